Background: an optimization exercise with open tools, aiming at small area, a short achievable clock period and few clock cycles per item. Do not read the settings as production practice.
Function was checked by simulation only, so behaviour that the tests miss may differ from the original.
The runs stand in the order in which they began. Some may have run side by side, so a run need not build on the results above it, and the first need not be the original design.
Some runs may be left out. An edit can pass the tests and still lose a function that they never use.
No activity file was given, so power comes from the tool's default toggle rates.

## design/flow/config.mk

```make
export PLATFORM = sky130hd
export DESIGN_NAME = decrypt_rc4
export DESIGN_NICKNAME = decrypt_rc4
export VERILOG_FILES = /design/flow/design.v
export SDC_FILE = /design/flow/constraint.sdc
export NUM_CORES = 4
export LEC_CHECK = 0
export CAP_MARGIN = 20
export CORE_MARGIN = 2
export CORE_UTILIZATION = 55
export PLACE_DENSITY = 0.65
export SETUP_SLACK_MARGIN = 5
export SLEW_MARGIN = 20
export SYNTH_MEMORY_MAX_BITS = 4096
export TNS_END_PERCENT = 100
```

## design/flow/constraint.sdc

```tcl
create_clock -name core_clock -period 8.0 [get_ports {clk}]
set_input_delay 1.6000 -clock core_clock [delete_from_list [all_inputs] [get_ports {clk}]]
set_output_delay 1.6000 -clock core_clock [all_outputs]
set_load 0.01 [all_outputs]
```

## design/flow/design.v

```verilog
`default_nettype none
module decrypt_rc4 #(
    parameter K_BYTES_LEN =  3,
    parameter M_BYTES_LEN = 16
) (
    input wire logic                                        clk,         
    input wire logic                                        reset,       
    input wire logic                                        enable,      
    input wire logic    [(K_BYTES_LEN * 8) - 1:0]           key,         
    input wire logic    [(M_BYTES_LEN * 8) - 1:0]           bytes_in,    
    output logic        [(M_BYTES_LEN * 8) - 1:0]           bytes_out,   
    output logic                                            done         
);
    logic st_idle, st_ksa, st_b0, st_a, st_b, st_done;
    logic [7:0]  si;         
    logic [7:0]  sp;         
    logic [7:0]  a;          
    logic [7:0]  kk;         
    logic [1:0]  kq;         
    logic [7:0]  pa, qa;     
    logic        we2;        
    logic [7:0]  n;          
    logic [15:0] w;          
    logic [7:0]   R [0:256-1];
    logic [255:0] dec;       
    logic [7:0]   x;         
    logic [7:0]   wr;        
    logic         init, we;
    assign init = st_idle | st_done;
    assign we   = (st_ksa & we2) | st_b0 | st_a;
    logic [7:0]  h, g;
    logic [3:0]  e0 [0:7];   
    logic [15:0] dlo;
    logic [31:0] dhi;
    assign h = pa ^ qa;
    assign g = pa & qa;
    always_comb begin
        for (int b = 0; b < 8; b++)
            for (int c = 0; c < 4; c++) begin
                if (b == 0)
                    e0[b][c] = (h[0] == c[1]);
                else
                    e0[b][c] = ((h[b] ^ c[1]) == (g[b-1] | (h[b-1] & ~c[0])));
            end
        for (int k = 0; k < 16; k++)
            dlo[k] = e0[0][{k[0], 1'b0}] & e0[1][{k[1], k[0]}] &
                     e0[2][{k[2], k[1]}] & e0[3][{k[3], k[2]}];
        for (int k = 0; k < 32; k++)    
            dhi[k] = e0[4][{k[1], k[0]}] & e0[5][{k[2], k[1]}] &
                     e0[6][{k[3], k[2]}] & e0[7][{k[4], k[3]}];
        for (int k = 0; k < 256; k++)
            dec[k] = dlo[k % 16] & dhi[k / 8];
    end
    always_comb begin
        x = 8'd0;
        for (int k = 0; k < 256; k++)
            x = x | ({8{dec[k]}} & R[(k + 1) % 256]);
    end
    always_comb begin
        wr = 8'd0;
        for (int k = 0; k < 16; k++)
            wr = wr | ({8{w[k]}} & R[(240 + k + 2) % 256]);
    end
    genvar p;
    generate
        for (p = 0; p < 256; p++) begin : g_ent
            logic [7:0] q;
            always_comb begin
                q = R[(p + 1) % 256];
                if (we && dec[p])
                    q = sp;
                if (p >= 240) begin
                    if (we && w[(p - 240) % 16])
                        q = x;
                end
                if (init)
                    q = p[7:0];
            end
            always_ff @(posedge clk)
                R[p] <= q;
        end
    endgenerate
    logic [7:0] knext;
    always_comb begin
        case (kq)
            2'd0:    knext = key[7:0];
            2'd1:    knext = key[15:8];
            default: knext = key[23:16];
        endcase
    end
    logic       fwd_new, fwd_old;
    logic [7:0] si_next;
    assign fwd_new = st_ksa & ((si ^ a) == 8'hff);    
    assign fwd_old = we & dec[0];                      
    assign si_next = fwd_new ? si : (fwd_old ? sp : R[1]);
    always_ff @(posedge clk) begin
        if (init) begin
            si  <= 8'd0;
            a   <= key[7:0] - 8'd2;
            kk  <= key[15:8];
            kq  <= 2'd2;
            pa  <= 8'd0;
            qa  <= 8'd0;
            we2 <= 1'b0;
            n   <= 8'd0;
            w   <= 16'h4000;
        end else if (st_ksa) begin
            si  <= si_next;
            sp  <= si;
            pa  <= a + si;
            a   <= a + si + kk - 8'd1;
            kk  <= knext;
            kq  <= (kq == 2'd2) ? 2'd0 : kq + 2'd1;
            we2 <= 1'b1;
            n   <= n + 8'd1;
        end else if (st_b0) begin
            si  <= si_next;
            sp  <= si_next;
            pa  <= fwd_old ? sp - 8'd2 : R[1] - 8'd2;
            w   <= 16'h8000;
            n   <= 8'd1;
        end else if (st_a) begin
            pa  <= x;
            qa  <= sp + ~{n[6:0], 1'b0};
            a   <= pa - 8'd2;
            w   <= w >> 1;
        end else if (st_b) begin
            si  <= wr;
            sp  <= wr;
            pa  <= a + wr;
            qa  <= 8'd0;
            n   <= n + 8'd1;
        end
    end
    logic [3:0] ob;
    assign ob = 4'd0 - n[3:0];
    generate
        for (p = 0; p < 16; p++) begin : g_out
            always_ff @(posedge clk)
                if (st_b && ob == p)
                    bytes_out[p*8 +: 8] <= bytes_in[p*8 +: 8] ^ x;
        end
    endgenerate
    always_ff @(posedge clk) begin
        done <= 1'b0;
        if (reset) begin
            st_idle <= 1'b1;
            st_ksa  <= 1'b0;
            st_b0   <= 1'b0;
            st_a    <= 1'b0;
            st_b    <= 1'b0;
            st_done <= 1'b0;
        end else begin
            if (st_idle && enable) begin
                st_idle <= 1'b0;
                st_ksa  <= 1'b1;
            end
            if (st_ksa && n == 8'd255) begin
                st_ksa <= 1'b0;
                st_b0  <= 1'b1;
            end
            if (st_b0) begin
                st_b0 <= 1'b0;
                st_a  <= 1'b1;
            end
            if (st_a) begin
                st_a <= 1'b0;
                st_b <= 1'b1;
            end
            if (st_b) begin
                st_b <= 1'b0;
                if (n == 8'd16) begin
                    st_done <= 1'b1;
                    done    <= 1'b1;
                end else begin
                    st_a <= 1'b1;
                end
            end
            if (st_done && !enable) begin
                st_done <= 1'b0;
                st_idle <= 1'b1;
            end
        end
    end
endmodule
```

## design/flow/run.sh

```bash
#!/bin/bash
# synth_recipe.tcl (not shown) runs the flow's synth.tcl, then flattens the netlist and writes it again
# the make line also repeats each setting of config.mk as NAME=value (left out here)
make -C /OpenROAD-flow-scripts/flow DESIGN_CONFIG=/design/flow/config.mk WORK_HOME=/design/flow/orfs CLKGATE_MAP_FILE= SYNTH_SCRIPT=/design/flow/synth_recipe.tcl finish
```

==> results of run 1 <==
## power groups by stage
stage	Combinational, mW	Sequential [mW]	Clock, mW
4_1_cts	5.04	12.4	11.1
3_3_place_gp	3.31	12.7	0
3_5_place_dp	3.38	12.7	0
2_1_floorplan	1.94	12.1	0
## per-stage QoR
stage | util | total power [mW]
global placement | 0.595 | 16.0
CTS | 0.716 | 28.6
floorplan | - | 14.1
detailed placement | 0.596 | 16.0
## worst min path at each step
stage	start	to	slack, ns	cells after the start
2_1_floorplan	R[234][4]	R[233][4]	0.43	2
4_1_cts	R[31][7]	R[30][7]	0.45	2
3_3_place_gp	R[98][1]	R[97][1]	0.45	2
3_5_place_dp	R[46][7]	R[45][7]	0.45	2
## cells by family after synthesis
| logic type | share of synthesized area |
|---|---|
| multiplexers | 0.0196 |
| buffers and inverters | 0.0401 |
| flip-flops | 0.460 |
| XOR/XNOR | 0.0187 |
| AO/OA/AOI/OAI | 0.171 |
| AND/OR/NAND/NOR | 0.283 |
| adder cells (fa/ha/maj) | 0.00769 |
## metal layers
metal,GRT overflow,track usage
met5,400,0.909
met4,3413,1.06
met3,3463,0.990
met2,14191,1.34
met1,7492,1.09
## timing repair
action | 4_1_cts
buffers inserted | 642
gates cloned | 80
hold buffers | 0
pin swaps | 334
resized for setup | 1980
endpoints found under the setup margin | 2325
==> impl_metrics.py, run 1 <==
metrics = {
    "status": {
        "lastStage": "global routing (5_1_grt)",
        "run_status": "aborted with a tool error",
        "flow.first_error": "[ERROR GRT-0116] Global routing finished with congestion. Check the congestion regions in the DRC Viewer.",
    },
    "placed_design": {
        "dp_worst_setup_slack_ns": 1.80,
        "place.detailed.instances": 15068,
        "portBuffers": 283,
        "place.gp.congestion": 2.32,
        "post_detail_place_hpwl_um": 663000,
        "placedInstanceArea_mm2": 0.109,
    },
    "floorplanning": {
        "std_cell_rows": 157,
        "floorplan.initialDensity": 0.554,
        "die_w_um": 434,
        "die_height_um": 434,
        "io_pins": 284,
    },
    "logic_synthesis": {
        "synth_commonest_cells": "nand2_1 (3760), dfxtp_1 (2106), nand3_1 (1103)",
        "netlist.top_cell.by_area": "dfxtp_1",
        "synth.cell_area_mm2": 0.102,
        "synth_top_flop_cell": "dfxtp_1",
        "postSynthAreaPerCell_um2": 7.93,
        "synth_cell_type_count": 91,
        "yosys.cell_count.top_type": "nand2_1",
        "post_synth_inst_count": 12802,
        "ys_seq_area_frac": 0.460,
        "share_of_the_synthesized_area_in_the_top_cell_type": 0.415,
        "synth-edff-count": 152,
        "yosys_warning_total": 3,
        "synth_top_cells_by_area": "dfxtp_1 (42%), nand2_1 (14%), nand3_1 (5.4%)",
        "net_count_of_the_mapped_netlist": 13017,
        "asyncSetResetFlopFracSynth": 0,
        "synth_seq_cells": 2258,
    },
    "global_route": {
        "grt_pass1_wl_um": 1430000,
        "number_of_global_route_vias_before_repair": 140653,
        "grt_usage": 1.13,
        "grt_overflow": 28959,
        "largest_net_degree_at_the_start_of_global_routing": 230,
    },
    "clocking": {
        "cts.sinks": 2258,
        "cts-htree-levels": 4,
        "cts_buffer_depth": 3,
        "cts_made_buffers": 224,
        "clock_tree.root_cell": "clkbuf_16",
    },
}
Testbench counts, summed over its fixed seeds: cycles 18,616, items 64.
==> run 2, diff against run 1 <==
==> design/flow/design.v (replaced) <==
`default_nettype none
module decrypt_rc4 #(
    parameter K_BYTES_LEN =  3,
    parameter M_BYTES_LEN = 16
) (
    input wire logic                                        clk,         
    input wire logic                                        reset,       
    input wire logic                                        enable,      
    input wire logic    [(K_BYTES_LEN * 8) - 1:0]           key,         
    input wire logic    [(M_BYTES_LEN * 8) - 1:0]           bytes_in,    
    output logic        [(M_BYTES_LEN * 8) - 1:0]           bytes_out,   
    output logic                                            done         
);
    logic st_idle, st_ksa, st_f, st_a, st_r, st_done;
    logic [7:0]  si;         
    logic [7:0]  sp;         
    logic [7:0]  a;          
    logic [7:0]  kk;         
    logic [1:0]  kq;         
    logic        we2;        
    logic [7:0]  n;          
    logic [15:0] w;          
    logic [15:0] dlo, dlo2, wlo;
    logic [31:0] dhi, whi;
    logic [7:0]  dm;         
    logic [7:0]  xr;         
    logic [7:0]  qv;         
    logic        eq_i, eq_j; 
    logic [7:0]   R [0:255];
    logic [7:0]   x;         
    logic [7:0]   wr;        
    logic         init, we;
    assign init = st_idle | st_done;
    assign we   = (st_ksa & we2) | st_f | st_a;
    function automatic logic [47:0] sumdec(input logic [7:0] u, input logic [7:0] v);
        logic [7:0]  h, g;
        logic [3:0]  e [0:7];    
        logic [15:0] lo;
        logic [31:0] hi;
        h = u ^ v;
        g = u & v;
        for (int b = 0; b < 8; b++)
            for (int c = 0; c < 4; c++) begin
                if (b == 0)
                    e[b][c] = (h[0] == c[1]);
                else
                    e[b][c] = ((h[b] ^ c[1]) == (g[b-1] | (h[b-1] & ~c[0])));
            end
        for (int k = 0; k < 16; k++)
            lo[k] = e[0][{k[0], 1'b0}] & e[1][{k[1], k[0]}] &
                    e[2][{k[2], k[1]}] & e[3][{k[3], k[2]}];
        for (int k = 0; k < 32; k++)
            hi[k] = e[4][{k[1], k[0]}] & e[5][{k[2], k[1]}] &
                    e[6][{k[3], k[2]}] & e[7][{k[4], k[3]}];
        sumdec = {hi, lo};
    endfunction
    logic [7:0] xg [0:31];
    always_comb begin
        for (int gi = 0; gi < 32; gi++) begin
            xg[gi] = 8'd0;
            for (int l = 0; l < 8; l++)
                xg[gi] = xg[gi] | ({8{(gi < 16) ? dlo[(gi * 8 + l) % 16] : dlo2[(gi * 8 + l) % 16]}} &
                                   R[(gi * 8 + l + 1) % 256]);
        end
        x = 8'd0;
        for (int gi = 0; gi < 32; gi++)
            x = x | ({8{dhi[gi]}} & xg[gi]);
    end
    always_comb begin
        wr = 8'd0;
        for (int k = 0; k < 16; k++)
            wr = wr | ({8{w[k]}} & R[(240 + k + 2) % 256]);
    end
    function automatic logic [7:0] mask(input integer p);
        logic [7:0] pm;
        pm = p - 1;
        mask = ~pm;
    endfunction
    logic [7:0] Q [0:255];       
    genvar p;
    generate
        for (p = 0; p < 256; p++) begin : g_ent
            localparam logic [7:0] M  = mask(p);
            localparam logic [7:0] MN = mask((p + 1) % 256);
            logic       t1, t2;
            logic [7:0] a, m, q;
            assign t1 = ~(wlo[p % 16] & whi[p / 8]);
            assign t2 = (wlo[p % 16] & whi[p / 8]) | init;
            assign a  = Q[(p + 1) % 256];
            for (genvar b = 0; b < 8; b++) begin : g_bit
                if (M[b] != MN[b]) begin : g_inv
                    rc4_oi u_c (.t1(t1), .t2(t2), .b(~(sp[b] ^ M[b])), .a(a[b]), .y(m[b]));
                end else begin : g_non
                    rc4_o u_c (.t1(t1), .t2(t2), .b(sp[b] ^ M[b]), .a(a[b]), .y(m[b]));
                end
            end
            if (p >= 240) begin : g_win
                assign q = (we && w[(p - 240) % 16]) ? (x ^ M) : m;
            end else begin : g_nowin
                assign q = m;
            end
            always_ff @(posedge clk)
                Q[p] <= q;
            assign R[p] = Q[p] ^ M;
        end
    endgenerate
    logic [7:0] knext;
    always_comb begin
        case (kq)
            2'd0:    knext = key[7:0];
            2'd1:    knext = key[15:8];
            default: knext = key[23:16];
        endcase
    end
    logic       fwd_new, fwd_old;
    logic [7:0] si_next;
    assign fwd_new = st_ksa & ((si ^ a) == 8'hff);    
    assign fwd_old = wlo[0] & whi[0];            
    assign si_next = fwd_new ? si : (fwd_old ? sp : R[1]);
    logic [7:0] tv;          
    assign tv = xr + qv;
    logic [7:0] du, dv;
    always_comb begin
        if (st_ksa) begin
            du = a;
            dv = si;
        end else if (st_f) begin
            du = si_next;
            dv = 8'hfe;
        end else if (st_a || (st_r && n == 8'd16)) begin
            du = xr;
            dv = qv;
        end else begin
            du = a;
            dv = wr;
        end
    end
    logic we_next;
    assign we_next = ~reset & (st_ksa | st_f | (st_r & n < 8'd16));
    always_ff @(posedge clk) begin
        logic [47:0] dd;
        dd = sumdec(du, dv);
        dlo  <= dd[15:0];
        dlo2 <= dd[15:0];
        dhi  <= dd[47:16];
        wlo  <= dd[15:0] & {16{we_next}};
        whi  <= dd[47:16];
    end
    always_ff @(posedge clk) begin
        if (init) begin
            si  <= 8'd0;
            a   <= key[7:0] - 8'd2;
            kk  <= key[15:8];
            kq  <= 2'd2;
            we2 <= 1'b0;
            n   <= 8'd0;
            w   <= 16'h4000;
        end else if (st_ksa) begin
            si  <= si_next;
            sp  <= si;
            a   <= a + si + kk - 8'd1;
            kk  <= knext;
            kq  <= (kq == 2'd2) ? 2'd0 : kq + 2'd1;
            we2 <= 1'b1;
            n   <= n + 8'd1;
        end else if (st_f) begin
            si  <= si_next;
            sp  <= si_next;
            dm  <= si_next - 8'd2;
            w   <= 16'h8000;
            n   <= 8'd1;
        end else if (st_a) begin
            xr  <= x;
            eq_i <= (tv == ~n);
            eq_j <= (tv == dm - 8'd1);
            qv  <= sp + ~{n[6:0] + 7'd1, 1'b0} + {7'd0, n == 8'd16};
            a   <= dm - 8'd2;
            w   <= w >> 1;
        end else if (st_r) begin
            si  <= wr;
            sp  <= wr;
            if (n == 8'd16) begin
                eq_i <= 1'b0;
                eq_j <= 1'b0;
            end
            dm  <= a + wr;
            n   <= n + 8'd1;
        end
    end
    logic [7:0] ks;
    logic [3:0] ob;
    assign ks = eq_i ? sp : (eq_j ? xr : x);
    assign ob = 4'd1 - n[3:0];
    generate
        for (p = 0; p < 16; p++) begin : g_out
            always_ff @(posedge clk)
                if (st_r && n != 8'd1 && ob == p)
                    bytes_out[p*8 +: 8] <= bytes_in[p*8 +: 8] ^ ks;
        end
    endgenerate
    always_ff @(posedge clk) begin
        done <= 1'b0;
        if (reset) begin
            st_idle <= 1'b1;
            st_ksa  <= 1'b0;
            st_f    <= 1'b0;
            st_a    <= 1'b0;
            st_r    <= 1'b0;
            st_done <= 1'b0;
        end else begin
            if (st_idle && enable) begin
                st_idle <= 1'b0;
                st_ksa  <= 1'b1;
            end
            if (st_ksa && n == 8'd255) begin
                st_ksa <= 1'b0;
                st_f   <= 1'b1;
            end
            if (st_f) begin
                st_f <= 1'b0;
                st_a <= 1'b1;
            end
            if (st_a) begin
                st_a <= 1'b0;
                st_r <= 1'b1;
            end
            if (st_r) begin
                if (n == 8'd17) begin
                    st_r    <= 1'b0;
                    st_done <= 1'b1;
                    done    <= 1'b1;
                end else if (n != 8'd16) begin
                    st_r <= 1'b0;
                    st_a <= 1'b1;
                end
            end
            if (st_done && !enable) begin
                st_done <= 1'b0;
                st_idle <= 1'b1;
            end
        end
    end
endmodule
module rc4_oi (input wire logic t1, t2, b, a, output logic y);
    assign y = ~((t1 | b) & (t2 | a));
endmodule
module rc4_o (input wire logic t1, t2, b, a, output logic y);
    assign y = (t1 | b) & (t2 | a);
endmodule
--- a/design/flow/config.mk
+++ b/design/flow/config.mk
@@ -7,9 +7,11 @@
 export LEC_CHECK = 0
 export CAP_MARGIN = 20
 export CORE_MARGIN = 2
-export CORE_UTILIZATION = 55
-export PLACE_DENSITY = 0.65
-export SETUP_SLACK_MARGIN = 5
+export CORE_UTILIZATION = 40
+export PLACE_DENSITY = 0.55
+export SETUP_SLACK_MARGIN = 4
 export SLEW_MARGIN = 20
+export SYNTH_HIERARCHICAL = 1
 export SYNTH_MEMORY_MAX_BITS = 4096
-export TNS_END_PERCENT = 100
+export SYNTH_MINIMUM_KEEP_SIZE = 0
+export TNS_END_PERCENT = 10
==> impl_metrics.py, run 2 <==
metrics = {
    "status": {
        "run_status": "no timing/DRC/antenna violations",
    },
    "floorplanning": {
        "io_pins": 284,
        "floorplan.initialDensity": 0.402,
        "std_cell_rows": 177,
        "die_height_um": 488,
        "floorplan.core_area_mm2": 0.233,
        "die_w_um": 488,
        "die-area_mm2": 0.238,
    },
    "route": {
        "dr.max_layer_used": "met5",
        "drcViolationCount": 0,
        "drt.antenna.violating_nets": 0,
        "routed-wl-met2_um": 198000,
        "drt_wl_total_um": 480000,
        "routedWlPerCell_um": 37.1,
        "drt_iter0_markers": 14070,
        "post_drt_via_cell_ratio": 7.01,
        "first_pass_iters": 9,
        "via_count": 90607,
        "route.met3.wl_um": 60500,
        "wirelength_met1_um": 188000,
    },
    "clocking": {
        "cts-htree-levels": 5,
        "cts_buffer_depth": 4,
        "clk_latency_ns": 0.96,
        "cts_made_buffers": 275,
        "cts.sinks": 2332,
        "clock_tree.root_cell": "clkbuf_16",
        "clk_pin_slew_worst_paths_ns": 0.06,
        "cts_tree": "built",
    },
    "worst_setup_path": {
        "critical_path.reg2reg.startpoint": "dlo[8]",
        "timing.critical_path.cells": "clkinv_4, buf_12, o21ai_0, o41ai_4, o2111ai_2, or4_1, buf_4, nor2_8, inv_2",
        "timing.critical_path.slowest_cell_delay_ns": 0.86,
        "worst-path-buf-inv": 4,
        "ff2ff_setup_slack_ns": 3.66,
        "worst_path_dominant_cell_family": "compound AO/OA/AOI/OAI gates",
        "critical_path_class": "register to register",
        "cp.required_ns": 8.63,
        "rr_worst_depth": 9,
        "worst_path_max_delay_cell": "o41ai_4",
        "worst_r2r_endpoint": "xr[2]",
        "cp-end-kind": "register",
        "worst_setup_path_start_kind": "register",
        "timing.critical_path.fanout_max": 29,
        "worstPathArrival_ns": 4.97,
    },
    "timing": {
        "report.final.hold_viol_count": 0,
        "final_setup_violation_count": 0,
        "worst_hold_slack_ns": 0.427,
        "setup_tns_ns": 0,
        "timing.fmax_ghz": 0.230,
        "rsz0062_at_grt": "yes",
        "max_slew_margin": 0.150,
        "worst_clock_skew_ns": 0.0673,
        "layout_worst_path_cycle_share": 0.543,
        "maxSlewViolCount": 0,
        "max_slew.worst_pin.slew_ns": 1.27,
        "final_period_minus_worst_setup_slack_ns": 4.34,
    },
    "pwr": {
        "switching_power_mw": 11.0,
        "power_frac_seq": 0.387,
        "fraction_of_power_consumed_by_the_clock_network": 0.388,
        "internal-power_mw": 21.7,
        "power_frac_comb": 0.224,
        "switching_share": 0.336,
        "p_leak_nw": 37.4,
        "fin_total_pwr_mw": 32.7,
        "power.ir.vdd_worst_uv": 240,
        "pwr_density_cell_mw_per_mm2": 296,
    },
    "min_path": {
        "worstHoldStart": "Q[234][0]",
        "worst_hold_path.endpoint": "Q[233][0]",
        "hold_class": "register to register",
        "hold-path-cell-count": 1,
    },
    "layout": {
        "stdcell_area_mm2": 0.110,
        "largest_register_ff_count": 2048,
        "layout_commonest_cell": "dfxtp_1",
        "fillerInstances": 21573,
        "biggestRegsByFlops": "Q x2048, bytes_out x128, dhi x32",
        "largest-register": "Q",
        "proportion_of_layout_cells_with_a_drive_suffix_above_1": 0.0977,
        "areaGrowthSynthToFinish_pct": 18.0,
        "finalNetCount": 9809,
        "layout.cells.most_common_list": "dfxtp_1 (2129), o22a_1 (1545), nand2_1 (1224), o22ai_1 (931), a22oi_1 (359)",
    },
    "logic_synthesis": {
        "ys_seq_area_frac": 0.518,
        "synth.cell_area_mm2": 0.0937,
        "synth_cell_type_count": 72,
        "postSynthAreaPerCell_um2": 10.1,
        "yosys_warning_total": 11,
        "post_synth_inst_count": 9296,
        "asyncSetResetFlopFracSynth": 0,
        "share_of_the_synthesized_area_in_the_top_cell_type": 0.460,
        "synth_seq_cells": 2332,
        "yosys.cell_count.top_type": "dfxtp_1",
        "synth_top_cells_by_area": "dfxtp_1 (46%), o22a_1 (14%), o22ai_1 (6.2%)",
        "synth_commonest_cells": "dfxtp_1 (2154), o22a_1 (1545), nand2_1 (1224)",
        "net_count_of_the_mapped_netlist": 9521,
        "synth_top_flop_cell": "dfxtp_1",
        "netlist.top_cell.by_area": "dfxtp_1",
        "synth-edff-count": 178,
    },
    "global_route": {
        "grt_pass1_wl_um": 664000,
        "grt_usage": 0.386,
        "largest_net_degree_at_the_start_of_global_routing": 131,
        "number_of_global_route_vias_before_repair": 85130,
        "antenna_found_initial": 58,
        "grt_overflow": 0,
    },
    "placed_design": {
        "place.gp.congestion": 1.00,
        "placedInstanceArea_mm2": 0.101,
        "post_detail_place_hpwl_um": 324000,
        "portBuffers": 283,
    },
    "flow_run": {
        "max_cap_viol_count": 0,
    },
}
-- run 2: cell types whose count changed after synthesis, moves of 236 or more --
cell	before	now
nand2_1	3760	1224
o22a_1	2	1545
nand3_1	1103	156
o22ai_1	17	931
a21oi_1	1060	196
clkbuf_1	688	284
nand4_1	426	85
nor2_1	478	160
o211ai_1	245	9
-- run 2: cells by family (layout without fill, tap and decap cells) --
family / Yosys count / after routing / synth area share
buf+inv: 687 / 1164 / 0.0370
compound gates: 3983 / 3983 / 0.319
xor+xnor: 99 / 99 / 0.00987
mux: 13 / 13 / 0.00140
simple gates: 2112 / 2112 / 0.105
fa+ha+maj: 70 / 70 / 0.0102
flops: 2332 / 2332 / 0.518
other cells: 0 / 28 / 0
-- run 2: how the worst max path moves through the flow --
stage                  from            end  slack, ns  depth (start not counted)
global route           a[1]        dhi[24]       3.73                         13
detailed placement   dlo[0]          xr[3]       2.83                          9
finish               dlo[8]          xr[2]       3.66                          9
floorplan             sp[5]        dhi[17]       1.64                         10
CTS                  dlo[6]  bytes_out[22]       3.75                         12
global placement    dlo[14]          xr[2]       1.34                         10
-- run 2: worst reg2reg max path: cells and delay by family (launching register included) --
family,cells,cell delay [ns]
AO/OA/AOI/OAI,3,1.53
flip-flops,1,0.45
AND/OR/NAND/NOR,2,0.89
buffers and inverters,4,1.16
-- run 2: power groups by stage --
stage	clock network [mW]	registers, mW	logic, mW
global route	13.2	12.7	7.36
CTS	12.7	12.6	6.78
floorplan	0	12.6	3.64
detailed placement	0	12.9	6.60
global placement	0	12.9	6.48
finish	12.7	12.7	7.33
-- run 2: metrics by stage --
step,setup slack (ns),instances,utilization
after global placement,1.34,12419,0.431
after floorplan,1.64,9296,-
after detailed placement,2.83,12430,0.432
after CTS,3.75,12901,0.472
final,3.66,12933,0.475
after global routing,3.73,12921,0.475
-- run 2: final cells by class --
cell class | count | area [µm²] | area share
Clock buffer | 409 | 8200 | 0.0742
Tap cell | 3132 | 3920 | 0.0355
Antenna cell | 28 | 70.1 | 0.000634
Inverter | 137 | 607 | 0.00549
Sequential cell | 2332 | 48500 | 0.439
Clock inverter | 57 | 718 | 0.00650
Multi-Input combinational cell | 6277 | 43200 | 0.391
Timing Repair Buffer | 561 | 5250 | 0.0475
-- run 2: metal layers --
layer	up-vias	global-route usage
met5	-	0
met4	46	0.237
met3	1524	0.125
met2	6909	0.550
met1	44788	0.504
li1	37340	-
-- run 2: timing repair --
| action | 4_1_cts | 5_1_grt |
|---|---|---|
| resized for setup | 72 | 78 |
| setup endpoints to repair | 280 | 301 |
| buffers inserted | 5 | 4 |
| pin swaps | 13 | 11 |
| hold buffers | 0 | 0 |
| cloned | 0 | 0 |
-- run 2: Yosys stat by module, one instance, submodules excluded --
module | flip-flops and latches | cells inside | cell area, µm²
decrypt_rc4 | 2332 | 7248 | 77000
rc4_o | 0 | 1 | 8.76
rc4_oi | 0 | 1 | 6.26
Testbench counts for the RTL of run 2, summed over its fixed seeds: cycles 18,680, items 64.
==> run 3, diff against run 2 <==
--- a/design/flow/config.mk
+++ b/design/flow/config.mk
@@ -9,7 +9,7 @@
 export CORE_MARGIN = 2
 export CORE_UTILIZATION = 40
 export PLACE_DENSITY = 0.55
-export SETUP_SLACK_MARGIN = 4
+export SETUP_SLACK_MARGIN = 3
 export SLEW_MARGIN = 20
 export SYNTH_HIERARCHICAL = 1
 export SYNTH_MEMORY_MAX_BITS = 4096
==> impl_metrics.py, run 3 <==
metrics = {
    "route": {
        "post_drt_via_cell_ratio": 6.99,
        "drt.antenna.violating_nets": 0,
        "routedWlPerCell_um": 37.1,
        "first_pass_iters": 9,
        "drt_iter0_markers": 14213,
        "via_count": 90340,
        "drcViolationCount": 0,
        "drt_wl_total_um": 479000,
    },
    "layout": {
        "fillerInstances": 21661,
        "layout.cells.most_common_list": "dfxtp_1 (2129), o22a_1 (1545), nand2_1 (1224), o22ai_1 (931), a22oi_1 (360)",
        "largest-register": "Q",
        "proportion_of_layout_cells_with_a_drive_suffix_above_1": 0.0897,
        "biggestRegsByFlops": "Q x2048, bytes_out x128, dhi x32",
        "areaGrowthSynthToFinish_pct": 17.0,
        "finalNetCount": 9800,
        "largest_register_ff_count": 2048,
        "layout_commonest_cell": "dfxtp_1",
    },
    "floorplanning": {
        "floorplan.core_area_mm2": 0.233,
        "io_pins": 284,
        "die_w_um": 488,
        "std_cell_rows": 177,
        "floorplan.initialDensity": 0.402,
        "die_height_um": 488,
        "die-area_mm2": 0.238,
    },
    "worst_setup_path": {
        "rr_worst_depth": 9,
        "worstPathArrival_ns": 5.79,
        "cp-end-kind": "register",
        "worst_path_dominant_cell_family": "compound AO/OA/AOI/OAI gates",
        "timing.critical_path.fanout_max": 52,
        "worst_path_max_delay_cell": "or4_2",
        "timing.critical_path.cells": "buf_4, inv_4, buf_12, o21ai_0, o41ai_2, o2111ai_1, or4_2, nor2_8, inv_2",
        "timing.critical_path.slowest_cell_delay_ns": 1.26,
        "worst-path-buf-inv": 4,
        "number_of_logic_stages_on_the_critical_path_including_buffering": 9,
        "critical_path_class": "register to register",
        "worst_setup_path_start_kind": "register",
        "ff2ff_setup_slack_ns": 2.84,
        "cp.required_ns": 8.63,
    },
    "timing": {
        "maxSlewViolCount": 0,
        "final_period_minus_worst_setup_slack_ns": 5.16,
        "rsz0062_at_grt": "yes",
        "worst_clock_skew_ns": 0.0659,
        "layout_worst_path_cycle_share": 0.645,
        "max_slew.worst_pin.slew_ns": 1.29,
        "worst_hold_slack_ns": 0.430,
        "report.final.hold_viol_count": 0,
        "final_setup_violation_count": 0,
        "max_slew_margin": 0.132,
        "setup_tns_ns": 0,
        "timing.fmax_ghz": 0.194,
    },
    "logic_synthesis": {
        "share_of_the_synthesized_area_in_the_top_cell_type": 0.460,
        "synth_top_cells_by_area": "dfxtp_1 (46%), o22a_1 (14%), o22ai_1 (6.2%)",
        "net_count_of_the_mapped_netlist": 9521,
        "synth-edff-count": 178,
        "asyncSetResetFlopFracSynth": 0,
        "synth_top_flop_cell": "dfxtp_1",
        "postSynthAreaPerCell_um2": 10.1,
        "ys_seq_area_frac": 0.518,
        "post_synth_inst_count": 9296,
        "netlist.top_cell.by_area": "dfxtp_1",
        "synth_seq_cells": 2332,
        "synth_cell_type_count": 72,
        "yosys.cell_count.top_type": "dfxtp_1",
        "yosys_warning_total": 11,
        "synth_commonest_cells": "dfxtp_1 (2154), o22a_1 (1545), nand2_1 (1224)",
        "synth.cell_area_mm2": 0.0937,
    },
    "placed_design": {
        "place.gp.congestion": 1.00,
        "portBuffers": 283,
        "post_detail_place_hpwl_um": 324000,
    },
    "clocking": {
        "post_cts.repair.setup_buffers": 0,
        "cts_hold_buf": 0,
        "cts_tree": "built",
        "clk_pin_slew_worst_paths_ns": 0.06,
        "cts_made_buffers": 275,
        "cts-htree-levels": 5,
        "cts.sinks": 2332,
        "clock_tree.root_cell": "clkbuf_16",
        "clk_latency_ns": 0.96,
        "cts_buffer_depth": 4,
    },
    "global_route": {
        "largest_net_degree_at_the_start_of_global_routing": 131,
        "number_of_global_route_vias_before_repair": 85021,
        "grt_pass1_wl_um": 663000,
        "grt_usage": 0.386,
        "grt_overflow": 0,
        "antenna_found_initial": 68,
    },
    "min_path": {
        "hold_class": "register to register",
        "hold-path-cell-count": 1,
    },
    "flow_run": {
        "max_cap_viol_count": 0,
    },
    "pwr": {
        "p_leak_nw": 36.9,
        "pwr_density_cell_mw_per_mm2": 295,
        "power.ir.vdd_worst_uv": 242,
        "fin_total_pwr_mw": 32.3,
    },
    "status": {
        "run_status": "no timing/DRC/antenna violations",
    },
}
## run 3: final timing paths
| kind | from | to |
|---|---|---|
| setup / recovery | dlo[0] | xr[0] |
| hold / removal | Q[234][0] | Q[233][0] |
| setup reg to reg | dlo[0] | xr[0] |
| hold reg to reg | Q[234][0] | Q[233][0] |
## run 3: routing by layer
layer,vias to the layer above,GRT usage,share of wire
met4,58,0.238,0.072
met3,1555,0.126,0.13
li1,37306,-,-
met2,6678,0.549,0.41
met5,-,0,0.00076
met1,44743,0.502,0.39
## run 3: cells by family (layout without fill, tap and decap cells)
kind of cell | after synthesis | count (layout) | synth area share
flops | 2332 | 2332 | 0.518
buf+inv | 687 | 1155 | 0.0370
fa+ha+maj | 70 | 70 | 0.0102
xor+xnor | 99 | 99 | 0.00987
compound gates | 3983 | 3983 | 0.319
mux | 13 | 13 | 0.00140
simple gates | 2112 | 2112 | 0.105
other cells | 0 | 30 | 0
## run 3: where the power goes
group	total [mW]	internal (mW)	switching (mW)
logic	6.97	1.69	5.28
registers	12.6	12.2	0.480
clock network	12.7	7.58	5.11
## run 3: layout make-up
class	count	area, µm²	area share
Tap cell	3132	3920	0.0358
Timing Repair Buffer	552	5000	0.0457
Multi-Input combinational cell	6277	42600	0.388
Inverter	137	568	0.00518
Clock inverter	57	718	0.00655
Sequential cell	2332	48500	0.443
Clock buffer	409	8200	0.0748
Antenna cell	30	75.1	0.000685
## run 3: stage by stage
step	worst slack, ns	std cells	utilization	instance area, µm²
2_1_floorplan	1.64	9296	-	93900
3_3_place_gp	1.34	12419	0.431	100000
3_5_place_dp	2.83	12430	0.432	101000
4_1_cts	3.01	12896	0.470	109000
5_1_grt	2.98	12914	0.471	110000
6_report	2.84	12926	0.471	110000
## run 3: per-module statistics from Yosys (local to each module, per instance)
module,area [µm²],flip-flops and latches,cells
rc4_oi,6.26,0,1
rc4_o,8.76,0,1
decrypt_rc4,77000,2332,7248
## run 3: what timing repair did
| action | 4_1_cts | 5_1_grt |
|---|---|---|
| gates resized for setup | 1 | 3 |
| endpoints found under the setup margin | 33 | 12 |
| cloned | 0 | 0 |
| endpoints found under the hold margin | 0 | 0 |
==> run 4, diff against run 3 <==
--- a/design/flow/design.v
+++ b/design/flow/design.v
@@ -125,7 +125,7 @@
             du = a;
             dv = si;
         end else if (st_f) begin
-            du = si_next;
+            du = fwd_old ? sp : R[1];    
             dv = 8'hfe;
         end else if (st_a || (st_r && n == 8'd16)) begin
             du = xr;
--- a/design/flow/config.mk
+++ b/design/flow/config.mk
@@ -8,8 +8,11 @@
 export CAP_MARGIN = 20
 export CORE_MARGIN = 2
 export CORE_UTILIZATION = 40
+export CTS_BUF_LIST = sky130_fd_sc_hd__clkbuf_8 sky130_fd_sc_hd__clkbuf_16
+export CTS_CLUSTER_DIAMETER = 80
+export CTS_CLUSTER_SIZE = 30
 export PLACE_DENSITY = 0.55
-export SETUP_SLACK_MARGIN = 3
+export SETUP_SLACK_MARGIN = 4.5
 export SLEW_MARGIN = 20
 export SYNTH_HIERARCHICAL = 1
 export SYNTH_MEMORY_MAX_BITS = 4096
==> impl_metrics.py, run 4 <==
metrics = {
    "clocking": {
        "cts.sinks": 2332,
        "cts_hold_buf": 0,
        "clk_pin_slew_worst_paths_ns": 0.11,
        "cts_made_buffers": 133,
        "clock_tree.root_cell": "clkbuf_16",
        "cts-htree-levels": 4,
        "cts_buffer_depth": 3,
        "clk_latency_ns": 0.89,
        "cts_tree": "built",
    },
    "timing": {
        "worst_clock_skew_ns": 0.0675,
        "rsz0062_at_grt": "yes",
        "maxSlewViolCount": 0,
        "final_setup_violation_count": 0,
        "max_slew.worst_pin.slew_ns": 1.41,
        "max_slew_margin": 0.0584,
        "layout_worst_path_cycle_share": 0.465,
        "report.final.hold_viol_count": 0,
        "final_period_minus_worst_setup_slack_ns": 3.72,
        "postLayoutSetupSlackWorst_ns": 4.28,
        "timing.fmax_ghz": 0.269,
        "setup_tns_ns": 0,
    },
    "route": {
        "routedWlPerCell_um": 38.2,
        "first_pass_iters": 7,
        "drt.antenna.violating_nets": 0,
        "drcViolationCount": 0,
        "post_drt_via_cell_ratio": 7.12,
        "drt_iter0_markers": 14410,
        "via_count": 90787,
        "drt_wl_total_um": 488000,
    },
    "logic_synthesis": {
        "synth_top_cells_by_area": "dfxtp_1 (46%), o22a_1 (14%), o22ai_1 (6.1%)",
        "synth-edff-count": 178,
        "post_synth_inst_count": 9315,
        "ys_seq_area_frac": 0.518,
        "share_of_the_synthesized_area_in_the_top_cell_type": 0.461,
        "net_count_of_the_mapped_netlist": 9540,
        "postSynthAreaPerCell_um2": 10.0,
        "yosys.cell_count.top_type": "dfxtp_1",
        "synth_commonest_cells": "dfxtp_1 (2154), o22a_1 (1546), nand2_1 (1225)",
        "yosys_warning_total": 11,
        "synth_top_flop_cell": "dfxtp_1",
        "synth.cell_area_mm2": 0.0936,
        "netlist.top_cell.by_area": "dfxtp_1",
        "synth_seq_cells": 2332,
        "asyncSetResetFlopFracSynth": 0,
        "synth_cell_type_count": 70,
    },
    "floorplanning": {
        "floorplan.initialDensity": 0.402,
        "die-area_mm2": 0.238,
        "die_height_um": 488,
        "floorplan.core_area_mm2": 0.233,
        "die_w_um": 488,
        "io_pins": 284,
        "std_cell_rows": 177,
    },
    "layout": {
        "biggestRegsByFlops": "Q x2048, bytes_out x128, dhi x32",
        "finalNetCount": 9779,
        "layout.cells.most_common_list": "dfxtp_1 (2128), o22a_1 (1546), nand2_1 (1220), o22ai_1 (917), o21ai_0 (345)",
        "largest-register": "Q",
        "proportion_of_layout_cells_with_a_drive_suffix_above_1": 0.106,
        "instances_no_fill": 12751,
        "final-seq-area_mm2": 0.0485,
        "areaGrowthSynthToFinish_pct": 17.1,
        "layout_commonest_cell": "dfxtp_1",
        "fillerInstances": 21511,
        "largest_register_ff_count": 2048,
        "multi_input_comb_area_mm2": 0.0444,
    },
    "min_path": {
        "hold_class": "register to register",
        "worst_hold_path.endpoint": "Q[58][0]",
        "hold-path-cell-count": 1,
        "worstHoldStart": "Q[59][0]",
    },
    "global_route": {
        "number_of_global_route_vias_before_repair": 84337,
        "grt_usage": 0.387,
        "grt_pass1_wl_um": 665000,
        "largest_net_degree_at_the_start_of_global_routing": 130,
        "grt_overflow": 0,
        "antenna_found_initial": 60,
    },
    "worst_setup_path": {
        "critical_path.reg2reg.startpoint": "dlo[4]",
        "critical_path.startpoint": "dlo[4]",
        "worstPathArrival_ns": 4.32,
        "cp-end-kind": "register",
        "worst_r2r_endpoint": "xr[7]",
        "worst_setup_path_start_kind": "register",
        "critical_path_class": "register to register",
        "ff2ff_setup_slack_ns": 4.28,
        "timing.critical_path.fanout_max": 33,
        "rr_worst_depth": 10,
        "cp.required_ns": 8.60,
    },
    "placed_design": {
        "place.gp.congestion": 0.990,
        "dp_worst_setup_slack_ns": 2.68,
        "place.detailed.instances": 12331,
        "post_detail_place_hpwl_um": 318000,
        "portBuffers": 283,
    },
    "pwr": {
        "pwr_density_cell_mw_per_mm2": 269,
        "p_leak_nw": 37.2,
        "power.ir.vdd_worst_uv": 199,
        "fin_total_pwr_mw": 29.5,
    },
    "flow_run": {
        "max_cap_viol_count": 0,
    },
    "status": {
        "run_status": "no timing/DRC/antenna violations",
    },
}
## run 4: cell types whose count changed after synthesis, sizes merged, moves of 21 or more
cell	delta
a211oi	-35
a21oi	-32
o211a	+32
clkbuf	+31
nor4	+27
o21ai	+21
## run 4: worst max-delay path by stage
stage,end,slack [ns],cells after the start
3_3_place_gp,xr[4],1.54,8
5_1_grt,xr[7],4.36,11
2_1_floorplan,wlo[0],1.63,11
6_report,xr[7],4.28,10
4_1_cts,bytes_out[14],4.38,9
3_5_place_dp,Q[241][4],2.68,8
## run 4: per-layer routing
metal	track usage	vias up	wire length [µm]
met2	0.549	6848	200000
met3	0.123	1509	65000
met4	0.237	32	33800
met5	0	-	190
li1	-	37233	-
met1	0.510	45165	189000
## run 4: cell families (layout without fill, tap and decap cells)
group | after synthesis | after routing | share of synthesized area
adder cells (fa/ha/maj) | 70 | 70 | 0.0102
buffers and inverters | 700 | 1049 | 0.0374
XOR/XNOR | 99 | 99 | 0.00988
flip-flops | 2332 | 2332 | 0.518
AND/OR/NAND/NOR | 2164 | 2166 | 0.106
multiplexers | 18 | 18 | 0.00197
AO/OA/AOI/OAI | 3932 | 3932 | 0.316
other | 0 | 42 | 0
## run 4: per-module statistics from Yosys (local to each module, per instance)
module / flops+latches / area, µm²
rc4_o: 0 / 8.76
decrypt_rc4: 2332 / 76900
rc4_oi: 0 / 6.26
## run 4: timing repair
item | CTS | global route
setup buffers | 49 | 56
gates cloned | 9 | 16
endpoints found under the setup margin | 339 | 308
pin swaps | 53 | 81
gates resized for setup | 331 | 197
## run 4: critical path, cell delays in order, from the launching register on
cell and delay (ns):
dfxtp_4 0.45, buf_6 0.23, a22oi_2 0.24, nand4_1 0.60, a21oi_2 0.48, nand2_1 0.12, or4_4 0.54, buf_12 0.18
nor2_4 0.23, buf_4 0.17, inv_1 0.04
## run 4: power by group
| group | leakage, nW | switching (mW) | internal [mW] | total [mW] |
|---|---|---|---|---|
| sequential | 19.2 | 0.465 | 12.2 | 12.6 |
| combinational | 15.6 | 5.99 | 2.46 | 8.45 |
| clock | 2.37 | 4.75 | 3.70 | 8.45 |
## run 4: area by class of cell
class,instances,area share
well taps,3043,0.0347
repair buffers,662,0.0651
diodes,42,0.000959
multi-input cells,6285,0.406
inverters,138,0.00643
clock buffers,151,0.0335
flip-flops and latches,2332,0.443
clock inverters,96,0.0107
repair inverters,2,0.000126
## run 4: through the flow
step                      hold slack (ns)  instance area, µm²  utilization
after detailed placement            0.431              100000        0.430
after floorplan                     0.420               93800            -
after global routing                0.424              110000        0.471
final                               0.427              110000        0.471
after global placement              0.426               99700        0.429
after CTS                           0.430              108000        0.463
Testbench counts for the RTL of run 4, summed over its fixed seeds: cycles 18,680, items 64.
==> run 5, diff against run 4 <==
--- a/design/flow/design.v
+++ b/design/flow/design.v
@@ -11,7 +11,7 @@
     output logic        [(M_BYTES_LEN * 8) - 1:0]           bytes_out,   
     output logic                                            done         
 );
-    logic st_idle, st_ksa, st_f, st_a, st_r, st_done;
+    logic st_idle, st_ksa, st_f, st_a, st_r, st_w, st_done;
     logic [7:0]  si;         
     logic [7:0]  sp;         
     logic [7:0]  a;          
@@ -24,6 +24,7 @@
     logic [31:0] dhi, whi;
     logic [7:0]  dm;         
     logic [7:0]  xr;         
+    logic [7:0]  xh;         
     logic [7:0]  qv;         
     logic        eq_i, eq_j; 
     logic [7:0]   R [0:255];
@@ -118,7 +119,7 @@
     assign fwd_old = wlo[0] & whi[0];            
     assign si_next = fwd_new ? si : (fwd_old ? sp : R[1]);
     logic [7:0] tv;          
-    assign tv = xr + qv;
+    assign tv = xh + qv;
     logic [7:0] du, dv;
     always_comb begin
         if (st_ksa) begin
@@ -127,7 +128,10 @@
         end else if (st_f) begin
             du = fwd_old ? sp : R[1];    
             dv = 8'hfe;
-        end else if (st_a || (st_r && n == 8'd16)) begin
+        end else if (st_a) begin
+            du = xh;
+            dv = qv;
+        end else if (st_r && n == 8'd16) begin
             du = xr;
             dv = qv;
         end else begin
@@ -137,6 +141,10 @@
     end
     logic we_next;
     assign we_next = ~reset & (st_ksa | st_f | (st_r & n < 8'd16));
+    always_ff @(posedge clk) begin
+        xr <= x;
+        xh <= xr;
+    end
     always_ff @(posedge clk) begin
         logic [47:0] dd;
         dd = sumdec(du, dv);
@@ -170,7 +178,6 @@
             w   <= 16'h8000;
             n   <= 8'd1;
         end else if (st_a) begin
-            xr  <= x;
             eq_i <= (tv == ~n);
             eq_j <= (tv == dm - 8'd1);
             qv  <= sp + ~{n[6:0] + 7'd1, 1'b0} + {7'd0, n == 8'd16};
@@ -191,11 +198,19 @@
     logic [3:0] ob;
     assign ks = eq_i ? sp : (eq_j ? xr : x);
     assign ob = 4'd1 - n[3:0];
+    logic [7:0] ks_r;
+    logic [3:0] ob_r;
+    logic       ow_r;
+    always_ff @(posedge clk) begin
+        ks_r <= ks;
+        ob_r <= ob;
+        ow_r <= st_r && n != 8'd1;
+    end
     generate
         for (p = 0; p < 16; p++) begin : g_out
             always_ff @(posedge clk)
-                if (st_r && n != 8'd1 && ob == p)
-                    bytes_out[p*8 +: 8] <= bytes_in[p*8 +: 8] ^ ks;
+                if (ow_r && ob_r == p)
+                    bytes_out[p*8 +: 8] <= bytes_in[p*8 +: 8] ^ ks_r;
         end
     endgenerate
     always_ff @(posedge clk) begin
@@ -206,6 +221,7 @@
             st_f    <= 1'b0;
             st_a    <= 1'b0;
             st_r    <= 1'b0;
+            st_w    <= 1'b0;
             st_done <= 1'b0;
         end else begin
             if (st_idle && enable) begin
@@ -226,13 +242,17 @@
             end
             if (st_r) begin
                 if (n == 8'd17) begin
-                    st_r    <= 1'b0;
-                    st_done <= 1'b1;
-                    done    <= 1'b1;
+                    st_r <= 1'b0;
+                    st_w <= 1'b1;
                 end else if (n != 8'd16) begin
                     st_r <= 1'b0;
                     st_a <= 1'b1;
                 end
+            end
+            if (st_w) begin
+                st_w    <= 1'b0;
+                st_done <= 1'b1;
+                done    <= 1'b1;
             end
             if (st_done && !enable) begin
                 st_done <= 1'b0;
==> impl_metrics.py, run 5 <==
metrics = {
    "layout": {
        "multi_input_comb_area_mm2": 0.0385,
        "final-seq-area_mm2": 0.0489,
        "layout.cells.most_common_list": "dfxtp_1 (2146), o22a_1 (1538), nand2_1 (941), o22ai_1 (909), a22oi_1 (366)",
        "layout_commonest_cell": "dfxtp_1",
        "biggestRegsByFlops": "Q x2048, bytes_out x128, dhi x32",
        "areaGrowthSynthToFinish_pct": 15.4,
        "stdcell_area_mm2": 0.102,
        "fillerInstances": 20356,
        "finalNetCount": 8714,
        "proportion_of_layout_cells_with_a_drive_suffix_above_1": 0.0972,
        "largest-register": "Q",
        "largest_register_ff_count": 2048,
    },
    "timing": {
        "setup_tns_ns": 0,
        "timing.fmax_ghz": 0.259,
        "worst_clock_skew_ns": 0.0794,
        "layout_worst_path_cycle_share": 0.482,
        "max_slew_margin": 0.107,
        "rsz0062_at_grt": "yes",
        "report.final.hold_viol_count": 0,
        "max_slew.worst_pin.slew_ns": 1.32,
        "worst_hold_slack_ns": 0.399,
        "final_setup_violation_count": 0,
        "final_period_minus_worst_setup_slack_ns": 3.85,
        "maxSlewViolCount": 0,
    },
    "min_path": {
        "worst_hold_path.endpoint": "xh[3]",
        "hold-path-cell-count": 0,
        "hold_class": "register to register",
        "worstHoldStart": "xr[3]",
    },
    "clocking": {
        "cts-htree-levels": 3,
        "clk_latency_ns": 0.90,
        "clk_pin_slew_worst_paths_ns": 0.11,
        "clock_tree.root_cell": "clkbuf_16",
        "cts_tree": "built",
        "cts_hold_buf": 0,
        "cts.sinks": 2354,
        "cts_buffer_depth": 3,
        "cts_made_buffers": 121,
    },
    "worst_setup_path": {
        "ff2ff_setup_slack_ns": 4.15,
        "cp.required_ns": 8.73,
        "rr_worst_depth": 8,
        "critical_path_class": "register to register",
        "timing.critical_path.fanout_max": 18,
        "worst_r2r_endpoint": "Q[247][4]",
        "worst_setup_path_start_kind": "register",
        "worstPathArrival_ns": 4.59,
        "critical_path.reg2reg.startpoint": "dlo[7]",
        "cp-end-kind": "register",
    },
    "logic_synthesis": {
        "netlist.top_cell.by_area": "dfxtp_1",
        "synth.cell_area_mm2": 0.0882,
        "yosys_warning_total": 11,
        "ys_seq_area_frac": 0.554,
        "synth_top_cells_by_area": "dfxtp_1 (50%), o22a_1 (15%), o22ai_1 (6.4%)",
        "yosys.cell_count.top_type": "dfxtp_1",
        "post_synth_inst_count": 8237,
        "synth_top_flop_cell": "dfxtp_1",
        "synth_commonest_cells": "dfxtp_1 (2184), o22a_1 (1538), nand2_1 (955)",
        "asyncSetResetFlopFracSynth": 0,
        "net_count_of_the_mapped_netlist": 8460,
        "synth_seq_cells": 2354,
        "postSynthAreaPerCell_um2": 10.7,
        "share_of_the_synthesized_area_in_the_top_cell_type": 0.496,
        "synth-edff-count": 170,
        "synth_cell_type_count": 83,
    },
    "route": {
        "via_count": 80326,
        "drt_wl_total_um": 434000,
        "post_drt_via_cell_ratio": 7.00,
        "first_pass_iters": 6,
        "drcViolationCount": 0,
        "routedWlPerCell_um": 37.8,
        "drt.antenna.violating_nets": 0,
        "drt_iter0_markers": 12965,
    },
    "status": {
        "run_status": "no timing/DRC/antenna violations",
    },
    "global_route": {
        "grt_usage": 0.373,
        "grt_overflow": 0,
        "antenna_found_initial": 32,
        "largest_net_degree_at_the_start_of_global_routing": 130,
        "number_of_global_route_vias_before_repair": 76064,
        "grt_pass1_wl_um": 601000,
    },
    "floorplanning": {
        "std_cell_rows": 172,
        "io_pins": 284,
        "floorplan.initialDensity": 0.402,
        "die_height_um": 474,
        "die-area_mm2": 0.224,
        "die_w_um": 474,
        "floorplan.core_area_mm2": 0.220,
    },
    "pwr": {
        "pwr_density_cell_mw_per_mm2": 265,
        "p_leak_nw": 34.3,
        "power.ir.vdd_worst_uv": 346,
        "fin_total_pwr_mw": 26.9,
    },
    "placed_design": {
        "place.gp.congestion": 0.993,
        "portBuffers": 283,
        "post_detail_place_hpwl_um": 286000,
        "placedInstanceArea_mm2": 0.0948,
    },
    "flow_run": {
        "max_cap_viol_count": 0,
    },
}
==> run 5: layout make-up <==
class                      instances  share of cell area
timing repair inverter             3            0.000406
tap                             2871              0.0353
clock inverter                    99              0.0130
clock buffer                     130              0.0312
timing repair buffer             538              0.0542
antenna                           15            0.000369
sequential                      2354               0.481
multi-input combinational       5351               0.378
inverter                         122             0.00671
==> run 5: power by group <==
part	internal [mW]	switching, mW	total (mW)
Clock	3.27	4.72	7.99
Combinational	1.80	4.24	6.03
Sequential	12.4	0.512	12.9
==> run 5: metrics by stage <==
step	cells	util	setup slack, ns
after global routing	11471	0.463	4.29
final	11483	0.464	4.15
after CTS	11443	0.461	4.38
after global placement	11157	0.431	0.494
after floorplan	8237	-	1.27
after detailed placement	11161	0.432	2.65
==> run 5: cell families (layout without fill, tap and decap cells) <==
| group | Yosys count | after routing | synth area share |
|---|---|---|---|
| AO/OA/AOI/OAI | 3583 | 3583 | 0.308 |
| XOR/XNOR | 223 | 223 | 0.0228 |
| adder cells (fa/ha/maj) | 68 | 68 | 0.0105 |
| buffers and inverters | 532 | 892 | 0.0255 |
| flip-flops | 2354 | 2354 | 0.554 |
| multiplexers | 114 | 114 | 0.0143 |
| other | 0 | 15 | 0 |
| AND/OR/NAND/NOR | 1363 | 1363 | 0.0654 |
==> run 5: routing by layer <==
metal | up-vias | routed length (µm) | GRT usage
met5 | - | 405 | 0.00844
met4 | 22 | 30300 | 0.217
met3 | 1277 | 53300 | 0.104
met2 | 5981 | 180000 | 0.536
met1 | 40157 | 171000 | 0.497
li1 | 32889 | - | -
==> run 5: Yosys stat by module (local to each module, per instance) <==
module	cells inside	copies in the design	flops+latches	cell area, µm²
rc4_o	1	1538	0	8.76
rc4_oi	1	510	0	6.26
decrypt_rc4	6189	1	2354	71500
==> run 5: what timing repair did <==
| action | CTS | global route |
|---|---|---|
| endpoints found under the hold margin | 0 | 0 |
| gates cloned | 10 | 2 |
| resized for setup | 217 | 55 |
| pin swaps | 23 | 21 |
| endpoints found under the setup margin | 208 | 184 |
| setup buffers | 43 | 23 |
==> run 5: critical path, stage by stage, from the launching register on <==
cell and delay, ns:
dfxtp_4 0.47, inv_4 0.30, buf_4 0.37, o22ai_1 0.14, o41ai_1 0.71, nand4_1 0.29
nor4_2 0.61, nand2_4 0.36, mux2_2 0.39
==> run 5: how the worst max path moves through the flow <==
| stage | from | end | slack [ns] | cells after the start |
|---|---|---|---|---|
| 6_report | dlo[7] | Q[247][4] | 4.15 | 8 |
| 5_1_grt | dlo[0] | Q[245][2] | 4.29 | 10 |
| 4_1_cts | w[8] | dm[7] | 4.38 | 14 |
| 3_5_place_dp | dlo[5] | Q[245][7] | 2.65 | 9 |
| 3_3_place_gp | dlo[4] | ks_r[0] | 0.49 | 9 |
| 2_1_floorplan | sp[1] | wlo[4] | 1.27 | 11 |
Testbench counts for the RTL of run 5, summed over its fixed seeds: cycles 18,744, items 64.
==> run 6, diff against run 5 <==
--- a/design/flow/config.mk
+++ b/design/flow/config.mk
@@ -12,9 +12,9 @@
 export CTS_CLUSTER_DIAMETER = 80
 export CTS_CLUSTER_SIZE = 30
 export PLACE_DENSITY = 0.55
-export SETUP_SLACK_MARGIN = 4.5
+export SETUP_SLACK_MARGIN = 5
 export SLEW_MARGIN = 20
 export SYNTH_HIERARCHICAL = 1
 export SYNTH_MEMORY_MAX_BITS = 4096
 export SYNTH_MINIMUM_KEEP_SIZE = 0
-export TNS_END_PERCENT = 10
+export TNS_END_PERCENT = 5
==> impl_metrics.py, run 6 <==
metrics = {
    "status": {
        "run_status": "no timing/DRC/antenna violations",
    },
    "worst_setup_path": {
        "worst-path-buf-inv": 2,
        "worst_path_max_delay_cell": "o41ai_4",
        "timing.critical_path.cells": "buf_12, nand2_1, o21ai_1, o41ai_4, nand4_1, or4_4, buf_12, or4b_4, mux2_4",
        "critPathMostFrequentCell": "buf_12",
        "critical_path_class": "register to register",
        "worst_path_dominant_cell_family": "simple AND/OR/NAND/NOR gates",
        "cp-end-kind": "register",
        "timing.critical_path.slowest_cell_delay_ns": 0.69,
        "worstPathArrival_ns": 4.58,
        "timing.critical_path.fanout_max": 21,
        "worst_setup_path_start_kind": "register",
        "cp.required_ns": 8.77,
    },
    "logic_synthesis": {
        "synth_commonest_cells": "dfxtp_1 (2184), o22a_1 (1538), nand2_1 (955)",
        "synth_seq_cells": 2354,
        "ys_seq_area_frac": 0.554,
        "share_of_the_synthesized_area_in_the_top_cell_type": 0.496,
        "synth.cell_area_mm2": 0.0882,
        "netlist.top_cell.by_area": "dfxtp_1",
        "yosys.cell_count.top_type": "dfxtp_1",
        "post_synth_inst_count": 8237,
        "synth_top_cells_by_area": "dfxtp_1 (50%), o22a_1 (15%), o22ai_1 (6.4%)",
        "synth-edff-count": 170,
        "net_count_of_the_mapped_netlist": 8460,
        "asyncSetResetFlopFracSynth": 0,
        "synth_cell_type_count": 83,
        "postSynthAreaPerCell_um2": 10.7,
        "yosys_warning_total": 11,
        "synth_top_flop_cell": "dfxtp_1",
    },
    "pwr": {
        "power.ir.vdd_worst_uv": 270,
        "p_leak_nw": 34.6,
        "pwr_density_cell_mw_per_mm2": 264,
        "fin_total_pwr_mw": 27.0,
    },
    "route": {
        "post_drt_via_cell_ratio": 7.01,
        "via_count": 80825,
        "drcViolationCount": 0,
        "drt_wl_total_um": 441000,
        "routedWlPerCell_um": 38.3,
        "drt_iter0_markers": 12354,
        "drt.antenna.violating_nets": 0,
        "first_pass_iters": 7,
    },
    "layout": {
        "layout.cells.most_common_list": "dfxtp_1 (2147), o22a_1 (1538), nand2_1 (946), o22ai_1 (909), a22oi_1 (367)",
        "layout_commonest_cell": "dfxtp_1",
        "stdcell_area_mm2": 0.102,
        "fillerInstances": 20475,
        "finalNetCount": 8750,
        "areaGrowthSynthToFinish_pct": 16.1,
        "largest-register": "Q",
        "largest_register_ff_count": 2048,
        "proportion_of_layout_cells_with_a_drive_suffix_above_1": 0.0999,
        "biggestRegsByFlops": "Q x2048, bytes_out x128, dhi x32",
    },
    "timing": {
        "rsz0062_at_grt": "yes",
        "layout_worst_path_cycle_share": 0.476,
        "max_slew.worst_pin.slew_ns": 1.35,
        "final_period_minus_worst_setup_slack_ns": 3.81,
        "max_slew_margin": 0.102,
        "maxSlewViolCount": 0,
        "postLayoutSetupSlackWorst_ns": 4.19,
        "worst_hold_slack_ns": 0.395,
        "worst_clock_skew_ns": 0.0496,
        "final_setup_violation_count": 0,
        "report.final.hold_viol_count": 0,
        "setup_tns_ns": 0,
        "timing.fmax_ghz": 0.263,
    },
    "floorplanning": {
        "io_pins": 284,
        "floorplan.initialDensity": 0.402,
        "die-area_mm2": 0.224,
        "die_height_um": 474,
        "die_w_um": 474,
        "floorplan.core_area_mm2": 0.220,
        "std_cell_rows": 172,
    },
    "clocking": {
        "cts_buffer_depth": 3,
        "clock_tree.root_cell": "clkbuf_16",
        "cts_made_buffers": 120,
        "cts_hold_buf": 0,
        "cts-htree-levels": 3,
        "cts.sinks": 2354,
        "clk_latency_ns": 0.89,
        "cts_tree": "built",
        "clk_pin_slew_worst_paths_ns": 0.11,
    },
    "flow_run": {
        "max_cap_viol_count": 0,
    },
    "placed_design": {
        "post_detail_place_hpwl_um": 284000,
        "placedInstanceArea_mm2": 0.0949,
        "place.gp.congestion": 0.989,
        "portBuffers": 283,
        "dp_worst_setup_slack_ns": 2.87,
    },
    "global_route": {
        "grt_pass1_wl_um": 606000,
        "number_of_global_route_vias_before_repair": 76732,
        "largest_net_degree_at_the_start_of_global_routing": 130,
        "antenna_found_initial": 36,
        "grt_overflow": 0,
        "grt_usage": 0.377,
    },
    "min_path": {
        "hold_class": "register to register",
    },
}
## run 6: cell counts after synthesis
No cell type changed its count.
## run 6: where the power goes
| part | total [mW] | internal [mW] | switching [mW] | leakage [nW] |
|---|---|---|---|---|
| Combinational | 6.11 | 1.88 | 4.23 | 13.0 |
| Sequential | 12.9 | 12.4 | 0.498 | 19.4 |
| Clock | 8.02 | 3.34 | 4.68 | 2.18 |
| Total | 27.0 | 17.6 | 9.41 | 34.6 |
## run 6: through the flow
stage,util,std cells
after floorplan,-,8237
after global placement,0.431,11159
after detailed placement,0.432,11167
after CTS,0.463,11480
after global routing,0.466,11505
final,0.466,11523
## run 6: cell type report
cell class	instances	area [µm²]	share of cell area
sequential	2354	48900	0.478
multi-input combinational	5352	38700	0.378
timing repair buffer	572	5930	0.0579
tap	2871	3590	0.0351
clock buffer	126	3110	0.0304
clock inverter	99	1360	0.0132
inverter	122	706	0.00689
timing repair inverter	5	66.3	0.000648
antenna	22	55.1	0.000538
## run 6: metal layers
layer  routed length [µm]  vias to the layer above  global-route usage
li1                     -                    33052                   -
met1               171000                    40281               0.492
met2               179000                     6053               0.533
met3                57900                     1413               0.124
met4                32900                       26               0.237
met5                  183                        -                   0
## run 6: cells by family after synthesis
family                   synth area share
multiplexers                       0.0143
adder cells (fa/ha/maj)            0.0105
XOR/XNOR                           0.0228
flip-flops                          0.554
buffers and inverters              0.0255
AO/OA/AOI/OAI                       0.308
AND/OR/NAND/NOR                    0.0654
## run 6: worst paths after layout
path / from / end / slack [ns] / depth (start not counted)
worst max-delay path: dlo[4] / Q[240][2] / 4.19 / 9
worst min-delay path: xr[4] / xh[4] / 0.39 / 0
worst max register to register: dlo[4] / Q[240][2] / 4.19 / 9
worst min register to register: xr[4] / xh[4] / 0.39 / 0
## run 6: per-module statistics from Yosys, one instance, submodules excluded
module / area (µm²) / cells / copies in the design
rc4_o: 8.76 / 1 / 1538
rc4_oi: 6.26 / 1 / 510
decrypt_rc4: 71500 / 6189 / 1
## run 6: repair_timing
item,in CTS,in global routing
gates cloned,12,2
endpoints found under the hold margin,0,0
setup endpoints to repair,377,374
gates resized for setup,229,84
buffers inserted,76,19
pin swaps,29,13
==> run 7, diff against run 6 <==
--- a/design/flow/design.v
+++ b/design/flow/design.v
@@ -20,6 +20,7 @@
     logic        we2;        
     logic [7:0]  n;          
     logic [15:0] w;          
+    logic        dw;         
     logic [15:0] dlo, dlo2, wlo;
     logic [31:0] dhi, whi;
     logic [7:0]  dm;         
@@ -29,6 +30,7 @@
     logic        eq_i, eq_j; 
     logic [7:0]   R [0:255];
     logic [7:0]   x;         
+    logic [7:0]   xq;        
     logic [7:0]   wr;        
     logic         init, we;
     assign init = st_idle | st_done;
@@ -63,14 +65,14 @@
                 xg[gi] = xg[gi] | ({8{(gi < 16) ? dlo[(gi * 8 + l) % 16] : dlo2[(gi * 8 + l) % 16]}} &
                                    R[(gi * 8 + l + 1) % 256]);
         end
-        x = 8'd0;
+        xq = 8'd0;
         for (int gi = 0; gi < 32; gi++)
-            x = x | ({8{dhi[gi]}} & xg[gi]);
+            xq = xq | ({8{dhi[gi]}} & xg[gi]);
     end
     always_comb begin
         wr = 8'd0;
         for (int k = 0; k < 16; k++)
-            wr = wr | ({8{w[k]}} & R[(240 + k + 2) % 256]);
+            wr = wr | ({8{w[k]}} & R[(239 + k + 2) % 256]);
     end
     function automatic logic [7:0] mask(input integer p);
         logic [7:0] pm;
@@ -95,8 +97,8 @@
                     rc4_o u_c (.t1(t1), .t2(t2), .b(sp[b] ^ M[b]), .a(a[b]), .y(m[b]));
                 end
             end
-            if (p >= 240) begin : g_win
-                assign q = (we && w[(p - 240) % 16]) ? (x ^ M) : m;
+            if (p >= 239 && p <= 254) begin : g_win
+                assign q = (dw && w[(p - 239) % 16] && !(wlo[p % 16] && whi[p / 8])) ? (xr ^ M) : m;
             end else begin : g_nowin
                 assign q = m;
             end
@@ -141,9 +143,11 @@
     end
     logic we_next;
     assign we_next = ~reset & (st_ksa | st_f | (st_r & n < 8'd16));
+    assign x = (dw && dlo[13] && dhi[31]) ? xr : xq;
     always_ff @(posedge clk) begin
         xr <= x;
         xh <= xr;
+        dw <= we & ~reset;
     end
     always_ff @(posedge clk) begin
         logic [47:0] dd;
@@ -175,15 +179,16 @@
             si  <= si_next;
             sp  <= si_next;
             dm  <= si_next - 8'd2;
-            w   <= 16'h8000;
             n   <= 8'd1;
         end else if (st_a) begin
             eq_i <= (tv == ~n);
             eq_j <= (tv == dm - 8'd1);
             qv  <= sp + ~{n[6:0] + 7'd1, 1'b0} + {7'd0, n == 8'd16};
             a   <= dm - 8'd2;
+            if (n == 8'd1)
+                w <= 16'h8000;
+        end else if (st_r) begin
             w   <= w >> 1;
-        end else if (st_r) begin
             si  <= wr;
             sp  <= wr;
             if (n == 8'd16) begin
@@ -196,7 +201,7 @@
     end
     logic [7:0] ks;
     logic [3:0] ob;
-    assign ks = eq_i ? sp : (eq_j ? xr : x);
+    assign ks = eq_i ? sp : (eq_j ? xr : xq);
     assign ob = 4'd1 - n[3:0];
     logic [7:0] ks_r;
     logic [3:0] ob_r;
--- a/design/flow/config.mk
+++ b/design/flow/config.mk
@@ -9,8 +9,8 @@
 export CORE_MARGIN = 2
 export CORE_UTILIZATION = 40
 export CTS_BUF_LIST = sky130_fd_sc_hd__clkbuf_8 sky130_fd_sc_hd__clkbuf_16
-export CTS_CLUSTER_DIAMETER = 80
-export CTS_CLUSTER_SIZE = 30
+export CTS_CLUSTER_DIAMETER = 70
+export CTS_CLUSTER_SIZE = 24
 export PLACE_DENSITY = 0.55
 export SETUP_SLACK_MARGIN = 5
 export SLEW_MARGIN = 20
==> impl_metrics.py, run 7 <==
metrics = {
    "floorplanning": {
        "die-area_mm2": 0.225,
        "floorplan.initialDensity": 0.402,
        "io_pins": 284,
        "die_height_um": 474,
        "floorplan.core_area_mm2": 0.220,
        "std_cell_rows": 172,
        "die_w_um": 474,
    },
    "layout": {
        "fin_util": 0.479,
        "largest-register": "Q",
        "finalNetCount": 8884,
        "final-seq-area_mm2": 0.0491,
        "areaGrowthSynthToFinish_pct": 19.1,
        "layout.cells.most_common_list": "dfxtp_1 (2120), o22a_1 (1543), o22ai_1 (919), nand2_1 (882), a22oi_1 (374)",
        "proportion_of_layout_cells_with_a_drive_suffix_above_1": 0.125,
        "largest_register_ff_count": 2048,
        "multi_input_comb_area_mm2": 0.0390,
        "stdcell_area_mm2": 0.105,
        "layout_commonest_cell": "dfxtp_1",
        "biggestRegsByFlops": "Q x2048, bytes_out x128, dhi x32",
        "fillerInstances": 20149,
    },
    "logic_synthesis": {
        "synth_seq_cells": 2355,
        "post_synth_inst_count": 8234,
        "yosys_warning_total": 11,
        "postSynthAreaPerCell_um2": 10.7,
        "ys_seq_area_frac": 0.554,
        "synth.cell_area_mm2": 0.0883,
        "synth_cell_type_count": 75,
        "netlist.top_cell.by_area": "dfxtp_1",
        "synth_top_cells_by_area": "dfxtp_1 (49%), o22a_1 (15%), o22ai_1 (6.6%)",
        "synth_commonest_cells": "dfxtp_1 (2177), o22a_1 (1543), o22ai_1 (926)",
        "net_count_of_the_mapped_netlist": 8457,
        "synth-edff-count": 178,
        "asyncSetResetFlopFracSynth": 0,
        "share_of_the_synthesized_area_in_the_top_cell_type": 0.493,
        "synth_top_flop_cell": "dfxtp_1",
        "yosys.cell_count.top_type": "dfxtp_1",
    },
    "worst_setup_path": {
        "worst_setup_path_start_kind": "register",
        "ff2ff_setup_slack_ns": 4.64,
        "cp-end-kind": "register",
        "worstPathArrival_ns": 4.10,
        "critical_path_class": "register to register",
        "cp.required_ns": 8.74,
        "timing.critical_path.fanout_max": 9,
    },
    "clocking": {
        "cts_buffer_depth": 3,
        "clk_latency_ns": 0.87,
        "cts-htree-levels": 4,
        "cts_hold_buf": 0,
        "clock_tree.root_cell": "clkbuf_16",
        "cts.sinks": 2355,
        "cts_made_buffers": 141,
        "cts_tree": "built",
        "clk_pin_slew_worst_paths_ns": 0.09,
    },
    "global_route": {
        "grt_pass1_wl_um": 632000,
        "number_of_global_route_vias_before_repair": 78393,
        "grt_usage": 0.397,
        "grt_overflow": 0,
        "groute.layer.met1.usage": 0.503,
        "routing_usage_on_met3": 0.149,
        "grt.busiest_layer": "met2",
        "antenna_found_initial": 54,
        "gr-usage-met2": 0.556,
        "largest_net_degree_at_the_start_of_global_routing": 139,
    },
    "timing": {
        "timing.fmax_ghz": 0.298,
        "setup_tns_ns": 0,
        "layout_worst_path_cycle_share": 0.420,
        "final_period_minus_worst_setup_slack_ns": 3.36,
        "final_setup_violation_count": 0,
        "max_slew.worst_pin.slew_ns": 1.44,
        "maxSlewViolCount": 0,
        "report.final.hold_viol_count": 0,
        "max_slew_margin": 0.0401,
        "rsz0062_at_grt": "yes",
        "worst_clock_skew_ns": 0.0511,
    },
    "placed_design": {
        "placedInstanceArea_mm2": 0.0953,
        "post_detail_place_hpwl_um": 286000,
        "place.gp.congestion": 0.984,
        "portBuffers": 283,
    },
    "min_path": {
        "hold_class": "register to register",
    },
    "route": {
        "drt.antenna.violating_nets": 0,
        "routedWlPerCell_um": 40.2,
        "drcViolationCount": 0,
        "via_count": 83056,
        "drt_wl_total_um": 468000,
        "first_pass_iters": 8,
        "post_drt_via_cell_ratio": 7.13,
        "drt_iter0_markers": 13098,
    },
    "pwr": {
        "pwr_density_cell_mw_per_mm2": 280,
        "power.ir.vdd_worst_uv": 263,
        "p_leak_nw": 36.2,
    },
    "status": {
        "run_status": "no timing/DRC/antenna violations",
    },
    "flow_run": {
        "max_cap_viol_count": 0,
    },
}
==> run 7: per-stage QoR <==
step | hold WS, ns | power [mW] | instances | worst slack, ns
after floorplan | 0.346 | 16.1 | 8234 | 1.37
after global placement | 0.425 | 19.1 | 11154 | 3.11
after detailed placement | 0.431 | 19.1 | 11158 | 3.60
after CTS | 0.432 | 28.5 | 11585 | 4.76
after global routing | 0.430 | 29.8 | 11639 | 4.68
final | 0.421 | 29.4 | 11656 | 4.64
==> run 7: kinds of logic after synthesis <==
group | synth area share
AOI/OAI and AO/OA | 0.309
xor gates and xnor gates | 0.0228
adders and majority gates | 0.0105
buffers and inverters | 0.0249
DFF | 0.554
muxes | 0.0140
and+or+nand+nor | 0.0646
==> run 7: layer usage <==
metal  part of all wire  up-vias
met5             0.0012        -
met4              0.084       52
met3               0.14     1812
met2               0.40     6645
met1               0.38    41230
li1                   -    33317
==> run 7: final cells by class <==
| type | instances | share of cell area |
|---|---|---|
| inverters | 119 | 0.00672 |
| well taps | 2871 | 0.0341 |
| diodes | 20 | 0.000476 |
| clock buffers | 160 | 0.0374 |
| repair buffers | 699 | 0.0737 |
| flip-flops and latches | 2355 | 0.466 |
| repair inverters | 10 | 0.000928 |
| multi-input cells | 5335 | 0.371 |
| clock inverters | 87 | 0.00961 |
==> run 7: path summary, 6_finish.rpt <==
check	from	endpoint	cells past startpoint
setup / recovery	dlo[6]	ks_r[3]	9
hold reg to reg	n[1]	ob_r[1]	0
hold / removal	n[1]	ob_r[1]	0
setup reg to reg	dlo[6]	ks_r[3]	9
==> run 7: repair_timing <==
action,4_1_cts,5_1_grt
resized for setup,451,170
setup buffers,142,42
pin swaps,44,50
setup endpoints to repair,481,888
gates cloned,38,8
==> run 7: report_power, final <==
part	internal [mW]	switching [mW]	total, mW
logic	2.47	5.37	7.83
registers	12.5	0.620	13.1
clock network	3.91	4.62	8.53
==> run 7: worst max-delay path, cell delays in order, from the launching register on <==
cell and delay, ns:
dfxtp_4 0.42, clkinv_8 0.07, buf_4 0.29, buf_4 0.20, o22ai_1 0.07, o41ai_2 0.53, nand4_1 0.81, nor4_4 0.50
nand2_1 0.16, o21a_1 0.19
==> run 7: modules after synthesis, one instance, submodules excluded <==
| module | cells inside | copies in the design | flops+latches | area [µm²] |
|---|---|---|---|---|
| rc4_oi | 1 | 510 | 0 | 6.26 |
| rc4_o | 1 | 1538 | 0 | 8.76 |
| decrypt_rc4 | 6186 | 1 | 2355 | 71700 |
Testbench counts for the RTL of run 7, summed over its fixed seeds: cycles 18,744, items 64.
==> run 8, diff against run 7 <==
--- a/design/flow/config.mk
+++ b/design/flow/config.mk
@@ -5,7 +5,7 @@
 export SDC_FILE = /design/flow/constraint.sdc
 export NUM_CORES = 4
 export LEC_CHECK = 0
-export CAP_MARGIN = 20
+export CAP_MARGIN = 25
 export CORE_MARGIN = 2
 export CORE_UTILIZATION = 40
 export CTS_BUF_LIST = sky130_fd_sc_hd__clkbuf_8 sky130_fd_sc_hd__clkbuf_16
@@ -13,7 +13,7 @@
 export CTS_CLUSTER_SIZE = 24
 export PLACE_DENSITY = 0.55
 export SETUP_SLACK_MARGIN = 5
-export SLEW_MARGIN = 20
+export SLEW_MARGIN = 35
 export SYNTH_HIERARCHICAL = 1
 export SYNTH_MEMORY_MAX_BITS = 4096
 export SYNTH_MINIMUM_KEEP_SIZE = 0
==> impl_metrics.py, run 8 <==
metrics = {
    "worst_setup_path": {
        "critical_path.startpoint": "dlo[4]",
        "timing.critical_path.fanout_max": 7,
        "worstPathArrival_ns": 4.14,
        "worst_r2r_endpoint": "ks_r[3]",
        "ff2ff_setup_slack_ns": 4.61,
        "worst_path_max_delay_cell": "nand4_1",
        "timing.critical_path.slowest_cell_delay_ns": 0.81,
        "worst_setup_path_start_kind": "register",
        "critical_path_class": "register to register",
        "cp-end-kind": "register",
        "endpoint": "ks_r[3]",
        "cp.required_ns": 8.75,
        "critical_path.reg2reg.startpoint": "dlo[4]",
        "timing.critical_path.cells": "buf_12, inv_16, buf_6, buf_4, o22ai_1, o41ai_2, nand4_1, nor4_4, nand2_1, o21a_1",
        "rr_worst_depth": 10,
    },
    "logic_synthesis": {
        "yosys_warning_total": 11,
        "share_of_the_synthesized_area_in_the_top_cell_type": 0.493,
        "ys_seq_area_frac": 0.554,
        "net_count_of_the_mapped_netlist": 8457,
        "synth_top_flop_cell": "dfxtp_1",
        "synth.cell_area_mm2": 0.0883,
        "netlist.top_cell.by_area": "dfxtp_1",
        "synth_cell_type_count": 75,
        "post_synth_inst_count": 8234,
        "asyncSetResetFlopFracSynth": 0,
        "postSynthAreaPerCell_um2": 10.7,
        "synth_commonest_cells": "dfxtp_1 (2177), o22a_1 (1543), o22ai_1 (926)",
        "synth_seq_cells": 2355,
        "synth-edff-count": 178,
        "yosys.cell_count.top_type": "dfxtp_1",
        "synth_top_cells_by_area": "dfxtp_1 (49%), o22a_1 (15%), o22ai_1 (6.6%)",
    },
    "pwr": {
        "power.ir.vdd_worst_uv": 327,
        "p_leak_nw": 36.3,
        "pwr_density_cell_mw_per_mm2": 281,
    },
    "clocking": {
        "clk_pin_slew_worst_paths_ns": 0.10,
        "clk_latency_ns": 0.88,
        "clock_tree.root_cell": "clkbuf_16",
        "cts-htree-levels": 4,
        "cts_tree": "built",
        "cts_buffer_depth": 3,
        "cts_hold_buf": 0,
        "cts_made_buffers": 144,
        "cts.sinks": 2355,
    },
    "floorplanning": {
        "die_w_um": 474,
        "floorplan.initialDensity": 0.402,
        "die_height_um": 474,
        "io_pins": 284,
        "std_cell_rows": 172,
        "floorplan.core_area_mm2": 0.220,
        "die-area_mm2": 0.225,
    },
    "layout": {
        "proportion_of_layout_cells_with_a_drive_suffix_above_1": 0.125,
        "layout_commonest_cell": "dfxtp_1",
        "largest_register_ff_count": 2048,
        "fillerInstances": 20186,
        "finalNetCount": 8876,
        "instances_no_fill": 11654,
        "largest-register": "Q",
        "biggestRegsByFlops": "Q x2048, bytes_out x128, dhi x32",
        "layout.cells.most_common_list": "dfxtp_1 (2117), o22a_1 (1543), o22ai_1 (916), nand2_1 (881), a22oi_1 (379)",
        "areaGrowthSynthToFinish_pct": 19.5,
    },
    "global_route": {
        "grt_pass1_wl_um": 638000,
        "antenna_found_initial": 45,
        "routing_usage_on_met3": 0.161,
        "largest_net_degree_at_the_start_of_global_routing": 130,
        "grt_usage": 0.401,
        "grt.busiest_layer": "met2",
        "groute.layer.met1.usage": 0.499,
        "gr-usage-met2": 0.559,
        "grt_overflow": 0,
        "number_of_global_route_vias_before_repair": 78802,
    },
    "timing": {
        "setup_tns_ns": 0,
        "report.final.hold_viol_count": 0,
        "timing.fmax_ghz": 0.295,
        "max_slew.worst_pin.slew_ns": 1.08,
        "final_setup_violation_count": 0,
        "maxSlewViolCount": 0,
        "layout_worst_path_cycle_share": 0.424,
        "worst_clock_skew_ns": 0.0511,
        "max_slew_margin": 0.272,
        "final_period_minus_worst_setup_slack_ns": 3.39,
        "rsz0062_at_grt": "yes",
    },
    "route": {
        "drt_wl_total_um": 469000,
        "drt.antenna.violating_nets": 0,
        "via_count": 83027,
        "drt_iter0_markers": 12972,
        "drcViolationCount": 0,
        "post_drt_via_cell_ratio": 7.12,
        "first_pass_iters": 7,
        "routedWlPerCell_um": 40.3,
    },
    "placed_design": {
        "place.gp.congestion": 0.984,
        "portBuffers": 283,
        "place.detailed.instances": 11160,
        "post_detail_place_hpwl_um": 288000,
    },
    "min_path": {
        "hold_class": "register to register",
    },
    "status": {
        "run_status": "no timing/DRC/antenna violations",
    },
    "flow_run": {
        "max_cap_viol_count": 0,
    },
}
-- run 8: cell count changes in the layout (fill, tap and decap cells not counted), sizes merged --
cell           change
buf               -20
dlygate4sd2        +1
clkinv            -14
bufinv             +3
clkdlybuf4s15      +2
clkinvlp           +3
inv               +10
bufbuf            +13
-- run 8: where the power goes --
group	switching [mW]	internal (mW)
clock	4.66	4.08
sequential	0.607	12.5
combinational	5.34	2.48
total	10.6	19.0
-- run 8: repair_timing --
| item | in CTS | in global routing |
|---|---|---|
| pin swaps | 48 | 45 |
| buffers inserted | 148 | 15 |
| gates resized for setup | 460 | 119 |
| setup endpoints to repair | 376 | 732 |
| cloned | 47 | 1 |
-- run 8: kinds of logic after synthesis --
family	after synthesis	share of synthesized area
xor+xnor	223	0.0228
buf+inv	544	0.0249
compound gates	3596	0.309
fa+ha+maj	68	0.0105
mux	113	0.0140
simple gates	1335	0.0646
flops	2355	0.554
-- run 8: area by class of cell --
cell class / instances / area (µm²) / share of cell area
Antenna cell: 20 / 50.0 / 0.000474
Clock buffer: 166 / 4010 / 0.0380
Clock inverter: 90 / 1080 / 0.0103
Inverter: 119 / 728 / 0.00690
Multi-Input combinational cell: 5335 / 38900 / 0.369
Sequential cell: 2355 / 49100 / 0.465
Tap cell: 2871 / 3590 / 0.0340
Timing Repair Buffer: 689 / 7990 / 0.0757
Timing Repair inverter: 9 / 78.8 / 0.000747
-- run 8: per-module statistics from Yosys, one instance, submodules excluded --
| module | flops+latches | copies in the design | cell area (µm²) |
|---|---|---|---|
| decrypt_rc4 | 2355 | 1 | 71700 |
| rc4_o | 0 | 1538 | 8.76 |
| rc4_oi | 0 | 510 | 6.26 |
-- run 8: how the worst min path moves through the flow --
stage | startpoint | endpoint | slack [ns] | cells after the start
floorplan | xr[3] | xh[3] | 0.35 | 0
global placement | Q[231][0] | Q[230][0] | 0.43 | 1
detailed placement | Q[5][1] | Q[4][1] | 0.43 | 1
CTS | Q[207][1] | Q[206][1] | 0.43 | 1
global route | n[1] | ob_r[1] | 0.43 | 0
finish | Q[221][1] | Q[220][1] | 0.43 | 1
-- run 8: per-stage QoR --
stage / util / hold WS, ns / total power, mW / worst slack [ns] / instance area [µm²]
4_1_cts: 0.477 / 0.430 / 28.9 / 4.74 / 105000
2_1_floorplan: - / 0.346 / 16.1 / 1.37 / 88500
3_3_place_gp: 0.433 / 0.425 / 19.1 / 3.11 / 95100
5_1_grt: 0.481 / 0.426 / 30.0 / 4.72 / 105000
6_report: 0.481 / 0.433 / 29.6 / 4.61 / 106000
3_5_place_dp: 0.435 / 0.430 / 19.2 / 3.62 / 95500
-- run 8: per-layer routing --
layer,part of all wire,wire (µm),up-vias
met5,0.0015,693,-
met4,0.087,40900,40
met3,0.14,66500,1884
met2,0.40,187000,6619
met1,0.37,175000,41133
li1,-,-,33351
-- run 8: critical path: cells and delay by family (launching register included) --
| family | cells | cell delay (ns) |
|---|---|---|
| AO/OA/AOI/OAI | 3 | 0.80 |
| buffers and inverters | 4 | 0.56 |
| flip-flops | 1 | 0.38 |
| AND/OR/NAND/NOR | 3 | 1.50 |

re-timing with driven ports:
How much do the figures lean on ideal ports? The routed layouts below were timed once more, with nothing changed but the port constraints. Step 1 assumes that a clkbuf_16 drives the clock port and a buf_2 every other input. Step 2 also shifts input and output timing later by t, the mid clock arrival at the registers, as if the neighbouring blocks saw the same clock. Three values: ideal ports, drivers, drivers and shift; two values: the first two.
| run | t, ns | setup slack, ns | worst setup path at the end | clock arrival spread, ns | pins driven straight from the clock port |
|---|---|---|---|---|---|
| run 2 | 1.027 | 3.658 / 3.658 / 3.658 | register to register | 0.073 / 0.074 | 1 |
| run 3 | 1.013 | 2.842 / 2.842 / 2.842 | register to register | 0.072 / 0.072 | 1 |
| run 4 | 0.953 | 4.279 / 4.279 / 4.279 | register to register | 0.069 / 0.069 | 1 |
| run 5 | 0.964 | 4.146 / 4.146 / 4.146 | register to register | 0.080 / 0.080 | 1 |
| run 6 | 0.953 | 4.193 / 4.193 / 4.193 | register to register | 0.057 / 0.058 | 1 |
| run 7 | 0.954 | 4.642 / 4.642 / 4.524 | input to register | 0.051 / 0.051 | 1 |
| run 8 | 0.960 | 4.612 / 4.612 / 4.553 | input to register | 0.054 / 0.054 | 1 |
After both steps every run listed still meets setup and hold. For run 7, which loses most, drivers alone change the setup slack by 0.000 ns; drivers and shift together by -0.118 ns.
